Background: an optimization exercise with open tools, aiming at small area. Do not read the settings as production practice. In this exercise RTL edits were held to simulation tests only and were not proved equivalent to the original. Runs are listed by start time; runs that overlapped did not see each other's results, and the first one shown may already differ from the original design. The series may have gaps, and a smaller design here may also do less where the tests do not look. In runs 6 to 17 the design's own scripts or RTL, not TritonCTS, make the clock network. The clock input has no modelled driver; a real chip could not lean on it and would need a root buffer or a full tree. Power is estimated from default activity; no workload was simulated.

File: flow/config.mk
export PLATFORM = sky130hd
export DESIGN_NAME = Elevator
export DESIGN_NICKNAME = Elevator
export VERILOG_FILES = /design/flow/design.v
export SDC_FILE = /design/flow/constraint.sdc
export NUM_CORES = 4
export LEC_CHECK = 0
export CAP_MARGIN = 20
export CORE_MARGIN = 2
export CORE_UTILIZATION = 40
export SLEW_MARGIN = 20
File: flow/constraint.sdc
create_clock -name core_clock -period 10.0 [get_ports {CLOCK_50}]
set_input_delay 2.0000 -clock core_clock [delete_from_list [all_inputs] [get_ports {CLOCK_50}]]
set_output_delay 2.0000 -clock core_clock [all_outputs]
set_load 0.01 [all_outputs]
File: flow/design.v
`timescale 1ns / 1ns
module Elevator(CLOCK_50, reset_n, SW, HEX0, LEDR, GPIO); 
	input [5:0] SW;
	output [2:0] LEDR;
	output [4:0] GPIO;
	output [6:0] HEX0;
	input CLOCK_50;
	input reset_n;
	reg stop;
	wire [3:0] count;
	Counter counter(.reset_n(reset_n), .Clear_b(SW[0]), .clock(CLOCK_50), .ParLoad(2'b01), .q(count));
	hex_decoder hexd0(.hex_digit(count[3:0]), .segments(HEX0));
	always @ (posedge CLOCK_50)
	begin
		if (reset_n == 1'b0)
			stop <= 1'b0;
		else if (count == 4'b0011)
			stop <= 1'b1;
	end
    StepperControl driver(CLOCK_50, reset_n, SW[3], SW[4], stop, LEDR[2:0], GPIO[3:0]);
	assign GPIO[4] = 1'b0;
endmodule
module Counter(reset_n, Clear_b, clock, ParLoad, q);
  input reset_n;
  input Clear_b;
  input clock;
  input [1:0] ParLoad;
  output reg [3:0] q;
  wire Enable;
  reg [27:0] f;
  always @(*)
  begin
	  if (ParLoad == 2'b00)
		 f = 28'd1;
	  else if (ParLoad == 2'b01)
		 f = 28'd49_999;
	  else if (ParLoad == 2'b10)
		 f = 28'd99_999;
	  else
	    f = 28'd199_499;
   end
  stop slow_rate(.reset_n(reset_n), .delay(Enable), .CLOCK_50(clock), .rate(f));
  always @(posedge clock)
  begin
    if (reset_n == 1'b0 || Clear_b == 1'b0) 
      q <= 0;
    else if (q == 4'b1111)
      q <= 0; 
    else if (Enable == 1'b1) 
      q <= q + 1'b1;
  end
endmodule
module stop(reset_n, delay, CLOCK_50, rate);
  input reset_n;
  output reg delay;
  input CLOCK_50;
  input [27:0] rate;
  reg	[27:0] count;
  always @(posedge CLOCK_50)
  begin
    if (reset_n == 1'b0)
      begin
        count<=28'd0;
        delay<=0;
      end
    else if(count==rate)
      begin
        count<=28'd0;
        delay<=1;
      end
    else
      begin
        count<=count+1;
        delay<=0;
      end
  end
endmodule
module hex_decoder(hex_digit, segments);
    input [3:0] hex_digit;
    output reg [6:0] segments;
    always @(*)
        case (hex_digit)
            4'h0: segments = 7'b100_0000;
            4'h1: segments = 7'b111_1001;
            4'h2: segments = 7'b010_0100;
            4'h3: segments = 7'b011_0000;
            4'h4: segments = 7'b001_1001;
            4'h5: segments = 7'b001_0010;
            4'h6: segments = 7'b000_0010;
            4'h7: segments = 7'b111_1000;
            4'h8: segments = 7'b000_0000;
            4'h9: segments = 7'b001_1000;
            4'hA: segments = 7'b000_1000;
            4'hB: segments = 7'b000_0011;
            4'hC: segments = 7'b100_0110;
            4'hD: segments = 7'b010_0001;
            4'hE: segments = 7'b000_0110;
            4'hF: segments = 7'b000_1110;
            default: segments = 7'h7f;
        endcase
endmodule
module StepperControl(clock, reset_n, reset, direction, stop, led, stepperPins);
input clock, reset_n, reset, direction, stop;
output [2:0] led;
reg [2:0] SevenCount;
reg [31:0] Count1;
localparam RATE = 50000;
always @ (posedge clock)
begin
    if (reset_n == 0)
        begin
            SevenCount <= 3'd0;
            Count1 <= 32'd0;
        end
    else
        begin
            if(SevenCount == 3'b111 || reset == 0)
                SevenCount <= 1'b0;
            if(Count1 + 1'b1 == RATE)
                begin
                    Count1 <= 1'b0;
                    SevenCount <= SevenCount + 1'b1;
                end
            else
                Count1 <= Count1 + 1'b1;
        end
end
assign led = ~SevenCount;
output [3:0] stepperPins;
reg [3:0] stepperPins;
reg [31:0] Count2;
reg [2:0] step; 
always @ (posedge clock)
begin
	if (reset_n == 0)
		begin
			step <= 3'd0;
			Count2 <= 32'd0;
		end
	else if (stop) 
		begin
			if(Count2 >= 5000 * (SevenCount + 1))
				begin
					step <= step + 1'b1;
					Count2 <= 1'b0;
				end
			else
				Count2 <= Count2 + 1'b1;
		 end
	else
		if(Count2 >= 45 * (SevenCount + 1))
			begin
				step <= step + 1'b1;
				Count2 <= 1'b0;
			end
		else
			Count2 <= Count2 + 1'b1;
end
always @ (*)
begin
    case(step)
        0: stepperPins = direction ? 4'b1000 : 4'b0001;
        1: stepperPins = direction ? 4'b1100 : 4'b0011;
        2: stepperPins = direction ? 4'b0100 : 4'b0010;
        3: stepperPins = direction ? 4'b0110 : 4'b0110;
        4: stepperPins = direction ? 4'b0010 : 4'b0100;
        5: stepperPins = direction ? 4'b0011 : 4'b1100;
        6: stepperPins = direction ? 4'b0001 : 4'b1000;
        7: stepperPins = direction ? 4'b1001 : 4'b1001;
    endcase
end
endmodule
File: flow/run.sh
#!/bin/bash
# synth_recipe.tcl (not shown) runs the flow's synth.tcl, then flattens the netlist and writes it again
# the make line also repeats each setting of config.mk as NAME=value (left out here)
make -C /OpenROAD-flow-scripts/flow DESIGN_CONFIG=/design/flow/config.mk WORK_HOME=/design/flow/orfs CLKGATE_MAP_FILE= SYNTH_SCRIPT=/design/flow/synth_recipe.tcl finish
==> results of run 1 <==
critical path, cell delays in order (launching register included):
cell and delay (ps):
dfxtp_1 520, inv_1 320, ha_1 480, inv_1 320, fa_1 510, xnor2_1 150
ha_1 280, a21oi_1 220, nor2b_1 70, o21a_1 170, o21ai_0 140, nand2b_1 130
nand2_1 100, xnor2_1 80, ha_1 310, nand4_1 100, or4_1 500, a31o_2 230
a21oi_1 360, or3_1 540, nor2_1 110
sequential cells by signal (all words and copies together) (netlist names):
signal                   flops
counter.q                    4
driver.step                  3
HEX0                         7
counter.slow_rate.delay      1
driver.Count2               32
stop                         1
driver.SevenCount            3
driver.Count1               32
counter.slow_rate.count     28
routing by layer:
| metal | track usage | share of wire | vias up |
|---|---|---|---|
| li1 | - | - | 2636 |
| met1 | 0.202 | 0.48 | 2442 |
| met2 | 0.284 | 0.48 | 55 |
| met3 | 0.0377 | 0.026 | 21 |
| met4 | 0.0494 | 0.014 | 0 |
| met5 | 0 | 0 | - |
cell type report:
class / count / area [um^2]
clock buffer: 9 / 225
clock inverter: 7 / 86.3
fill: 1555 / 8660
inverter: 41 / 154
multi-input combinational: 583 / 4030
sequential: 111 / 2220
tap: 216 / 270
timing repair buffer: 18 / 180
logic make-up after synthesis:
| group | after synthesis | synth area share |
|---|---|---|
| adders and majority gates | 67 | 0.132 |
| and+or+nand+nor | 307 | 0.249 |
| xor gates and xnor gates | 87 | 0.118 |
| buffers and inverters | 62 | 0.0407 |
| AOI/OAI and AO/OA | 99 | 0.103 |
| muxes | 8 | 0.0126 |
| DFF | 111 | 0.344 |
| other | 1 | 0.000581 |
final timing paths:
kind	cells past startpoint	endpoint	from	slack [ps]
setup reg to reg	20	driver.Count2[15]	driver.SevenCount[0]	4200
setup / recovery	20	driver.Count2[15]	driver.SevenCount[0]	4200
hold reg to reg	1	counter.slow_rate.count[0]	counter.slow_rate.count[0]	470
hold / removal	1	counter.slow_rate.count[0]	counter.slow_rate.count[0]	470
power by group:
group | internal [uW] | switching [uW] | leakage, uW
Clock | 201 | 178 | 0.000151
Combinational | 13.4 | 17.1 | 0.00179
Sequential | 448 | 5.03 | 0.000901
layout by cell type, fill, tap and decap left out, drive strengths merged, types with 15 or more instances in the layout:
cell           Yosys  routed
nand2             44      44
nor3              17      17
inv               40      45
nand3             33      33
nor4              18      18
a21oi             29      29
ha                65      65
nor2             107     107
clkdlybuf4s50      0      18
dfxtp            111     111
xor2              42      42
nand4             32      32
conb               1      15
xnor2             45      45
o21ai             19      19
through the flow:
step	utilization	hold slack [ps]
floorplan	-	430
global placement	0.433	442
detailed placement	0.433	452
CTS	0.453	471
global route	0.453	500
finish	0.453	465
==> flow_summary.json, run 1 <==
{
  "grt_pass1_wl_um": 22800,
  "cts_tree": "built",
  "fin_setup_tns_ps": 0,
  "cellPowerDensity_nw_per_um2": 120,
  "hold_buffers": 0,
  "cap_violations": 0,
  "synth_top_cell_by_area": "dfxtp_1",
  "clockBufferDepth": 2,
  "place_area_um2": 6850,
  "clk-insertion-delay-late_ps": 360,
  "io_buffers": 18,
  "dr.pass1.iters": 4,
  "final_hold_viol_count": 0,
  "ir_drop_mv": 0.0798,
  "setup_viol": 0,
  "netlist.area_leader.share": 0.344,
  "timing.final.crit_share": 0.580,
  "path_max_fanout": 17,
  "die_height_um": 131,
  "synth_common_cells": "dfxtp_1, nor2_1, ha_1, xnor2_1, nand2_1",
  "fin_crit_ps": 5800,
  "ant_nets": 0,
  "grt_max_degree": 28,
  "routed_wl_um": 13300,
  "synth-main-ff-cell": "dfxtp_1",
  "report.final.slew_viol_count": 0,
  "num_rows": 46,
  "clock_skew_ps": 9.15,
  "cts_buffers": 9,
  "synthCells": 742,
  "synth.area.top_cells": "dfxtp_1, ha_1, nor2_1",
  "gr-total-overflow": 0,
  "io_pins": 23,
  "antenna_found_initial": 0,
  "die_width_um": 131,
  "yosysWarningCount": 5,
  "gp_congestion": 0.852,
  "route.detailed.drc": 0,
  "tightest_slew_ps": 1010,
  "drive_above_1_share": 0.0442,
  "synth_edf_count": 0,
  "max_slew_margin": 0.328,
  "hold_class": "flop to flop",
  "grt_pass1_vias": 4999,
  "vias_per_cell": 5.23,
  "place.detailed.hpwl_um": 9990,
  "path_clk_slew_ps": 70,
  "critPathKind": "flop to flop",
  "leakage_uw": 0.00284,
  "ctsResizeCount": 0,
  "fmax_mhz": 172,
  "cts_setup_buffers": 0,
  "p_total_uw": 862,
  "diodes": 0,
  "setup_slack_ps": 4200,
  "end_kind": "flop",
  "avgSynthCellArea_um2": 8.70,
  "place_ws_ps": 4170,
  "vias": 5154,
  "cp.arrival_ps": 6020,
  "status": "finished clean",
  "area_growth_pct": 10.9,
  "yosysUniqueCellTypes": 62,
  "dr.first_iter.drc_count": 345,
  "wl_per_cell_um": 13.5,
  "ys_seq_area_frac": 0.344,
  "die_area_um2": 17200,
  "syn_area_um2": 6460,
  "synth_most_common_cell": "dfxtp_1",
  "design_area_um2": 7160,
  "cp.required_ps": 10220,
  "initial_core_util": 0.408,
  "synthArstFlopShare": 0,
  "num-nets-final": 839,
  "critPathLaunchType": "flop",
  "instances_no_fill": 985,
  "cts_root_buf": "clkbuf_16",
  "grt_use_total": 0.163,
  "cts.sinks": 111,
  "h-tree-depth": 3,
  "synth-seq-cells": 111,
  "dp.cells": 969,
  "coreArea_um2": 15800,
  "rsz0062_at_grt": "false"
}
==> run 2, diff against run 1 <==
==> flow/design.v (replaced) <==
`timescale 1ns / 1ns
module Elevator(CLOCK_50, reset_n, SW, HEX0, LEDR, GPIO);
	input [5:0] SW;
	output [2:0] LEDR;
	output [4:0] GPIO;
	output [6:0] HEX0;
	input CLOCK_50;
	input reset_n;
	localparam [15:0] TICK_START = 16'h676B;
	localparam [15:0] TICK_END   = 16'h7AFD;
	reg [15:0] tick;
	reg delay;
	reg [3:0] q;
	reg stop;
	wire wrap = &(tick | ~TICK_END);
	always @(posedge CLOCK_50)
	begin
		if (reset_n == 1'b0 || wrap)
			tick <= TICK_START;
		else
			tick <= {tick[14:0], ~(tick[15] ^ tick[6])};
		delay <= reset_n & wrap;
	end
	always @(posedge CLOCK_50)
	begin
		if (reset_n == 1'b0 || SW[0] == 1'b0 || q == 4'b1111)
			q <= 4'd0;
		else if (delay)
			q <= q + 1'b1;
	end
	always @(posedge CLOCK_50)
	begin
		if (reset_n == 1'b0)
			stop <= 1'b0;
		else if (q == 4'b0011)
			stop <= 1'b1;
	end
	hex_decoder hexd0(.hex_digit(q), .segments(HEX0));
	StepperControl driver(CLOCK_50, reset_n, SW[3], SW[4], stop, wrap, LEDR[2:0], GPIO[3:0]);
	assign GPIO[4] = 1'b0;
endmodule
module hex_decoder(hex_digit, segments);
    input [3:0] hex_digit;
    output [6:0] segments;
    localparam [15:0] SEG0 = 16'b0010_1000_0001_0010;  
    localparam [15:0] SEG1 = 16'b1101_1000_0110_0000;
    localparam [15:0] SEG2 = 16'b1101_0000_0000_0100;
    localparam [15:0] SEG3 = 16'b1000_0110_1001_0010;
    localparam [15:0] SEG4 = 16'b0000_0010_1011_1010;
    localparam [15:0] SEG5 = 16'b0010_0000_1000_1110;
    localparam [15:0] SEG6 = 16'b0001_0000_1000_0011;
    assign segments = {SEG6[hex_digit], SEG5[hex_digit], SEG4[hex_digit],
                       SEG3[hex_digit], SEG2[hex_digit], SEG1[hex_digit],
                       SEG0[hex_digit]};
endmodule
module StepperControl(clock, reset_n, reset, direction, stop, wrap, led, stepperPins);
input clock, reset_n, reset, direction, stop;
input wrap;
output [2:0] led;
output reg [3:0] stepperPins;
reg [2:0] SevenCount_n;
wire [2:0] SevenCount = ~SevenCount_n;
always @ (posedge clock)
begin
    if (reset_n == 0)
        SevenCount_n <= 3'b111;
    else if (wrap)
        SevenCount_n <= ~(SevenCount + 1'b1);
    else if (SevenCount == 3'b111 || reset == 0)
        SevenCount_n <= 3'b111;
end
assign led = SevenCount_n;
reg [5:0] sub;
reg [6:0] unit;
reg [3:0] slow;
reg [2:0] step;
wire sub_end  = ~(sub[5] | sub[3] | sub[1] | sub[0]);    
wire last_5   = (unit[6:5] == 2'b11) & (unit[3:0] == 4'b1111);  
wire slow_end = last_5 & ~sub[3];                          
wire hit = stop ? (slow > {1'b0, SevenCount}) : (unit[3:0] > {1'b0, SevenCount});
always @ (posedge clock)
begin
	if (reset_n == 0 || hit || sub_end || slow_end)
		sub <= 6'b111111;
	else
		sub <= {sub[4:0], sub[5] ^ sub[0]};
	if (reset_n == 0 || hit || slow_end)
		unit <= 7'd0;
	else if (sub_end)
		unit <= unit + 1'b1;
	if (reset_n == 0 || hit)
		slow <= 4'd0;
	else if (slow_end)
		slow <= slow + 1'b1;
	if (reset_n == 0)
		step <= 3'd0;
	else if (hit)
		step <= step + 1'b1;
end
always @ (*)
begin
    case(step)
        0: stepperPins = direction ? 4'b1000 : 4'b0001;
        1: stepperPins = direction ? 4'b1100 : 4'b0011;
        2: stepperPins = direction ? 4'b0100 : 4'b0010;
        3: stepperPins = direction ? 4'b0110 : 4'b0110;
        4: stepperPins = direction ? 4'b0010 : 4'b0100;
        5: stepperPins = direction ? 4'b0011 : 4'b1100;
        6: stepperPins = direction ? 4'b0001 : 4'b1000;
        default: stepperPins = direction ? 4'b1001 : 4'b1001;
    endcase
end
endmodule
==> flow_summary.json, run 2 <==
{
  "cts_setup_buffers": 0,
  "io_buffers": 18,
  "path_delay_family": "buffers and inverters",
  "die_area_um2": 6120,
  "ctsResizeCount": 0,
  "cts.sinks": 45,
  "max_flop_register": "tick",
  "critPathKind": "input port to primary output",
  "gp_congestion": 0.763,
  "drive_above_1_share": 0.0700,
  "status": "finished clean",
  "final_cell_mix": "dfxtp_1, nor2_1, ha_1",
  "ant_nets": 0,
  "cts_tree": "built",
  "tightest_slew_ps": 831,
  "crit_top_cell": "clkdlybuf4s50_1",
  "cpMaxStageDelayCell": "clkdlybuf4s50_1",
  "antenna_found_initial": 0,
  "h-tree-depth": 2,
  "die_width_um": 78.3,
  "place.detailed.hpwl_um": 2720,
  "rsz0062_at_grt": "false",
  "critPathLaunchType": "input port",
  "synth.area.mux_share": 0.0380,
  "synthSimpleGateAreaFrac": 0.267,
  "ir_drop_mv": 0.0765,
  "cp.buffers_inverters": 3,
  "routed_wl_um": 3840,
  "clockBufferDepth": 2,
  "num_rows": 27,
  "vias": 1612,
  "synth_common_cells": "dfxtp_1, nor2_1, ha_1, nand2_1, inv_1",
  "wl_per_cell_um": 11.7,
  "ys_seq_area_frac": 0.408,
  "synth_most_common_cell": "dfxtp_1",
  "dr.first_iter.drc_count": 25,
  "hold_buffers": 0,
  "coreArea_um2": 5410,
  "instances_no_fill": 329,
  "swShare": 0.215,
  "timing.final.crit_share": 0.550,
  "cellPowerDensity_nw_per_um2": 132,
  "path_cells": "clkdlybuf4s50_1 -> inv_1 -> nor3_1 -> or3_1 -> clkdlybuf4s50_1",
  "final_hold_viol_count": 0,
  "io_pins": 23,
  "cts_buffers": 5,
  "combPwrFrac": 0.036,
  "fin_setup_tns_ps": 0,
  "p_sw_uw": 72.6,
  "clock_skew_ps": 7.67,
  "synth_top_cell_by_area": "dfxtp_1",
  "synth-seq-cells": 45,
  "dr.pass1.iters": 4,
  "end_kind": "primary output",
  "max_stage_delay_ps": 490,
  "largest_reg_flops": 16,
  "synth_edf_count": 0,
  "fillCellCount": 546,
  "synth_top_family_by_area": "simple AND/OR/NAND/NOR gates",
  "grt_pass1_wl_um": 6580,
  "area_growth_pct": 16.4,
  "hold_class": "flop to flop",
  "yosysWarningCount": 2,
  "fmax_mhz": 182,
  "syn_area_um2": 2210,
  "route.detailed.drc": 0,
  "grt_use_total": 0.133,
  "path_clk_slew_ps": 90,
  "synthArstFlopShare": 0,
  "leakage_uw": 0.00105,
  "power_frac_seq": 0.552,
  "vias_per_cell": 4.90,
  "intPower_uw": 265,
  "synth_xor_area_frac": 0.0556,
  "synth_compound_area_frac": 0.0754,
  "diodes": 0,
  "avgSynthCellArea_um2": 9.23,
  "path_max_fanout": 5,
  "fin_crit_ps": 5500,
  "synth-main-ff-cell": "dfxtp_1",
  "p_clk_frac": 0.412,
  "gr-total-overflow": 0,
  "yosysUniqueCellTypes": 40,
  "initial_core_util": 0.408,
  "synth.area.top_cells": "dfxtp_1, ha_1, xor2_1",
  "synthCells": 239,
  "cap_violations": 0,
  "cp.arrival_ps": 3500,
  "cts_root_buf": "clkbuf_8",
  "grt_pass1_vias": 1411,
  "clk-insertion-delay-late_ps": 300,
  "final_common_cell": "dfxtp_1",
  "die_height_um": 78.3,
  "top_regs": "tick (16), driver.unit (7), driver.sub (6)",
  "netlist.area_leader.share": 0.408,
  "cp.required_ps": 8000,
  "report.final.slew_viol_count": 0,
  "max_slew_margin": 0.446,
  "grt_max_degree": 21,
  "synth_fa_ha_area_frac": 0.113,
  "num-nets-final": 284,
  "dp.cells": 321,
  "setup_viol": 0
}
-- run 2: cell types whose count changed after synthesis, sizes merged, moves of 11 or more --
cell   previous run  this run
nand4            32         6
ha               65        20
xnor2            45         3
nand3            33         7
nor4             18         2
or3              12         1
nor2            107        22
xor2             42        11
inv              40        12
a21oi            29         8
nand2            44        14
dfxtp           111        45
o21ai            19         6
-- run 2: area by class of cell --
type | instances | area [um^2] | area share
inverters | 12 | 45.0 | 0.0175
repair buffers | 20 | 195 | 0.0760
well taps | 72 | 90.1 | 0.0351
clock buffers | 5 | 68.8 | 0.0268
multi-input cells | 172 | 1220 | 0.476
flip-flops and latches | 45 | 901 | 0.351
clock inverters | 3 | 46.3 | 0.0180
-- run 2: cells by family after synthesis --
| group | count (synthesis) |
|---|---|
| AND/OR/NAND/NOR | 105 |
| multiplexers | 8 |
| AO/OA/AOI/OAI | 24 |
| buffers and inverters | 22 |
| adder cells (fa/ha/maj) | 20 |
| flip-flops | 45 |
| other | 1 |
| XOR/XNOR | 14 |
-- run 2: metrics by stage --
step / cell area [um^2] / util / worst slack, ps / hold slack, ps / total power (uW)
detailed placement: 2450 / 0.453 / 4500 / 402 / 203
finish: 2570 / 0.475 / 4500 / 411 / 338
global placement: 2450 / 0.453 / 4510 / 390 / 203
CTS: 2560 / 0.474 / 4500 / 421 / 342
global route: 2570 / 0.475 / 4430 / 442 / 351
floorplan: 2210 / - / 5480 / 386 / 198
-- run 2: layer usage --
| layer | part of all wire | GRT usage |
|---|---|---|
| met1 | 0.50 | 0.176 |
| met2 | 0.46 | 0.214 |
| met3 | 0.025 | 0.0310 |
| met4 | 0.010 | 0.0474 |
| met5 | 0 | 0 |
-- run 2: power groups by stage --
stage | clock network, uW | registers, uW | logic, uW
finish | 139 | 186 | 12.3
global route | 150 | 187 | 14.0
CTS | 143 | 186 | 12.7
detailed placement | 0 | 191 | 12.6
global placement | 0 | 191 | 12.4
floorplan | 0 | 190 | 8.30
-- run 2: worst paths after layout --
path / start / endpoint / slack, ps / depth (start not counted)
max reg2reg: driver.SevenCount_n[2] / driver.sub[0] / 7800 / 5
min reg2reg: tick[8] / tick[9] / 410 / 1
min: tick[8] / tick[9] / 410 / 1
max: SW[4] / GPIO[1] / 4500 / 5
==> run 3, diff against run 2 <==
--- a/flow/config.mk
+++ b/flow/config.mk
@@ -7,5 +7,8 @@
 export LEC_CHECK = 0
 export CAP_MARGIN = 20
 export CORE_MARGIN = 2
-export CORE_UTILIZATION = 40
+export CORE_UTILIZATION = 60
+export CTS_BUF_LIST = sky130_fd_sc_hd__clkbuf_8
+export CTS_CLUSTER_DIAMETER = 200
+export CTS_CLUSTER_SIZE = 50
 export SLEW_MARGIN = 20
==> flow_summary.json, run 3 <==
{
  "final_hold_viol_count": 0,
  "critPathLaunchType": "input port",
  "rsz0062_at_grt": "false",
  "timing.final.crit_share": 0.549,
  "clockBufferDepth": 2,
  "synth_common_cells": "dfxtp_1, nor2_1, ha_1, nand2_1, inv_1",
  "gr-total-overflow": 0,
  "regArea_um2": 901,
  "clk-insertion-delay-late_ps": 290,
  "area_growth_pct": 13.2,
  "coreArea_um2": 3610,
  "cellPowerDensity_nw_per_um2": 123,
  "dr.pass1.iters": 4,
  "io_buffers": 18,
  "hold_buffers": 0,
  "synthCells": 239,
  "routed_wl_um": 4090,
  "setup_viol": 0,
  "hold_class": "flop to flop",
  "fin_crit_ps": 5490,
  "grt_use_total": 0.227,
  "final_cell_mix": "dfxtp_1, nor2_1, ha_1",
  "io_pins": 23,
  "place.detailed.hpwl_um": 3020,
  "die_area_um2": 4180,
  "max_flop_register": "tick",
  "intPower_uw": 238,
  "diodes": 0,
  "cts_tree": "built",
  "die_width_um": 64.6,
  "multi_input_area_um2": 1210,
  "ant_nets": 0,
  "report.final.slew_viol_count": 0,
  "final_common_cell": "dfxtp_1",
  "die_height_um": 64.6,
  "leakage_uw": 0.00104,
  "cap_violations": 0,
  "netlist.area_leader.share": 0.408,
  "ir_drop_mv": 0.0948,
  "cts_buffers": 5,
  "p_clk_frac": 0.351,
  "yosysUniqueCellTypes": 40,
  "vias_per_cell": 5.54,
  "power_frac_seq": 0.610,
  "h-tree-depth": 2,
  "avgSynthCellArea_um2": 9.23,
  "grt_pass1_wl_um": 7460,
  "fmax_mhz": 182,
  "clock_skew_ps": 9.73,
  "num-nets-final": 283,
  "fillCellCount": 293,
  "synthArstFlopShare": 0,
  "cp.required_ps": 8000,
  "combPwrFrac": 0.039,
  "path_clk_slew_ps": 90,
  "cts.sinks": 45,
  "ctsResizeCount": 0,
  "gp_congestion": 0.764,
  "route.detailed.drc": 0,
  "max_slew_margin": 0.494,
  "initial_core_util": 0.612,
  "synth_edf_count": 0,
  "num_rows": 22,
  "grt_pass1_vias": 1762,
  "vias": 1684,
  "drive_above_1_share": 0.0586,
  "wl_per_cell_um": 13.5,
  "status": "finished clean",
  "swShare": 0.221,
  "grt_max_degree": 21,
  "cts_setup_buffers": 0,
  "synth.area.top_cells": "dfxtp_1, ha_1, xor2_1",
  "end_kind": "primary output",
  "tightest_slew_ps": 759,
  "dr.first_iter.drc_count": 100,
  "cp.arrival_ps": 3490,
  "fin_setup_tns_ps": 0,
  "antenna_found_initial": 0,
  "path_max_fanout": 5,
  "hold_slack_ps": 418,
  "ys_seq_area_frac": 0.408,
  "p_sw_uw": 67.5,
  "synth_top_cell_by_area": "dfxtp_1",
  "synth-seq-cells": 45,
  "yosysWarningCount": 2,
  "synth_most_common_cell": "dfxtp_1",
  "syn_area_um2": 2210,
  "synth-main-ff-cell": "dfxtp_1",
  "critPathKind": "input port to primary output",
  "cts_root_buf": "clkbuf_8",
  "largest_reg_flops": 16,
  "top_regs": "tick (16), driver.unit (7), driver.sub (6)"
}
[run 3: cell counts after synthesis]
No cell type changed its count.
[run 3: path summary, 6_finish.rpt]
path | from | end | slack (ps) | cells past startpoint
worst max-delay path | SW[4] | GPIO[1] | 4510 | 5
worst min-delay path | driver.sub[4] | driver.sub[5] | 420 | 1
worst max register to register | driver.SevenCount_n[2] | driver.sub[0] | 7740 | 5
worst min register to register | driver.sub[4] | driver.sub[5] | 420 | 1
[run 3: layout make-up]
cell class              count  area share
clock inverters             3     0.00752
repair buffers             19      0.0752
clock buffers               5      0.0276
inverters                  12      0.0180
flip-flops and latches     45       0.361
multi-input cells         172       0.487
well taps                  48      0.0241
[run 3: power by group through the flow]
stage          combinational, uW  clock, uW  sequential, uW
2_1_floorplan               8.30          0             190
3_3_place_gp                11.4          0             190
3_5_place_dp                12.1          0             191
4_1_cts                     12.1        109             187
5_1_grt                     13.6        116             187
6_report                    12.0        107             187
[run 3: through the flow]
stage / util / power (uW) / instance area, um^2 / std cells / worst slack [ps]
final: 0.692 / 306 / 2500 / 304 / 4510
after global routing: 0.692 / 317 / 2500 / 304 / 4410
after CTS: 0.692 / 308 / 2500 / 304 / 4500
after detailed placement: 0.668 / 203 / 2410 / 296 / 4510
after global placement: 0.668 / 202 / 2410 / 296 / 4540
after floorplan: - / 198 / 2210 / 239 / 5480
[run 3: cell families (layout without fill, tap and decap cells)]
family / after synthesis / in the layout / share of synthesized area
and+or+nand+nor: 105 / 105 / 0.267
DFF: 45 / 45 / 0.408
AOI/OAI and AO/OA: 24 / 24 / 0.0754
buffers and inverters: 22 / 39 / 0.0408
adders and majority gates: 20 / 20 / 0.113
xor gates and xnor gates: 14 / 14 / 0.0556
muxes: 8 / 8 / 0.0380
other: 1 / 1 / 0.00170
[run 3: metal layers]
layer / routed length, um / track usage / part of all wire / up-vias
li1: - / - / - / 849
met1: 1870 / 0.270 / 0.46 / 802
met2: 2060 / 0.408 / 0.50 / 27
met3: 111 / 0.0503 / 0.027 / 6
met4: 46 / 0.0691 / 0.011 / 0
met5: 0 / 0 / 0 / -
[run 3: worst max-delay path, cell delays in order]
cell             delay (ps)
clkdlybuf4s50_1         470
inv_1                   140
nor3_1                   60
or3_1                   340
clkdlybuf4s50_1         480
==> run 4, diff against run 3 <==
==> flow/flow/run.sh (new file) <==
#!/bin/bash
# Layout flow: the standard ORFS flow (standard.sh) with
#  - synthesis mapped for area (flow/synth_area.tcl),
#  - ports buffered with the smallest buffer,
#  - a clock tree without dummy loads.
set -euo pipefail
here=$(pwd)
bash standard.sh finish \
  SYNTH_SCRIPT="$here/flow/synth_area.tcl" \
  BUFFER_PORTS_ARGS="-buffer_cell sky130_fd_sc_hd__buf_1" \
  CTS_ARGS="-sink_clustering_enable -repair_clock_nets -dont_use_dummy_load -buf_list sky130_fd_sc_hd__clkbuf_8 -sink_clustering_size 100 -sink_clustering_max_diameter 500" \
  > "$here/flow.log" 2>&1
==> flow/flow/abc_area.script (new file) <==
strash
&get -n
&fraig -x
&st
&dch -f
&nf -R 1000
&put
strash
&get -n
&dch -f
&nf -R 1000
&put
==> flow/flow/synth_area.tcl (new file) <==
# The standard synthesis (synth_recipe.tcl, sourced below) with two changes
# that only touch the combinational logic:
#  - extract_fa is skipped, so the adder and counter logic is not frozen
#    into half/full-adder cells before technology mapping;
#  - abc maps for area (abc_area.script in this folder) instead of speed.
# Registers, their names and cell types are those of the standard synthesis.
set my_flow_dir [file dirname [file normalize [info script]]]

proc extract_fa {args} {
  puts "extract_fa skipped by flow/synth_area.tcl"
}

proc abc {args} {
  global my_flow_dir
  set i [lsearch -exact $args -script]
  if { $i >= 0 } {
    set args [lreplace $args [expr { $i + 1 }] [expr { $i + 1 }] $my_flow_dir/abc_area.script]
  }
  puts "abc $args"
  yosys abc {*}$args
}

source [file join [file dirname $my_flow_dir] synth_recipe.tcl]
==> flow/standard.sh (new file) <==
#!/bin/bash
# synth_recipe.tcl (not shown) runs the flow's synth.tcl, then flattens the netlist and writes it again
# the make line also repeats each setting of config.mk as NAME=value (left out here)
make -C /OpenROAD-flow-scripts/flow DESIGN_CONFIG=/design/flow/config.mk WORK_HOME=/design/flow/orfs CLKGATE_MAP_FILE= SYNTH_SCRIPT=/design/flow/synth_recipe.tcl "${@:-finish}"
==> flow/config.mk (replaced) <==
export PLATFORM = sky130hd
export DESIGN_NAME = Elevator
export DESIGN_NICKNAME = Elevator
export VERILOG_FILES = /design/flow/design.v
export SDC_FILE = /design/flow/constraint.sdc
export NUM_CORES = 4
export LEC_CHECK = 0
export CAP_MARGIN = 20
export CORE_MARGIN = 2
export CORE_UTILIZATION = 40
export SLEW_MARGIN = 20
removed: flow/run.sh
==> flow_summary.json, run 4 <==
{
  "status": "finished clean",
  "gr-total-overflow": 0,
  "p_sw_uw": 62.5,
  "final_hold_viol_count": 0,
  "final_common_cell": "dfxtp_1",
  "synth.area.top_cells": "dfxtp_1, o21ai_0, nor2_1",
  "syn_area_um2": 1750,
  "routed_wl_um": 3090,
  "cts_tree": "built",
  "cp.arrival_ps": 2760,
  "diodes": 0,
  "path_max_fanout": 4,
  "ant_nets": 0,
  "wl_per_cell_um": 11.3,
  "synthCells": 197,
  "cts_setup_buffers": 0,
  "cts_buffers": 5,
  "power_frac_seq": 0.631,
  "io_pins": 23,
  "h-tree-depth": 2,
  "ff2ff_path_depth": 6,
  "timing.final.crit_share": 0.476,
  "critPathLaunchType": "input port",
  "fin_setup_tns_ps": 0,
  "final_cell_mix": "dfxtp_1, nor2_1, buf_1",
  "ctsResizeCount": 0,
  "report.final.slew_viol_count": 0,
  "end_kind": "primary output",
  "crit_path_start": "SW[4]",
  "largest_reg_flops": 16,
  "combPwrFrac": 0.036,
  "antenna_found_initial": 0,
  "grt_pass1_vias": 1203,
  "cts.sinks": 45,
  "fmax_mhz": 210,
  "avgSynthCellArea_um2": 8.86,
  "critPathKind": "input port to primary output",
  "rsz0062_at_grt": "false",
  "leakage_uw": 0.000696,
  "num-nets-final": 231,
  "cts_root_buf": "clkbuf_8",
  "yosysUniqueCellTypes": 28,
  "yosysWarningCount": 2,
  "ys_seq_area_frac": 0.516,
  "r2r_end": "driver.sub[0]",
  "clk-insertion-delay-late_ps": 300,
  "intPower_uw": 234,
  "max_slew_margin": 0.579,
  "synth_common_cells": "dfxtp_1, nor2_1, nand2_1, o21ai_0, a21oi_1",
  "initial_core_util": 0.409,
  "die_width_um": 70.1,
  "cellPowerDensity_nw_per_um2": 152,
  "synth_edf_count": 0,
  "die_height_um": 70.1,
  "tightest_slew_ps": 631,
  "path_clk_slew_ps": 70,
  "area_growth_pct": 12.0,
  "die_area_um2": 4910,
  "grt_max_degree": 17,
  "top_regs": "tick (16), driver.unit (7), driver.sub (6)",
  "synth-seq-cells": 45,
  "place.detailed.hpwl_um": 2110,
  "reg2reg_from": "driver.SevenCount_n[0]",
  "netlist.area_leader.share": 0.516,
  "ir_drop_mv": 0.109,
  "cap_violations": 0,
  "utilization": 0.458,
  "synth-main-ff-cell": "dfxtp_1",
  "synthArstFlopShare": 0,
  "coreArea_um2": 4260,
  "clockBufferDepth": 2,
  "reg2reg_slack_ps": 7830,
  "grt_use_total": 0.132,
  "drive_above_1_share": 0.0317,
  "clock_skew_ps": 25.9,
  "cp.required_ps": 8000,
  "fin_crit_ps": 4760,
  "min_from": "driver.sub[4]",
  "p_clk_frac": 0.332,
  "vias": 1386,
  "max_flop_register": "tick",
  "gp_congestion": 0.742,
  "setup_viol": 0,
  "synth_most_common_cell": "dfxtp_1",
  "num_rows": 24,
  "route.detailed.drc": 0,
  "grt_pass1_wl_um": 5180,
  "io_buffers": 18,
  "synth_top_cell_by_area": "dfxtp_1",
  "dr.pass1.iters": 4,
  "hold_buffers": 0,
  "dr.first_iter.drc_count": 52,
  "hold_class": "flop to flop",
  "endpoint": "GPIO[2]",
  "vias_per_cell": 5.08,
  "swShare": 0.211
}
==> run 4: cell count changes after synthesis, moves of 8 or more <==
cell,delta
ha_1,-20
or3_1,+8
o21ai_0,+10
and2_1,-9
inv_1,-12
xor2_1,-8
==> run 4: power by group through the flow <==
stage / Combinational [uW] / Clock, uW / Sequential, uW
after CTS: 11.0 / 102 / 187
after floorplan: 7.38 / 0 / 191
after global routing: 12.1 / 109 / 188
final: 10.8 / 98.6 / 187
after global placement: 10.7 / 0 / 191
after detailed placement: 10.9 / 0 / 191
==> run 4: cells by family (layout without fill, tap and decap cells) <==
kind of cell	Yosys count	count (layout)	synth area share
buffers and inverters	5	29	0.0129
multiplexers	2	2	0.0129
flip-flops	45	45	0.516
AND/OR/NAND/NOR	92	92	0.271
AO/OA/AOI/OAI	44	44	0.145
other	1	1	0.00215
XOR/XNOR	8	8	0.0401
==> run 4: final cells by class <==
type	count	area, um^2
Clock buffer	5	68.8
Fill cell	450	2310
Inverter	4	15.0
Multi-Input combinational cell	147	822
Sequential cell	45	901
Tap cell	52	65.1
Timing Repair Buffer	20	82.6
==> run 4: per-layer routing <==
metal	routed length, um	up-vias	track usage
li1	-	742	-
met4	67	0	0.0705
met3	138	7	0.0390
met5	0	-	0
met1	1630	613	0.177
met2	1250	24	0.189
==> run 4: worst min path at each step <==
| stage | end | slack [ps] | cells after the start |
|---|---|---|---|
| after global routing | tick[9] | 430 | 1 |
| after CTS | driver.sub[5] | 420 | 1 |
| after global placement | driver.sub[5] | 390 | 1 |
| after floorplan | tick[9] | 390 | 1 |
| final | driver.sub[5] | 420 | 1 |
| after detailed placement | driver.sub[5] | 400 | 1 |
==> run 4: stage by stage <==
step / total power (uW) / setup slack (ps) / cells / hold slack [ps] / instance area (um^2)
final: 297 / 5240 / 273 / 416 / 1950
after global routing: 309 / 5170 / 273 / 432 / 1950
after CTS: 300 / 5230 / 273 / 417 / 1950
after detailed placement: 202 / 5240 / 268 / 399 / 1890
after global placement: 202 / 5240 / 268 / 393 / 1890
after floorplan: 198 / 5520 / 197 / 386 / 1750
==> run 4: worst max-delay path, stage by stage <==
cell and delay, ps:
buf_1 120, nor2_1 80, or3_1 350, nand2_1 70
buf_1 140
==> run 5, diff against run 4 <==
==> flow/flow/run.sh (replaced) <==
#!/bin/bash
# Layout flow: the standard ORFS flow (standard.sh) with
#  - synthesis mapped for area (flow/synth_area.tcl),
#  - ports buffered with the smallest buffer,
#  - a one-level clock tree (flow/cts_pre.tcl),
#  - a denser floorplan.
# make's output goes to flow.log; ORFS keeps each step's log under orfs/logs.
set -euo pipefail
here=$(pwd)
bash standard.sh finish \
  SYNTH_SCRIPT="$here/flow/synth_area.tcl" \
  BUFFER_PORTS_ARGS="-buffer_cell sky130_fd_sc_hd__buf_1" \
  PRE_CTS_TCL="$here/flow/cts_pre.tcl" \
  CORE_UTILIZATION=60 \
  > "$here/flow.log" 2>&1
==> flow/flow/cts_pre.tcl (new file) <==
# Clock tree of one level (read by run.sh as PRE_CTS_TCL): the design has a few dozen registers, so the
# clock port drives clock_nbuf clock buffers, each placed at the centre
# of its group of registers (groups by k-means on the register positions).
# clock_tree_synthesis's H-tree would add a root buffer and larger leaves.
set clock_port CLOCK_50
set clock_buf sky130_fd_sc_hd__clkbuf_8
set clock_nbuf 3

rename clock_tree_synthesis my_orig_clock_tree_synthesis
proc clock_tree_synthesis {args} {
  global clock_port clock_buf clock_nbuf
  set block [ord::get_db_block]
  set db [ord::get_db]
  set clk_net [[$block findBTerm $clock_port] getNet]
  set master [$db findMaster $clock_buf]
  set k $clock_nbuf
  set sinks {}
  foreach iterm [$clk_net getITerms] {
    set box [[$iterm getInst] getBBox]
    lappend sinks [list $iterm [expr { ([$box xMin] + [$box xMax]) / 2.0 }] [expr { ([$box yMin] + [$box yMax]) / 2.0 }]]
  }
  set n [llength $sinks]
  # initial centres: sinks spread along the sorted x order
  set sorted [lsort -real -index 1 $sinks]
  set centres {}
  for {set c 0} {$c < $k} {incr c} {
    set s [lindex $sorted [expr { int(($c + 0.5) * $n / $k) }]]
    lappend centres [list [lindex $s 1] [lindex $s 2]]
  }
  for {set it 0} {$it < 50} {incr it} {
    set assign {}
    foreach s $sinks {
      set best 0; set bd 1e30
      for {set c 0} {$c < $k} {incr c} {
        set cx [lindex $centres $c 0]; set cy [lindex $centres $c 1]
        set d [expr { ([lindex $s 1] - $cx) ** 2 + ([lindex $s 2] - $cy) ** 2 }]
        if { $d < $bd } { set bd $d; set best $c }
      }
      lappend assign $best
    }
    set new {}
    for {set c 0} {$c < $k} {incr c} {
      set sx 0; set sy 0; set m 0
      foreach s $sinks a $assign {
        if { $a == $c } { set sx [expr { $sx + [lindex $s 1] }]; set sy [expr { $sy + [lindex $s 2] }]; incr m }
      }
      if { $m > 0 } { lappend new [list [expr { $sx / $m }] [expr { $sy / $m }]] } else { lappend new [lindex $centres $c] }
    }
    set centres $new
  }
  for {set c 0} {$c < $k} {incr c} {
    set inst [odb::dbInst_create $block $master clkbuf_0_$c]
    set net [odb::dbNet_create $block clknet_0_$c]
    $net setSigType CLOCK
    set m 0
    foreach s $sinks a $assign {
      if { $a == $c } {
        set iterm [lindex $s 0]
        $iterm disconnect
        $iterm connect $net
        incr m
      }
    }
    [$inst findITerm A] connect $clk_net
    [$inst findITerm X] connect $net
    $inst setLocation [expr { int([lindex $centres $c 0]) }] [expr { int([lindex $centres $c 1]) }]
    $inst setPlacementStatus PLACED
    puts "clock buffer clkbuf_0_$c ($clock_buf) drives $m clock pins"
  }
}
==> flow_summary.json, run 5 <==
{
  "synth_edf_count": 0,
  "place.detailed.hpwl_um": 2210,
  "place_area_um2": 1850,
  "synthCells": 197,
  "die_width_um": 57.9,
  "num_rows": 19,
  "synth.area.top_cells": "dfxtp_1, o21ai_0, nor2_1",
  "synth-main-ff-cell": "dfxtp_1",
  "synth_common_cells": "dfxtp_1, nor2_1, nand2_1, o21ai_0, a21oi_1",
  "gp_congestion": 0.804,
  "haltStage": "clock tree synthesis",
  "status": "aborted with a tool error",
  "syn_area_um2": 1750,
  "io_buffers": 18,
  "stop_error": "Error: cts.tcl, 36 can't read \"clock_port\": no such variable",
  "die_height_um": 57.9,
  "avgSynthCellArea_um2": 8.86,
  "synthArstFlopShare": 0,
  "yosysWarningCount": 2,
  "ys_seq_area_frac": 0.516,
  "synth-seq-cells": 45,
  "synth_most_common_cell": "dfxtp_1",
  "dp.cells": 246,
  "synth_top_cell_by_area": "dfxtp_1",
  "yosysUniqueCellTypes": 28,
  "initial_core_util": 0.633,
  "netlist.area_leader.share": 0.516,
  "io_pins": 23
}
==> run 5: cell counts after synthesis <==
Identical to the previous run, type by type.
==> run 5: cell families after synthesis <==
family / count (synthesis) / share of synthesized area
AOI/OAI and AO/OA: 44 / 0.145
xor gates and xnor gates: 8 / 0.0401
buffers and inverters: 5 / 0.0129
DFF: 45 / 0.516
muxes: 2 / 0.0129
other: 1 / 0.00215
and+or+nand+nor: 92 / 0.271
==> run 5: how the worst min path moves through the flow <==
stage               cells past startpoint            end     startpoint
global placement                        1        tick[9]        tick[8]
floorplan                               1        tick[9]        tick[8]
detailed placement                      1  driver.sub[3]  driver.sub[2]
==> run 5: power groups by stage <==
| stage | sequential, uW | clock [uW] | combinational [uW] |
|---|---|---|---|
| floorplan | 191 | 0 | 7.38 |
| global placement | 191 | 0 | 9.96 |
| detailed placement | 192 | 0 | 10.5 |
==> run 5: metrics by stage <==
stage / worst slack [ps] / utilization / hold WS, ps / power, uW
floorplan: 5520 / - / 386 / 198
global placement: 5260 / 0.672 / 393 / 201
detailed placement: 5230 / 0.672 / 411 / 202
==> run 6, diff against run 5 <==
--- a/flow/flow/cts_pre.tcl
+++ b/flow/flow/cts_pre.tcl
@@ -2,12 +2,12 @@
 # clock port drives clock_nbuf clock buffers, each placed at the centre
 # of its group of registers (groups by k-means on the register positions).
 # clock_tree_synthesis's H-tree would add a root buffer and larger leaves.
-set clock_port CLOCK_50
-set clock_buf sky130_fd_sc_hd__clkbuf_8
-set clock_nbuf 3
+set ::clock_port CLOCK_50
+set ::clock_buf sky130_fd_sc_hd__clkbuf_8
+set ::clock_nbuf 3
 
-rename clock_tree_synthesis my_orig_clock_tree_synthesis
-proc clock_tree_synthesis {args} {
+rename ::clock_tree_synthesis ::my_orig_clock_tree_synthesis
+proc ::clock_tree_synthesis {args} {
   global clock_port clock_buf clock_nbuf
   set block [ord::get_db_block]
   set db [ord::get_db]
==> flow_summary.json, run 6 <==
{
  "synthCells": 197,
  "timing.final.crit_share": 0.478,
  "power_frac_seq": 0.700,
  "dr.first_iter.drc_count": 94,
  "routed_wl_um": 3050,
  "path_clk_slew_ps": 120,
  "yosysUniqueCellTypes": 28,
  "synth-main-ff-cell": "dfxtp_1",
  "reg2reg_from": "driver.SevenCount_n[0]",
  "ys_seq_area_frac": 0.516,
  "report.final.slew_viol_count": 0,
  "min_path_cells": 1,
  "num_rows": 19,
  "ctsResizeCount": 0,
  "avgSynthCellArea_um2": 8.86,
  "fin_setup_tns_ps": 0,
  "p_clk_frac": 0.261,
  "fmax_mhz": 209,
  "ir_drop_mv": 0.122,
  "hold_class": "flop to flop",
  "yosysWarningCount": 2,
  "gp_congestion": 0.804,
  "synth_most_common_cell": "dfxtp_1",
  "top_regs": "tick (16), driver.unit (7), driver.sub (6)",
  "io_pins": 23,
  "final_common_cell": "dfxtp_1",
  "hold_buffers": 0,
  "end_kind": "primary output",
  "dr.pass1.iters": 4,
  "synth_common_cells": "dfxtp_1, nor2_1, nand2_1, o21ai_0, a21oi_1",
  "critPathLaunchType": "input port",
  "antenna_found_initial": 0,
  "largest_reg_flops": 16,
  "clk-insertion-delay-late_ps": 170,
  "swShare": 0.192,
  "crit_path_start": "SW[4]",
  "coreArea_um2": 2760,
  "cp.required_ps": 8000,
  "vias": 1408,
  "p_total_uw": 268,
  "wl_per_cell_um": 12.2,
  "synth_edf_count": 0,
  "clock_skew_ps": 51.4,
  "rsz0062_at_grt": "false",
  "place_ws_ps": 5230,
  "design_area_um2": 1890,
  "synth_top_cell_by_area": "dfxtp_1",
  "area_growth_pct": 8.46,
  "synth-seq-cells": 45,
  "hold_slack_ps": 403,
  "grt_use_total": 0.198,
  "setup_viol": 0,
  "critPathKind": "input port to primary output",
  "place_area_um2": 1850,
  "cts_setup_buffers": 0,
  "grt_pass1_vias": 1313,
  "gr-total-overflow": 0,
  "ant_nets": 0,
  "p_sw_uw": 51.4,
  "final_hold_viol_count": 0,
  "final_cell_mix": "dfxtp_1, nor2_1, buf_1",
  "path_max_fanout": 4,
  "grt_pass1_wl_um": 5500,
  "route.detailed.drc": 0,
  "drive_above_1_share": 0.0183,
  "synth.area.top_cells": "dfxtp_1, o21ai_0, nor2_1",
  "cap_violations": 0,
  "setup_slack_ps": 5220,
  "syn_area_um2": 1750,
  "die_area_um2": 3360,
  "leakage_uw": 0.000676,
  "io_buffers": 18,
  "combPwrFrac": 0.039,
  "diodes": 0,
  "status": "finished clean",
  "min_from": "tick[8]",
  "tightest_slew_ps": 704,
  "num-nets-final": 228,
  "cp.arrival_ps": 2780,
  "cellPowerDensity_nw_per_um2": 142,
  "place.detailed.hpwl_um": 2210,
  "grt_max_degree": 23,
  "max_flop_register": "tick",
  "die_height_um": 57.9,
  "vias_per_cell": 5.65,
  "intPower_uw": 217,
  "ff2ff_path_depth": 6,
  "initial_core_util": 0.633,
  "die_width_um": 57.9,
  "synthArstFlopShare": 0,
  "fin_crit_ps": 4780,
  "netlist.area_leader.share": 0.516,
  "max_slew_margin": 0.531
}
-- run 6: worst paths after layout --
kind,endpoint,slack [ps]
setup / recovery,GPIO[2],5220
hold / removal,tick[9],400
setup reg to reg,driver.sub[0],7710
hold reg to reg,tick[9],400
-- run 6: logic make-up (layout without fill, tap and decap cells) --
family          Yosys count  count (layout)  share of synthesized area
other cells               1               1                    0.00215
simple gates             92              92                      0.271
mux                       2               2                     0.0129
buf+inv                   5              26                     0.0129
xor+xnor                  8               8                     0.0401
compound gates           44              44                      0.145
flops                    45              45                      0.516
-- run 6: per-layer routing --
layer	global-route usage	part of all wire	vias up	wire (um)
li1	-	-	741	-
met1	0.272	0.50	634	1510
met2	0.344	0.45	30	1370
met3	0.0223	0.042	3	127
met4	0.0299	0.012	0	36
met5	0	0	-	0
-- run 6: cell type report --
class                      instances  area, um^2
tap                               31        38.8
buffer                             3        41.3
inverter                           4        15.0
timing repair buffer              19        75.1
fill                             248         865
sequential                        45         901
multi-input combinational        147         822
-- run 6: power groups by stage --
stage / Sequential, uW / Clock [uW] / Combinational, uW
final: 188 / 70.0 / 10.4
after global routing: 188 / 77.5 / 12.0
after CTS: 192 / 54.5 / 10.5
after detailed placement: 192 / 0 / 10.5
after global placement: 191 / 0 / 9.96
after floorplan: 191 / 0 / 7.38
-- run 6: through the flow --
| step | std cells | util |
|---|---|---|
| after global placement | 246 | 0.672 |
| after detailed placement | 246 | 0.672 |
| after CTS | 249 | 0.686 |
| after floorplan | 197 | - |
| after global routing | 249 | 0.686 |
| final | 249 | 0.686 |
-- run 6: worst max-delay path, stage by stage --
cell,delay (ps)
buf_1,140
nor2_1,90
or3_1,340
nand2_1,70
buf_1,140
==> run 7, diff against run 6 <==
==> flow/design.v (replaced) <==
`timescale 1ns / 1ns
module Elevator(CLOCK_50, reset_n, SW, HEX0, LEDR, GPIO);
	input [5:0] SW;
	output [2:0] LEDR;
	output [4:0] GPIO;
	output [6:0] HEX0;
	input CLOCK_50;
	input reset_n;
	localparam [15:0] TICK_START = 16'h676B;
	localparam [15:0] TICK_END   = 16'h7AFD;
	localparam [15:0] TICK_POL   = 16'hAAAA;
	reg [15:0] tick_r;
	wire [15:0] tick = tick_r ^ TICK_POL;
	wire wrap = &(tick | ~TICK_END);
	wire [15:0] tick_next = (reset_n == 1'b0 || wrap) ? TICK_START :
	                        {tick[14:0], ~(tick[15] ^ tick[6])};
	reg delay;
	always @(posedge CLOCK_50)
	begin
		tick_r <= tick_next ^ TICK_POL;
		delay <= reset_n & wrap;
	end
	localparam [15:0] Q_NEXT0 = 16'b1011001010110010;
	localparam [15:0] Q_NEXT1 = 16'b0000101001111011;
	localparam [15:0] Q_NEXT2 = 16'b1010000100011111;
	localparam [15:0] Q_NEXT3 = 16'b1100000111100011;
	localparam [15:0] SEG0 = 16'b1100110000000000;
	localparam [15:0] SEG1 = 16'b0001010100010101;
	localparam [15:0] SEG2 = 16'b0011000100000001;
	localparam [15:0] SEG3 = 16'b1001100011001000;
	localparam [15:0] SEG4 = 16'b1000100010101100;
	localparam [15:0] SEG5 = 16'b1110000010100000;
	localparam [15:0] SEG6 = 16'b1000000010000011;
	localparam [3:0] Q_0 = 4'd1, Q_3 = 4'd5, Q_15 = 4'd12;
	reg [3:0] q;
	reg stop;
	wire [3:0] q_next = {Q_NEXT3[q], Q_NEXT2[q], Q_NEXT1[q], Q_NEXT0[q]};
	always @(posedge CLOCK_50)
	begin
		if (reset_n == 1'b0 || SW[0] == 1'b0 || q == Q_15)
			q <= Q_0;
		else if (delay)
			q <= q_next;
	end
	always @(posedge CLOCK_50)
	begin
		if (reset_n == 1'b0)
			stop <= 1'b0;
		else if (q == Q_3)
			stop <= 1'b1;
	end
	assign HEX0 = {SEG6[q], SEG5[q], SEG4[q], SEG3[q], SEG2[q], SEG1[q], SEG0[q]};
	StepperControl driver(CLOCK_50, reset_n, SW[3], SW[4], stop, wrap, LEDR[2:0], GPIO[3:0]);
	assign GPIO[4] = 1'b0;
endmodule
module StepperControl(clock, reset_n, reset, direction, stop, wrap, led, stepperPins);
input clock, reset_n, reset, direction, stop;
input wrap;
output [2:0] led;
output [3:0] stepperPins;
reg [2:0] SevenCount_n;
wire [2:0] SevenCount = ~SevenCount_n;
always @ (posedge clock)
begin
    if (reset_n == 0)
        SevenCount_n <= 3'b111;
    else if (wrap)
        SevenCount_n <= ~(SevenCount + 1'b1);
    else if (SevenCount == 3'b111 || reset == 0)
        SevenCount_n <= 3'b111;
end
assign led = SevenCount_n;
reg [5:0] sub;
reg [6:0] unit;
reg [3:0] slow;
wire sub_end  = ~(sub[5] | sub[3] | sub[1] | sub[0]);    
wire last_5   = (unit[6:5] == 2'b11) & (unit[3:0] == 4'b1111);  
wire slow_end = last_5 & ~sub[3];                          
wire hit = stop ? (slow > {1'b0, SevenCount}) : (unit[3:0] > {1'b0, SevenCount});
always @ (posedge clock)
begin
	if (reset_n == 0 || hit || sub_end || slow_end)
		sub <= 6'b111111;
	else
		sub <= {sub[4:0], sub[5] ^ sub[0]};
	if (reset_n == 0 || hit || slow_end)
		unit <= 7'd0;
	else if (sub_end)
		unit <= unit + 1'b1;
	if (reset_n == 0 || hit)
		slow <= 4'd0;
	else if (slow_end)
		slow <= slow + 1'b1;
end
localparam [7:0] STEP_NEXT0 = 8'b00110011;
localparam [7:0] STEP_NEXT1 = 8'b11100001;
localparam [7:0] STEP_NEXT2 = 8'b10101010;
localparam [7:0] PIN_F0 = 8'b11000100;
localparam [7:0] PIN_F1 = 8'b10100010;
localparam [7:0] PIN_F2 = 8'b00011010;
localparam [7:0] PIN_F3 = 8'b00001101;
localparam [7:0] PIN_B0 = 8'b00001101;
localparam [7:0] PIN_B1 = 8'b00011010;
localparam [7:0] PIN_B2 = 8'b10100010;
localparam [7:0] PIN_B3 = 8'b11000100;
reg [2:0] step;
always @ (posedge clock)
begin
	if (reset_n == 0)
		step <= 3'd0;
	else if (hit)
		step <= {STEP_NEXT2[step], STEP_NEXT1[step], STEP_NEXT0[step]};
end
assign stepperPins = direction ? {PIN_F3[step], PIN_F2[step], PIN_F1[step], PIN_F0[step]}
                               : {PIN_B3[step], PIN_B2[step], PIN_B1[step], PIN_B0[step]};
endmodule
==> flow/flow/run.sh (replaced) <==
#!/bin/bash
# Layout flow: the standard ORFS flow (standard.sh) with
#  - synthesis mapped for area (flow/synth_area.tcl), kept only if its
#    registers are exactly the standard synthesis's (same names and cells);
#  - ports buffered with the smallest buffer;
#  - a one-level clock tree (flow/cts_pre.tcl);
set -euo pipefail
here=$(pwd)
res="$here/orfs/results/$FLOW_PLATFORM/Elevator/base"

regs() {
  # register instance, cell and output net of a synthesised netlist
  awk '/sky130_fd_sc_hd__df/ {cell=$1; name=$2} cell && /\.Q\(/ {print name, cell, $0; cell=""}' "$1" | sed 's/  */ /g' | sort
}

# 1. the standard synthesis, for reference
bash standard.sh synth > "$here/synth_standard.log" 2>&1
cp "$res/1_2_yosys.v" "$here/synth_standard.v"
regs "$here/synth_standard.v" > "$here/regs_standard.txt"

# 2. the area-mapped synthesis
rm -f "$res"/1_*
bash standard.sh synth SYNTH_SCRIPT="$here/flow/synth_area.tcl" > "$here/synth_area.log" 2>&1
regs "$res/1_2_yosys.v" > "$here/regs_area.txt"
if ! cmp -s "$here/regs_standard.txt" "$here/regs_area.txt"; then
  echo "registers differ from the standard synthesis: using the standard synthesis" | tee -a "$here/synth_area.log"
  rm -f "$res"/1_*
  bash standard.sh synth > "$here/synth_standard2.log" 2>&1
fi

# 3. the layout
bash standard.sh finish \
  BUFFER_PORTS_ARGS="-buffer_cell sky130_fd_sc_hd__buf_1" \
  PRE_CTS_TCL="$here/flow/cts_pre.tcl" \
  CORE_UTILIZATION= \
  > "$here/layout.log" 2>&1
--- a/flow/flow/cts_pre.tcl
+++ b/flow/flow/cts_pre.tcl
@@ -1,6 +1,6 @@
 # Clock tree of one level (read by run.sh as PRE_CTS_TCL): the design has a few dozen registers, so the
 # clock port drives clock_nbuf clock buffers, each placed at the centre
-# of its group of registers (groups by k-means on the register positions).
+# of its group of registers (groups of equal size by k-means on the register positions).
 # clock_tree_synthesis's H-tree would add a root buffer and larger leaves.
 set ::clock_port CLOCK_50
 set ::clock_buf sky130_fd_sc_hd__clkbuf_8
@@ -27,16 +27,26 @@
     set s [lindex $sorted [expr { int(($c + 0.5) * $n / $k) }]]
     lappend centres [list [lindex $s 1] [lindex $s 2]]
   }
+  # k-means with groups of at most ceil(n/k) registers: each round hands
+  # the (register, centre) pairs out nearest first
+  set cap [expr { ($n + $k - 1) / $k }]
   for {set it 0} {$it < 50} {incr it} {
-    set assign {}
-    foreach s $sinks {
-      set best 0; set bd 1e30
+    set pairs {}
+    for {set i 0} {$i < $n} {incr i} {
+      set s [lindex $sinks $i]
       for {set c 0} {$c < $k} {incr c} {
-        set cx [lindex $centres $c 0]; set cy [lindex $centres $c 1]
-        set d [expr { ([lindex $s 1] - $cx) ** 2 + ([lindex $s 2] - $cy) ** 2 }]
-        if { $d < $bd } { set bd $d; set best $c }
+        set d [expr { ([lindex $s 1] - [lindex $centres $c 0]) ** 2 + ([lindex $s 2] - [lindex $centres $c 1]) ** 2 }]
+        lappend pairs [list $d $i $c]
       }
-      lappend assign $best
+    }
+    set assign [lrepeat $n -1]
+    set count [lrepeat $k 0]
+    foreach p [lsort -real -index 0 $pairs] {
+      lassign $p d i c
+      if { [lindex $assign $i] < 0 && [lindex $count $c] < $cap } {
+        lset assign $i $c
+        lset count $c [expr { [lindex $count $c] + 1 }]
+      }
     }
     set new {}
     for {set c 0} {$c < $k} {incr c} {
--- a/flow/config.mk
+++ b/flow/config.mk
@@ -6,6 +6,6 @@
 export NUM_CORES = 4
 export LEC_CHECK = 0
 export CAP_MARGIN = 20
-export CORE_MARGIN = 2
-export CORE_UTILIZATION = 40
+export CORE_AREA = 2 2 61 61
+export DIE_AREA = 0 0 63 63
 export SLEW_MARGIN = 20
==> flow_summary.json, run 7 <==
{
  "synth.area.top_cells": "dfxtp_1, nor2_1, a21oi_1",
  "design_area_um2": 1870,
  "place_area_um2": 1830,
  "min_from": "tick_r[10]",
  "area_growth_pct": 10.3,
  "netlist.area_leader.share": 0.532,
  "clk-insertion-delay-late_ps": 150,
  "synth_top_cell_by_area": "dfxtp_1",
  "yosysWarningCount": 2,
  "cellPowerDensity_nw_per_um2": 143,
  "die_area_um2": 3970,
  "grt_use_total": 0.152,
  "drive_above_1_share": 0.0237,
  "vias": 1344,
  "avgSynthCellArea_um2": 8.96,
  "synth_edf_count": 0,
  "grt_max_degree": 19,
  "path_max_fanout": 6,
  "io_buffers": 18,
  "fin_setup_tns_ps": 0,
  "critPathKind": "input port to primary output",
  "path_clk_slew_ps": 90,
  "die_height_um": 63,
  "reg2reg_from": "driver.SevenCount_n[1]",
  "hold_class": "flop to flop",
  "status": "finished clean",
  "rsz0062_at_grt": "false",
  "routed_wl_um": 2970,
  "cp.arrival_ps": 2590,
  "synth-main-ff-cell": "dfxtp_1",
  "cp.buffers_inverters": 2,
  "clock_skew_ps": 2.37,
  "route.detailed.drc": 0,
  "cts_setup_buffers": 0,
  "dp.cells": 254,
  "path_cells": "buf_1 -> mux2i_1 -> buf_1",
  "io_pins": 23,
  "final_cell_mix": "dfxtp_1, nor2_1, buf_1",
  "gr-total-overflow": 0,
  "dr.first_iter.drc_count": 49,
  "initial_core_util": 0.507,
  "dr.pass1.iters": 4,
  "utilization": 0.559,
  "grt_pass1_vias": 1167,
  "instances_no_fill": 257,
  "ctsResizeCount": 0,
  "diodes": 0,
  "hold_buffers": 0,
  "antenna_found_initial": 0,
  "synth_common_cells": "dfxtp_1, nor2_1, a21oi_1, nand2_1, o21ai_0",
  "critPathLaunchType": "input port",
  "timing.final.crit_share": 0.459,
  "crit_path_start": "SW[4]",
  "synthCells": 189,
  "synth_most_common_cell": "dfxtp_1",
  "largest_reg_flops": 16,
  "die_width_um": 63,
  "synthArstFlopShare": 0,
  "cp.required_ps": 8000,
  "vias_per_cell": 5.23,
  "gp_congestion": 0.738,
  "path_delay_family": "buffers and inverters",
  "ys_seq_area_frac": 0.532,
  "leakage_uw": 0.000678,
  "cap_violations": 0,
  "wl_per_cell_um": 11.6,
  "p_total_uw": 267,
  "syn_area_um2": 1690,
  "max_stage_delay_ps": 220,
  "final_hold_viol_count": 0,
  "fmax_mhz": 218,
  "max_flop_register": "tick_r",
  "cpMaxStageDelayCell": "buf_1",
  "top_regs": "tick_r (16), driver.unit (7), driver.sub (6)",
  "grt_pass1_wl_um": 5150,
  "max_slew_margin": 0.451,
  "ir_drop_mv": 0.0657,
  "crit_top_cell": "buf_1",
  "num_rows": 21,
  "final_common_cell": "dfxtp_1",
  "setup_viol": 0,
  "synth-seq-cells": 45,
  "report.final.slew_viol_count": 0,
  "ant_nets": 0,
  "num-nets-final": 221,
  "fin_crit_ps": 4590,
  "tightest_slew_ps": 814,
  "end_kind": "primary output",
  "yosysUniqueCellTypes": 35,
  "place.detailed.hpwl_um": 2160,
  "coreArea_um2": 3340
}
run 7: report_power, final:
part           internal [uW]  switching (uW)
Combinational           4.22            6.06
Clock                   27.7            41.9
Sequential               184            3.01
run 7: path summary, 6_finish.rpt:
| check | endpoint | slack, ps | cells after the start |
|---|---|---|---|
| setup / recovery | GPIO[2] | 5410 | 3 |
| hold / removal | tick_r[11] | 380 | 1 |
| setup reg to reg | driver.sub[0] | 7530 | 7 |
| hold reg to reg | tick_r[11] | 380 | 1 |
run 7: area by class of cell:
class | count | area [um^2]
Fill cell | 331 | 1470
Sequential cell | 45 | 901
Multi-Input combinational cell | 140 | 773
Timing Repair Buffer | 20 | 82.6
Tap cell | 46 | 57.6
Buffer | 3 | 41.3
Inverter | 3 | 11.3
run 7: kinds of logic (layout without fill, tap and decap cells):
family / count (synthesis) / count (layout) / synth area share
xor+xnor: 8 / 8 / 0.0414
flops: 45 / 45 / 0.532
other cells: 1 / 1 / 0.00222
buf+inv: 4 / 26 / 0.0111
compound gates: 43 / 43 / 0.147
mux: 3 / 3 / 0.0177
simple gates: 85 / 85 / 0.248
run 7: per-stage QoR:
step,setup slack [ps],hold slack [ps]
final,5410,379
after global placement,5430,347
after CTS,5390,357
after floorplan,5720,343
after detailed placement,5390,357
after global routing,5340,396
run 7: metal layers:
metal	vias up	GRT usage	part of all wire
li1	709	-	-
met1	612	0.206	0.47
met2	18	0.270	0.48
met3	5	0.0108	0.032
met4	0	0.0222	0.016
met5	-	0	0
==> run 8, diff against run 7 <==
--- a/flow/config.mk
+++ b/flow/config.mk
@@ -8,4 +8,5 @@
 export CAP_MARGIN = 20
 export CORE_AREA = 2 2 61 61
 export DIE_AREA = 0 0 63 63
+export GPL_TIMING_DRIVEN = 0
 export SLEW_MARGIN = 20
==> flow_summary.json, run 8 <==
{
  "leakage_uw": 0.000673,
  "ant_nets": 0,
  "synth_top_cell_by_area": "dfxtp_1",
  "netlist.area_leader.share": 0.532,
  "clk-insertion-delay-late_ps": 150,
  "ctsResizeCount": 0,
  "final_hold_viol_count": 0,
  "largest_reg_flops": 16,
  "vias": 1357,
  "syn_area_um2": 1690,
  "synth-main-ff-cell": "dfxtp_1",
  "timing.final.crit_share": 0.460,
  "vias_per_cell": 5.30,
  "dr.pass1.iters": 5,
  "hold_buffers": 0,
  "avgSynthCellArea_um2": 8.96,
  "dr.first_iter.drc_count": 90,
  "area_growth_pct": 10.2,
  "gp_congestion": 0.747,
  "ir_drop_mv": 0.0660,
  "fin_crit_ps": 4600,
  "min_path_cells": 1,
  "grt_pass1_vias": 1229,
  "yosysUniqueCellTypes": 35,
  "antenna_found_initial": 0,
  "cts_setup_buffers": 0,
  "route.detailed.drc": 0,
  "fmax_mhz": 217,
  "fin_setup_tns_ps": 0,
  "final_common_cell": "dfxtp_1",
  "synthCells": 189,
  "end_kind": "primary output",
  "grt_use_total": 0.155,
  "diodes": 0,
  "crit_path_start": "SW[4]",
  "fillCellCount": 327,
  "grt_max_degree": 19,
  "ff2ff_path_depth": 7,
  "die_height_um": 63,
  "report.final.slew_viol_count": 0,
  "routed_wl_um": 2950,
  "status": "finished clean",
  "final_cell_mix": "dfxtp_1, nor2_1, buf_1",
  "path_clk_slew_ps": 80,
  "max_flop_register": "tick_r",
  "rsz0062_at_grt": "false",
  "setup_viol": 0,
  "io_pins": 23,
  "path_max_fanout": 6,
  "gr-total-overflow": 0,
  "cp.required_ps": 8000,
  "drive_above_1_share": 0.0238,
  "min_from": "tick_r[10]",
  "cap_violations": 0,
  "synthArstFlopShare": 0,
  "critPathLaunchType": "input port",
  "hold_class": "flop to flop",
  "io_buffers": 18,
  "clock_skew_ps": 4.77,
  "die_area_um2": 3970,
  "synth_edf_count": 0,
  "ys_seq_area_frac": 0.532,
  "top_regs": "tick_r (16), driver.unit (7), driver.sub (6)",
  "yosysWarningCount": 2,
  "num_rows": 21,
  "synth_common_cells": "dfxtp_1, nor2_1, a21oi_1, nand2_1, o21ai_0",
  "die_width_um": 63,
  "cellPowerDensity_nw_per_um2": 143,
  "num-nets-final": 220,
  "synth_most_common_cell": "dfxtp_1",
  "synth.area.top_cells": "dfxtp_1, nor2_1, a21oi_1",
  "grt_pass1_wl_um": 5290,
  "cp.arrival_ps": 2600,
  "place.detailed.hpwl_um": 2160,
  "max_slew_margin": 0.489,
  "synth-seq-cells": 45,
  "coreArea_um2": 3340,
  "initial_core_util": 0.507,
  "reg2reg_from": "driver.SevenCount_n[1]",
  "utilization": 0.559,
  "tightest_slew_ps": 757,
  "wl_per_cell_um": 11.5,
  "critPathKind": "input port to primary output"
}
run 8: cell counts after synthesis:
No cell type changed its count.
run 8: logic make-up after synthesis:
| family | Yosys count | synth area share |
|---|---|---|
| mux | 3 | 0.0177 |
| flops | 45 | 0.532 |
| other cells | 1 | 0.00222 |
| simple gates | 85 | 0.248 |
| xor+xnor | 8 | 0.0414 |
| compound gates | 43 | 0.147 |
| buf+inv | 4 | 0.0111 |
run 8: final timing paths:
check / slack [ps] / endpoint
worst max-delay path: 5400 / GPIO[1]
worst min-delay path: 370 / tick_r[11]
worst max register to register: 7490 / driver.sub[0]
worst min register to register: 370 / tick_r[11]
run 8: layout make-up:
class | instances | area [um^2] | area share
sequential | 45 | 901 | 0.483
timing repair buffer | 18 | 67.6 | 0.0362
multi-input combinational | 140 | 779 | 0.418
buffer | 4 | 48.8 | 0.0262
tap | 46 | 57.6 | 0.0309
inverter | 3 | 11.3 | 0.00604
run 8: per-layer routing:
| layer | vias to the layer above | wire length (um) | GRT usage |
|---|---|---|---|
| li1 | 706 | - | - |
| met3 | 5 | 104 | 0.0108 |
| met5 | - | 0 | 0 |
| met1 | 623 | 1400 | 0.201 |
| met2 | 23 | 1410 | 0.290 |
| met4 | 0 | 38 | 0.0139 |
run 8: worst max-delay path: stages:
cell and delay, ps:
buf_1 230, mux2i_1 210, buf_1 160
run 8: stage by stage:
step	power (uW)	hold slack, ps	area, um^2	setup slack, ps	std cells
floorplan	198	343	1690	5720	189
global placement	201	348	1820	5430	253
detailed placement	202	357	1820	5400	253
CTS	257	357	1860	5400	256
global route	280	390	1870	5320	256
finish	267	373	1870	5400	256
run 8: power breakdown:
| part | internal (uW) | total, uW | switching [uW] |
|---|---|---|---|
| combinational | 4.21 | 10.1 | 5.91 |
| clock | 27.7 | 69.5 | 41.9 |
| sequential | 184 | 187 | 3.07 |
| total | 216 | 267 | 50.8 |
==> run 9, diff against run 8 <==
--- a/flow/flow/cts_pre.tcl
+++ b/flow/flow/cts_pre.tcl
@@ -3,7 +3,7 @@
 # of its group of registers (groups of equal size by k-means on the register positions).
 # clock_tree_synthesis's H-tree would add a root buffer and larger leaves.
 set ::clock_port CLOCK_50
-set ::clock_buf sky130_fd_sc_hd__clkbuf_8
+set ::clock_buf sky130_fd_sc_hd__buf_6
 set ::clock_nbuf 3
 
 rename ::clock_tree_synthesis ::my_orig_clock_tree_synthesis
--- a/flow/config.mk
+++ b/flow/config.mk
@@ -8,5 +8,4 @@
 export CAP_MARGIN = 20
 export CORE_AREA = 2 2 61 61
 export DIE_AREA = 0 0 63 63
-export GPL_TIMING_DRIVEN = 0
 export SLEW_MARGIN = 20
==> flow_summary.json, run 9 <==
{
  "fin_setup_tns_ps": 0,
  "synth-main-ff-cell": "dfxtp_1",
  "grt_use_total": 0.152,
  "path_clk_slew_ps": 100,
  "coreArea_um2": 3340,
  "end_kind": "primary output",
  "grt_pass1_vias": 1167,
  "io_pins": 23,
  "intPower_uw": 213,
  "rsz0062_at_grt": "false",
  "synth_most_common_cell": "dfxtp_1",
  "grt_max_degree": 19,
  "regArea_um2": 901,
  "critPathKind": "input port to primary output",
  "swShare": 0.194,
  "num-nets-final": 221,
  "avgSynthCellArea_um2": 8.96,
  "cellPowerDensity_nw_per_um2": 142,
  "cp.arrival_ps": 2590,
  "synthArstFlopShare": 0,
  "synthCells": 189,
  "synth-seq-cells": 45,
  "fillCellCount": 332,
  "synth.area.top_cells": "dfxtp_1, nor2_1, a21oi_1",
  "dr.first_iter.drc_count": 50,
  "leakage_uw": 0.000675,
  "die_height_um": 63,
  "status": "finished clean",
  "drive_above_1_share": 0.0237,
  "netlist.area_leader.share": 0.532,
  "fin_crit_ps": 4590,
  "final_hold_viol_count": 0,
  "p_clk_frac": 0.251,
  "cp.required_ps": 8000,
  "synth_edf_count": 0,
  "clock_skew_ps": 3.11,
  "io_buffers": 18,
  "timing.final.crit_share": 0.459,
  "dp.cells": 254,
  "combPwrFrac": 0.039,
  "synth_top_cell_by_area": "dfxtp_1",
  "report.final.slew_viol_count": 0,
  "power_frac_seq": 0.710,
  "wl_per_cell_um": 11.6,
  "cap_violations": 0,
  "ant_nets": 0,
  "vias": 1345,
  "max_slew_margin": 0.450,
  "ys_seq_area_frac": 0.532,
  "gp_congestion": 0.738,
  "final_common_cell": "dfxtp_1",
  "yosysUniqueCellTypes": 35,
  "dr.pass1.iters": 4,
  "grt_pass1_wl_um": 5150,
  "max_flop_register": "tick_r",
  "hold_buffers": 0,
  "synth_common_cells": "dfxtp_1, nor2_1, a21oi_1, nand2_1, o21ai_0",
  "syn_area_um2": 1690,
  "clk-insertion-delay-late_ps": 120,
  "ir_drop_mv": 0.0634,
  "instances_no_fill": 257,
  "tightest_slew_ps": 814,
  "fmax_mhz": 218,
  "hold_class": "flop to flop",
  "die_width_um": 63,
  "antenna_found_initial": 0,
  "diodes": 0,
  "route.detailed.drc": 0,
  "path_max_fanout": 6,
  "top_regs": "tick_r (16), driver.unit (7), driver.sub (6)",
  "p_sw_uw": 51.1,
  "num_rows": 21,
  "gr-total-overflow": 0,
  "yosysWarningCount": 2,
  "final_cell_mix": "dfxtp_1, nor2_1, buf_1",
  "cts_setup_buffers": 0,
  "multi_input_area_um2": 773,
  "die_area_um2": 3970,
  "vias_per_cell": 5.23,
  "place.detailed.hpwl_um": 2160,
  "area_growth_pct": 9.83,
  "critPathLaunchType": "input port",
  "largest_reg_flops": 16,
  "routed_wl_um": 2980,
  "initial_core_util": 0.507,
  "p_total_uw": 264,
  "setup_viol": 0,
  "ctsResizeCount": 0
}
-- run 9: cell counts after synthesis --
No cell type changed its count.
-- run 9: stage by stage --
| step | setup slack [ps] | instance area [um^2] | hold slack (ps) | utilization |
|---|---|---|---|---|
| finish | 5410 | 1860 | 381 | 0.557 |
| global route | 5340 | 1860 | 399 | 0.557 |
| CTS | 5390 | 1860 | 357 | 0.557 |
| detailed placement | 5390 | 1830 | 357 | 0.547 |
| global placement | 5430 | 1830 | 347 | 0.547 |
| floorplan | 5720 | 1690 | 343 | - |
-- run 9: power groups by stage --
| stage | logic, uW | registers, uW | clock network, uW |
|---|---|---|---|
| 2_1_floorplan | 6.79 | 191 | 0 |
| 3_3_place_gp | 10.0 | 191 | 0 |
| 3_5_place_dp | 10.3 | 192 | 0 |
| 4_1_cts | 10.5 | 192 | 51.2 |
| 5_1_grt | 11.7 | 188 | 75.2 |
| 6_report | 10.3 | 187 | 66.2 |
-- run 9: cell families (layout without fill, tap and decap cells) --
group,after synthesis,in the layout,share of synthesized area
xor+xnor,8,8,0.0414
flops,45,45,0.532
compound gates,43,43,0.147
other cells,1,1,0.00222
simple gates,85,85,0.248
mux,3,3,0.0177
buf+inv,4,26,0.0111
-- run 9: routing by layer --
| metal | global-route usage | vias up | share of wire |
|---|---|---|---|
| met5 | 0 | - | 0 |
| met2 | 0.270 | 18 | 0.48 |
| met3 | 0.0108 | 5 | 0.032 |
| met1 | 0.206 | 611 | 0.47 |
| met4 | 0.0222 | 0 | 0.016 |
| li1 | - | 711 | - |
-- run 9: area by class of cell --
type / count / share of cell area
tap: 46 / 0.0310
inverter: 3 / 0.00606
timing repair buffer: 20 / 0.0444
sequential: 45 / 0.485
multi-input combinational: 140 / 0.416
buffer: 3 / 0.0182
-- run 9: worst paths after layout --
| check | slack [ps] | startpoint | cells after the start | to |
|---|---|---|---|---|
| worst min-delay path | 380 | tick_r[10] | 1 | tick_r[11] |
| worst min register to register | 380 | tick_r[10] | 1 | tick_r[11] |
| worst max-delay path | 5410 | SW[4] | 3 | GPIO[2] |
| worst max register to register | 7530 | driver.SevenCount_n[1] | 7 | driver.sub[0] |
-- run 9: critical path, stage by stage --
cell	delay, ps
buf_1	220
mux2i_1	210
buf_1	160
==> run 10, diff against run 9 <==
--- a/flow/flow/run.sh
+++ b/flow/flow/run.sh
@@ -1,7 +1,8 @@
 #!/bin/bash
 # Layout flow: the standard ORFS flow (standard.sh) with
 #  - synthesis mapped for area (flow/synth_area.tcl), kept only if its
-#    registers are exactly the standard synthesis's (same names and cells);
+#    registers are exactly the standard synthesis's (same names and cells),
+#    with the smallest buffer for pass-through outputs;
 #  - ports buffered with the smallest buffer;
 #  - a one-level clock tree (flow/cts_pre.tcl);
 set -euo pipefail
@@ -20,7 +21,8 @@
 
 # 2. the area-mapped synthesis
 rm -f "$res"/1_*
-bash standard.sh synth SYNTH_SCRIPT="$here/flow/synth_area.tcl" > "$here/synth_area.log" 2>&1
+bash standard.sh synth SYNTH_SCRIPT="$here/flow/synth_area.tcl" \
+  MIN_BUF_CELL_AND_PORTS="sky130_fd_sc_hd__buf_1 A X" > "$here/synth_area.log" 2>&1
 regs "$res/1_2_yosys.v" > "$here/regs_area.txt"
 if ! cmp -s "$here/regs_standard.txt" "$here/regs_area.txt"; then
   echo "registers differ from the standard synthesis: using the standard synthesis" | tee -a "$here/synth_area.log"
==> flow/flow/abc_area1.script (new file) <==
strash
&get -n
&fraig -x
&st
&dch -f
&nf -R 1000
&put
strash
&get -n
&dch -f
&nf -R 1000
&put
==> flow/flow/abc_area10.script (new file) <==
strash
dc2
&get -n
&fraig -x
&st
&dch
&nf -R 5000
&put
strash
&get -n
&dch -f
&nf -R 5000
&put
==> flow/flow/abc_area11.script (new file) <==
strash
balance
rewrite
refactor
balance
rewrite -z
refactor -z
balance
&get -n
&st
&dch
&nf -R 2000
&put
strash
&get -n
&dch -f
&nf -R 2000
&put
==> flow/flow/abc_area12.script (new file) <==
strash
dc2
&get -n
&st
&dch
&nf -R 2000
&put
==> flow/flow/abc_area2.script (new file) <==
strash
&get -n
&fraig -x
&st
&dch -f
&nf -R 1000
&put
strash
&get -n
&dch -f
&nf -R 1000
&put
strash
&get -n
&dch -f
&nf -R 1000
&put
==> flow/flow/abc_area3.script (new file) <==
&get -n
&st
&dch -f
&nf -R 1000
&put
==> flow/flow/abc_area4.script (new file) <==
strash
&get -n
&fraig -x
&st
&dc2
&dch -f
&nf -R 1000
&put
==> flow/flow/abc_area6.script (new file) <==
strash
dc2
&get -n
&fraig -x
&st
&dch
&nf -R 2000
&put
strash
&get -n
&dch -f
&nf -R 2000
&put
==> flow/flow/abc_area8.script (new file) <==
strash
&get -n
&fraig -x
&st
&dc2
&dch -f
&nf -R 1000
&put
strash
dch -f
map -a
==> flow/flow/abc_area9.script (new file) <==
strash
dc2
dc2
&get -n
&fraig -x
&st
&dch
&nf -R 2000
&put
strash
&get -n
&dch -f
&nf -R 2000
&put
==> flow/flow/synth_area.tcl (replaced) <==
# The standard synthesis (synth_recipe.tcl, sourced below) with two changes
# that only touch the combinational logic:
#  - extract_fa is skipped, so the adder and counter logic is not frozen
#    into half/full-adder cells before technology mapping;
#  - abc maps for area: it runs once with each abc_area*.script in this
#    folder and keeps the mapping with the smallest cell area.
# Registers, their names and cell types are those of the standard synthesis.
set my_flow_dir [file dirname [file normalize [info script]]]

proc extract_fa {args} {
  puts "extract_fa skipped by flow/synth_area.tcl"
}

proc abc {args} {
  global my_flow_dir
  set i [lsearch -exact $args -script]
  set lib [lindex $args [expr { [lsearch -exact $args -liberty] + 1 }]]
  yosys design -save my_pre_abc
  set best_area ""
  foreach script [lsort [glob $my_flow_dir/abc_area*.script]] {
    yosys design -load my_pre_abc
    set try_args [lreplace $args [expr { $i + 1 }] [expr { $i + 1 }] $script]
    puts "abc $try_args"
    yosys abc {*}$try_args
    set stat_file $my_flow_dir/../abc_try.stat
    yosys tee -q -o $stat_file stat -liberty $lib
    set f [open $stat_file r]
    set text [read $f]
    close $f
    regexp {Chip area for module[^:]*:\s*([0-9.]+)} $text -> area
    puts "abc with [file tail $script]: cell area $area"
    if { $best_area eq "" || $area < $best_area } {
      set best_area $area
      yosys design -save my_best_abc
    }
  }
  yosys design -load my_best_abc
  puts "abc: kept the mapping with cell area $best_area"
}

source [file join [file dirname $my_flow_dir] synth_recipe.tcl]
--- a/flow/config.mk
+++ b/flow/config.mk
@@ -8,4 +8,5 @@
 export CAP_MARGIN = 20
 export CORE_AREA = 2 2 61 61
 export DIE_AREA = 0 0 63 63
+export GPL_TIMING_DRIVEN = 0
 export SLEW_MARGIN = 20
removed: flow/flow/abc_area.script
==> flow_summary.json, run 10 <==
{
  "status": "finished clean",
  "reg2reg_from": "driver.SevenCount_n[1]",
  "grt_pass1_vias": 1238,
  "netlist.area_leader.share": 0.541,
  "top_regs": "tick_r (16), driver.unit (7), driver.sub (6)",
  "synth_top_cell_by_area": "dfxtp_1",
  "end_kind": "primary output",
  "avgSynthCellArea_um2": 8.76,
  "path_clk_slew_ps": 90,
  "p_total_uw": 265,
  "die_area_um2": 3970,
  "synth-seq-cells": 45,
  "initial_core_util": 0.499,
  "tightest_slew_ps": 811,
  "coreArea_um2": 3340,
  "max_slew_margin": 0.453,
  "timing.final.crit_share": 0.462,
  "hold_class": "flop to flop",
  "routed_wl_um": 3140,
  "fin_setup_tns_ps": 0,
  "area_growth_pct": 9.55,
  "grt_max_degree": 16,
  "synth.area.top_cells": "dfxtp_1, nor2_1, a21oi_1",
  "die_height_um": 63,
  "path_max_fanout": 6,
  "diodes": 0,
  "synth_edf_count": 0,
  "gr-total-overflow": 0,
  "cts_setup_buffers": 0,
  "synth_common_cells": "dfxtp_1, nor2_1, nand2_1, a21oi_1, o21ai_0",
  "dr.pass1.iters": 4,
  "fin_crit_ps": 4620,
  "dr.first_iter.drc_count": 61,
  "yosysUniqueCellTypes": 30,
  "num_rows": 21,
  "synth-main-ff-cell": "dfxtp_1",
  "cellPowerDensity_nw_per_um2": 145,
  "cp.arrival_ps": 2620,
  "io_buffers": 18,
  "rsz0062_at_grt": "false",
  "setup_viol": 0,
  "critPathKind": "input port to primary output",
  "critPathLaunchType": "input port",
  "reg2reg_slack_ps": 7500,
  "syn_area_um2": 1660,
  "grt_use_total": 0.163,
  "num-nets-final": 221,
  "yosysWarningCount": 2,
  "drive_above_1_share": 0.0142,
  "ant_nets": 0,
  "cap_violations": 0,
  "endpoint": "GPIO[1]",
  "gp_congestion": 0.776,
  "ys_seq_area_frac": 0.541,
  "final_cell_mix": "dfxtp_1, nor2_1, nand2_1",
  "final_common_cell": "dfxtp_1",
  "clock_skew_ps": 5.26,
  "synthArstFlopShare": 0,
  "max_flop_register": "tick_r",
  "place_ws_ps": 5390,
  "ir_drop_mv": 0.0662,
  "crit_path_start": "SW[4]",
  "final_hold_viol_count": 0,
  "hold_buffers": 0,
  "fmax_mhz": 217,
  "vias": 1365,
  "wl_per_cell_um": 12.2,
  "io_pins": 23,
  "synth_most_common_cell": "dfxtp_1",
  "r2r_end": "driver.sub[0]",
  "ff2ff_path_depth": 6,
  "synthCells": 190,
  "leakage_uw": 0.000662,
  "largest_reg_flops": 16,
  "route.detailed.drc": 0,
  "grt_pass1_wl_um": 5550,
  "place.detailed.hpwl_um": 2250,
  "report.final.slew_viol_count": 0,
  "cp.required_ps": 8000,
  "setup_slack_ps": 5380,
  "antenna_found_initial": 0,
  "clk-insertion-delay-late_ps": 130,
  "vias_per_cell": 5.31,
  "die_width_um": 63,
  "ctsResizeCount": 0
}
[run 10: changes by cell type after synthesis, moves of 2 or more]
| cell | change |
|---|---|
| and2_0 | +3 |
| nand2_1 | +3 |
| nand2b_1 | -2 |
| nor2_1 | +4 |
| nor2b_1 | -7 |
| nor4_1 | +2 |
| o21ai_0 | +2 |
| xnor2_1 | -2 |
[run 10: critical path, cell delays in order]
cell and delay [ps]:
buf_1 220, mux2i_1 220, buf_1 170
[run 10: per-layer routing]
metal,vias up,global-route usage,share of wire
met5,-,0,0
li1,711,-,-
met3,3,0.0126,0.044
met1,629,0.222,0.47
met2,22,0.291,0.47
met4,0,0.0194,0.0092
[run 10: worst min-delay path by stage]
stage                from          to  slack, ps  cells past startpoint
3_3_place_gp   tick_r[10]  tick_r[11]        350                      1
3_5_place_dp   tick_r[10]  tick_r[11]        350                      1
6_report       tick_r[10]  tick_r[11]        370                      1
4_1_cts        tick_r[10]  tick_r[11]        350                      1
2_1_floorplan  tick_r[10]  tick_r[11]        340                      1
5_1_grt        tick_r[10]  tick_r[11]        380                      1
[run 10: cell type report]
| type | count | area [um^2] |
|---|---|---|
| fillers | 348 | 1510 |
| flip-flops and latches | 45 | 901 |
| multi-input cells | 140 | 744 |
| repair buffers | 18 | 67.6 |
| well taps | 46 | 57.6 |
| plain buffers | 4 | 37.5 |
| inverters | 4 | 15.0 |
[run 10: power by group]
group | leakage, uW | switching, uW | internal [uW] | total [uW]
registers | 0.000368 | 3.07 | 184 | 188
logic | 0.000276 | 6.51 | 3.69 | 10.2
clock network | 0.0000182 | 43.1 | 24.2 | 67.3
total | 0.000662 | 52.7 | 212 | 265
[run 10: kinds of logic (layout without fill, tap and decap cells)]
kind of cell / after synthesis / after routing / share of synthesized area
compound gates: 43 / 43 / 0.149
xor+xnor: 5 / 5 / 0.0263
buf+inv: 5 / 26 / 0.0113
flops: 45 / 45 / 0.541
mux: 4 / 4 / 0.0241
other cells: 1 / 1 / 0.00225
simple gates: 87 / 87 / 0.246
[run 10: through the flow]
stage / hold WS [ps] / utilization / std cells / cell area (um^2)
floorplan: 343 / - / 190 / 1660
global placement: 353 / 0.536 / 254 / 1790
detailed placement: 352 / 0.536 / 254 / 1790
CTS: 352 / 0.546 / 257 / 1820
global route: 384 / 0.546 / 257 / 1820
finish: 372 / 0.546 / 257 / 1820
==> run 11, diff against run 10 <==
--- a/flow/design.v
+++ b/flow/design.v
@@ -20,18 +20,18 @@
 		tick_r <= tick_next ^ TICK_POL;
 		delay <= reset_n & wrap;
 	end
-	localparam [15:0] Q_NEXT0 = 16'b1011001010110010;
-	localparam [15:0] Q_NEXT1 = 16'b0000101001111011;
-	localparam [15:0] Q_NEXT2 = 16'b1010000100011111;
-	localparam [15:0] Q_NEXT3 = 16'b1100000111100011;
-	localparam [15:0] SEG0 = 16'b1100110000000000;
-	localparam [15:0] SEG1 = 16'b0001010100010101;
-	localparam [15:0] SEG2 = 16'b0011000100000001;
-	localparam [15:0] SEG3 = 16'b1001100011001000;
-	localparam [15:0] SEG4 = 16'b1000100010101100;
-	localparam [15:0] SEG5 = 16'b1110000010100000;
-	localparam [15:0] SEG6 = 16'b1000000010000011;
-	localparam [3:0] Q_0 = 4'd1, Q_3 = 4'd5, Q_15 = 4'd12;
+	localparam [15:0] Q_NEXT0 = 16'b0111000010001111;
+	localparam [15:0] Q_NEXT1 = 16'b1010101010101010;
+	localparam [15:0] Q_NEXT2 = 16'b1100110011001100;
+	localparam [15:0] Q_NEXT3 = 16'b1111000011110000;
+	localparam [15:0] SEG0 = 16'b0101000010100000;
+	localparam [15:0] SEG1 = 16'b1010110010010000;
+	localparam [15:0] SEG2 = 16'b1010101000000000;
+	localparam [15:0] SEG3 = 16'b0001100100101010;
+	localparam [15:0] SEG4 = 16'b0001010100100110;
+	localparam [15:0] SEG5 = 16'b0101001100000100;
+	localparam [15:0] SEG6 = 16'b1001000101000000;
+	localparam [3:0] Q_0 = 4'd6, Q_3 = 4'd2, Q_15 = 4'd11;
 	reg [3:0] q;
 	reg stop;
 	wire [3:0] q_next = {Q_NEXT3[q], Q_NEXT2[q], Q_NEXT1[q], Q_NEXT0[q]};
==> flow_summary.json, run 11 <==
{
  "status": "finished clean",
  "ctsResizeCount": 0,
  "instances_no_fill": 255,
  "cp.arrival_ps": 2600,
  "fin_crit_ps": 4600,
  "critPathKind": "input port to primary output",
  "max_slew_margin": 0.578,
  "synth-main-ff-cell": "dfxtp_1",
  "cp.buffers_inverters": 2,
  "largest_reg_flops": 16,
  "path_delay_family": "buffers and inverters",
  "synth_edf_count": 0,
  "dr.first_iter.drc_count": 92,
  "synthArstFlopShare": 0,
  "io_buffers": 18,
  "syn_area_um2": 1650,
  "final_hold_viol_count": 0,
  "synthCells": 187,
  "path_cells": "buf_1 -> mux2i_1 -> buf_1",
  "synth_common_cells": "dfxtp_1, nand2_1, nor2_1, a21oi_1, o21ai_0",
  "cp.required_ps": 8000,
  "grt_pass1_wl_um": 5260,
  "die_height_um": 63,
  "max_flop_register": "tick_r",
  "cellPowerDensity_nw_per_um2": 145,
  "timing.final.crit_share": 0.460,
  "wl_per_cell_um": 11.6,
  "cts_setup_buffers": 0,
  "io_pins": 23,
  "hold_buffers": 0,
  "reg2reg_slack_ps": 7500,
  "report.final.slew_viol_count": 0,
  "crit_top_cell": "buf_1",
  "synth.area.top_cells": "dfxtp_1, nand2_1, nor2_1",
  "diodes": 0,
  "gr-total-overflow": 0,
  "design_area_um2": 1810,
  "fillCellCount": 338,
  "initial_core_util": 0.493,
  "dp.cells": 251,
  "rsz0062_at_grt": "false",
  "coreArea_um2": 3340,
  "antenna_found_initial": 0,
  "synth_most_common_cell": "dfxtp_1",
  "num_rows": 21,
  "netlist.area_leader.share": 0.548,
  "vias_per_cell": 5.35,
  "path_max_fanout": 6,
  "clk-insertion-delay-late_ps": 120,
  "max_stage_delay_ps": 220,
  "grt_use_total": 0.153,
  "final_cell_mix": "dfxtp_1, nand2_1, nor2_1",
  "ys_seq_area_frac": 0.548,
  "top_regs": "tick_r (16), driver.unit (7), driver.sub (6)",
  "ir_drop_mv": 0.100,
  "synth_top_cell_by_area": "dfxtp_1",
  "cpMaxStageDelayCell": "buf_1",
  "yosysWarningCount": 2,
  "die_area_um2": 3970,
  "utilization": 0.542,
  "gp_congestion": 0.713,
  "drive_above_1_share": 0.0191,
  "end_kind": "primary output",
  "route.detailed.drc": 0,
  "final_common_cell": "dfxtp_1",
  "fmax_mhz": 217,
  "place_area_um2": 1770,
  "tightest_slew_ps": 626,
  "avgSynthCellArea_um2": 8.80,
  "leakage_uw": 0.000664,
  "num-nets-final": 219,
  "dr.pass1.iters": 4,
  "hold_class": "flop to flop",
  "clock_skew_ps": 6.84,
  "critPathLaunchType": "input port",
  "area_growth_pct": 9.96,
  "place.detailed.hpwl_um": 2210,
  "ant_nets": 0,
  "grt_max_degree": 16,
  "vias": 1364,
  "setup_viol": 0,
  "grt_pass1_vias": 1232,
  "path_clk_slew_ps": 90,
  "synth-seq-cells": 45,
  "yosysUniqueCellTypes": 28,
  "die_width_um": 63,
  "routed_wl_um": 2970,
  "cap_violations": 0,
  "fin_setup_tns_ps": 0
}
-- run 11: changes by cell type after synthesis, sizes merged, moves of 3 or more --
| cell | change |
|---|---|
| and2 | -3 |
| xnor2 | +3 |
| nor2 | -5 |
| nand2 | +6 |
-- run 11: report_power, final --
part           leakage, uW  switching [uW]  internal [uW]
Clock            0.0000182            41.4           24.1
Sequential        0.000368            3.05            184
Combinational     0.000278            6.23           3.63
-- run 11: kinds of logic after synthesis --
logic type / count (synthesis) / share of synthesized area
multiplexers: 3 / 0.0183
other: 1 / 0.00228
XOR/XNOR: 8 / 0.0426
flip-flops: 45 / 0.548
AND/OR/NAND/NOR: 80 / 0.221
AO/OA/AOI/OAI: 43 / 0.153
buffers and inverters: 7 / 0.0160
-- run 11: stage by stage --
| stage | setup slack [ps] | hold WS [ps] | power [uW] |
|---|---|---|---|
| detailed placement | 5390 | 355 | 202 |
| floorplan | 5720 | 343 | 197 |
| CTS | 5390 | 360 | 253 |
| global route | 5360 | 408 | 275 |
| finish | 5400 | 381 | 263 |
| global placement | 5430 | 351 | 201 |
-- run 11: layout make-up --
| type | count | area (um^2) | area share |
|---|---|---|---|
| multi-input combinational | 135 | 718 | 0.397 |
| timing repair buffer | 19 | 72.6 | 0.0401 |
| buffer | 4 | 37.5 | 0.0207 |
| sequential | 45 | 901 | 0.498 |
| inverter | 6 | 22.5 | 0.0124 |
| tap | 46 | 57.6 | 0.0318 |
-- run 11: metal layers --
metal	GRT usage	up-vias	wire [um]
met3	0.0108	5	80
li1	-	697	-
met4	0.0194	0	51
met5	0	-	0
met1	0.184	647	1350
met2	0.299	15	1490
-- run 11: worst paths after layout --
path / startpoint / to / depth (start not counted)
worst min register to register: tick_r[10] / tick_r[11] / 1
worst max register to register: driver.SevenCount_n[1] / driver.sub[0] / 6
worst min-delay path: tick_r[10] / tick_r[11] / 1
worst max-delay path: SW[4] / GPIO[2] / 3
-- run 11: worst register-to-register path, delay by kind of cell, from the launching register on --
family | cells | cell delay [ps]
compound gates | 3 | 790
flops | 1 | 400
simple gates | 3 | 1180
==> run 12, diff against run 11 <==
--- a/flow/flow/cts_pre.tcl
+++ b/flow/flow/cts_pre.tcl
@@ -3,8 +3,8 @@
 # of its group of registers (groups of equal size by k-means on the register positions).
 # clock_tree_synthesis's H-tree would add a root buffer and larger leaves.
 set ::clock_port CLOCK_50
-set ::clock_buf sky130_fd_sc_hd__buf_6
-set ::clock_nbuf 3
+set ::clock_buf sky130_fd_sc_hd__buf_8
+set ::clock_nbuf 2
 
 rename ::clock_tree_synthesis ::my_orig_clock_tree_synthesis
 proc ::clock_tree_synthesis {args} {
==> flow_summary.json, run 12 <==
{
  "timing.final.crit_share": 0.460,
  "critPathKind": "input port to primary output",
  "final_hold_viol_count": 0,
  "rsz0062_at_grt": "false",
  "cpMaxStageDelayCell": "buf_1",
  "tightest_slew_ps": 627,
  "p_sw_uw": 50.4,
  "largest_reg_flops": 16,
  "place_ws_ps": 5390,
  "end_kind": "primary output",
  "path_max_fanout": 6,
  "utilization": 0.541,
  "vias": 1370,
  "gr-total-overflow": 0,
  "coreArea_um2": 3340,
  "setup_slack_ps": 5400,
  "final_cell_mix": "dfxtp_1, nand2_1, nor2_1",
  "ctsResizeCount": 0,
  "synth_most_common_cell": "dfxtp_1",
  "avgSynthCellArea_um2": 8.80,
  "leakage_uw": 0.000661,
  "num_rows": 21,
  "synth_edf_count": 0,
  "path_cells": "buf_1 -> mux2i_1 -> buf_1",
  "cp.required_ps": 8000,
  "yosysUniqueCellTypes": 28,
  "ys_seq_area_frac": 0.548,
  "path_clk_slew_ps": 110,
  "critPathLaunchType": "input port",
  "final_common_cell": "dfxtp_1",
  "gp_congestion": 0.713,
  "ant_nets": 0,
  "synth-main-ff-cell": "dfxtp_1",
  "hold_class": "flop to flop",
  "synth_top_cell_by_area": "dfxtp_1",
  "dp.cells": 251,
  "grt_pass1_vias": 1221,
  "p_clk_frac": 0.245,
  "setup_viol": 0,
  "yosysWarningCount": 2,
  "multi_input_area_um2": 718,
  "regArea_um2": 901,
  "route.detailed.drc": 0,
  "max_flop_register": "tick_r",
  "intPower_uw": 211,
  "fmax_mhz": 217,
  "synthArstFlopShare": 0,
  "crit_top_cell": "buf_1",
  "dr.pass1.iters": 4,
  "instances_no_fill": 254,
  "cts_setup_buffers": 0,
  "combPwrFrac": 0.038,
  "cp.buffers_inverters": 2,
  "grt_pass1_wl_um": 5210,
  "die_width_um": 63,
  "drive_above_1_share": 0.0144,
  "area_growth_pct": 9.73,
  "vias_per_cell": 5.39,
  "syn_area_um2": 1650,
  "synth-seq-cells": 45,
  "die_height_um": 63,
  "diodes": 0,
  "clock_skew_ps": 4.43,
  "clk-insertion-delay-late_ps": 140,
  "netlist.area_leader.share": 0.548,
  "cp.arrival_ps": 2600,
  "max_slew_margin": 0.577,
  "num-nets-final": 218,
  "swShare": 0.193,
  "status": "finished clean",
  "top_regs": "tick_r (16), driver.unit (7), driver.sub (6)",
  "synth_common_cells": "dfxtp_1, nand2_1, nor2_1, a21oi_1, o21ai_0",
  "cellPowerDensity_nw_per_um2": 145,
  "initial_core_util": 0.493,
  "synthCells": 187,
  "grt_max_degree": 24,
  "ir_drop_mv": 0.0992,
  "antenna_found_initial": 0,
  "hold_slack_ps": 384,
  "hold_buffers": 0,
  "place.detailed.hpwl_um": 2210,
  "synth.area.top_cells": "dfxtp_1, nand2_1, nor2_1",
  "wl_per_cell_um": 11.6,
  "io_buffers": 18,
  "io_pins": 23,
  "power_frac_seq": 0.717,
  "fin_setup_tns_ps": 0,
  "path_delay_family": "buffers and inverters",
  "die_area_um2": 3970,
  "fin_crit_ps": 4600,
  "routed_wl_um": 2940,
  "dr.first_iter.drc_count": 74,
  "cap_violations": 0,
  "grt_use_total": 0.151,
  "max_stage_delay_ps": 220,
  "fillCellCount": 340,
  "report.final.slew_viol_count": 0
}
-- run 12: cell type report --
cell class | instances | share of cell area
plain buffers | 3 | 0.0187
flip-flops and latches | 45 | 0.499
repair buffers | 19 | 0.0402
well taps | 46 | 0.0319
multi-input cells | 135 | 0.398
inverters | 6 | 0.0125
-- run 12: final timing paths --
path / startpoint / cells after the start / end / slack (ps)
max: SW[4] / 3 / GPIO[2] / 5400
min reg2reg: tick_r[10] / 1 / tick_r[11] / 380
max reg2reg: driver.SevenCount_n[1] / 6 / driver.sub[0] / 7500
min: tick_r[10] / 1 / tick_r[11] / 380
-- run 12: power by group through the flow --
| stage | Combinational, uW | Clock, uW | Sequential (uW) |
|---|---|---|---|
| global route | 11.5 | 73.8 | 188 |
| global placement | 9.61 | 0 | 191 |
| floorplan | 6.48 | 0 | 191 |
| finish | 9.88 | 64.1 | 187 |
| CTS | 10.1 | 50.0 | 192 |
| detailed placement | 9.99 | 0 | 192 |
-- run 12: routing by layer --
layer | track usage | vias to the layer above | share of wire
met5 | 0 | - | 0
met4 | 0.00833 | 0 | 0.0068
met2 | 0.299 | 18 | 0.51
met1 | 0.184 | 653 | 0.45
li1 | - | 695 | -
met3 | 0.0108 | 4 | 0.027
-- run 12: per-stage QoR --
stage / power (uW) / instance area, um^2
global route: 274 / 1810
global placement: 201 / 1770
detailed placement: 202 / 1770
CTS: 252 / 1800
floorplan: 197 / 1650
finish: 261 / 1810
-- run 12: cells by family (layout without fill, tap and decap cells) --
logic type	Yosys count	after routing	share of synthesized area
AND/OR/NAND/NOR	80	80	0.221
flip-flops	45	45	0.548
AO/OA/AOI/OAI	43	43	0.153
XOR/XNOR	8	8	0.0426
buffers and inverters	7	28	0.0160
multiplexers	3	3	0.0183
other	1	1	0.00228
-- run 12: worst reg2reg max path, cell delays in order (launching register included) --
cell,delay [ps]
dfxtp_1,410
a22oi_1,190
o21ai_0,100
o21ai_0,510
nand2_1,250
or2_0,480
or3_1,450
==> run 13, diff against run 12 <==
--- a/flow/flow/cts_pre.tcl
+++ b/flow/flow/cts_pre.tcl
@@ -3,8 +3,8 @@
 # of its group of registers (groups of equal size by k-means on the register positions).
 # clock_tree_synthesis's H-tree would add a root buffer and larger leaves.
 set ::clock_port CLOCK_50
-set ::clock_buf sky130_fd_sc_hd__buf_8
-set ::clock_nbuf 2
+set ::clock_buf sky130_fd_sc_hd__buf_4
+set ::clock_nbuf 4
 
 rename ::clock_tree_synthesis ::my_orig_clock_tree_synthesis
 proc ::clock_tree_synthesis {args} {
==> flow_summary.json, run 13 <==
{
  "tightest_slew_ps": 627,
  "hold_class": "flop to flop",
  "vias_per_cell": 5.38,
  "leakage_uw": 0.000665,
  "largest_reg_flops": 16,
  "reg2reg_from": "driver.SevenCount_n[0]",
  "crit_path_start": "SW[4]",
  "min_from": "tick_r[10]",
  "hold_buffers": 0,
  "cpMaxStageDelayCell": "buf_1",
  "diodes": 0,
  "final_common_cell": "dfxtp_1",
  "max_slew_margin": 0.578,
  "yosysWarningCount": 2,
  "grt_use_total": 0.156,
  "gp_congestion": 0.713,
  "synth_common_cells": "dfxtp_1, nand2_1, nor2_1, a21oi_1, o21ai_0",
  "io_pins": 23,
  "area_growth_pct": 9.73,
  "cellPowerDensity_nw_per_um2": 143,
  "rsz0062_at_grt": "false",
  "grt_pass1_wl_um": 5360,
  "dr.first_iter.drc_count": 86,
  "syn_area_um2": 1650,
  "cp.arrival_ps": 2600,
  "gr-total-overflow": 0,
  "route.detailed.drc": 0,
  "final_cell_mix": "dfxtp_1, nand2_1, nor2_1",
  "critPathKind": "input port to primary output",
  "fmax_mhz": 218,
  "synth.area.mux_share": 0.0183,
  "synth-seq-cells": 45,
  "ys_seq_area_frac": 0.548,
  "report.final.slew_viol_count": 0,
  "vias": 1378,
  "synth.area.top_cells": "dfxtp_1, nand2_1, nor2_1",
  "fin_crit_ps": 4600,
  "ctsResizeCount": 0,
  "synth_top_cell_by_area": "dfxtp_1",
  "grt_pass1_vias": 1248,
  "antenna_found_initial": 0,
  "setup_viol": 0,
  "max_flop_register": "tick_r",
  "place.detailed.hpwl_um": 2210,
  "initial_core_util": 0.493,
  "ir_drop_mv": 0.0945,
  "final_hold_viol_count": 0,
  "utilization": 0.541,
  "path_max_fanout": 6,
  "cp.required_ps": 8000,
  "max_stage_delay_ps": 220,
  "dr.pass1.iters": 4,
  "top_regs": "tick_r (16), driver.unit (7), driver.sub (6)",
  "synthCells": 187,
  "synth_most_common_cell": "dfxtp_1",
  "clk-insertion-delay-late_ps": 140,
  "num_rows": 21,
  "routed_wl_um": 2980,
  "wl_per_cell_um": 11.7,
  "critPathLaunchType": "input port",
  "synthSimpleGateAreaFrac": 0.221,
  "crit_top_cell": "buf_1",
  "cts_setup_buffers": 0,
  "end_kind": "primary output",
  "num-nets-final": 220,
  "avgSynthCellArea_um2": 8.80,
  "grt_max_degree": 14,
  "yosysUniqueCellTypes": 28,
  "fillCellCount": 344,
  "status": "finished clean",
  "ant_nets": 0,
  "synth_xor_area_frac": 0.0426,
  "timing.final.crit_share": 0.460,
  "synth_edf_count": 0,
  "clock_skew_ps": 4.44,
  "fin_setup_tns_ps": 0,
  "drive_above_1_share": 0.0238,
  "synth_top_family_by_area": "simple AND/OR/NAND/NOR gates",
  "path_cells": "buf_1 -> mux2i_1 -> buf_1",
  "die_height_um": 63,
  "coreArea_um2": 3340,
  "io_buffers": 18,
  "synth_compound_area_frac": 0.153,
  "synth-main-ff-cell": "dfxtp_1",
  "synth_fa_ha_area_frac": 0,
  "cap_violations": 0,
  "die_area_um2": 3970,
  "path_clk_slew_ps": 100,
  "synthArstFlopShare": 0,
  "netlist.area_leader.share": 0.548,
  "die_width_um": 63
}
==> run 13: cell count changes in the layout (fill, tap and decap cells not counted), sizes merged <==
cell  change
buf       +2
==> run 13: metrics by stage <==
step           cells  cell area (um^2)  hold WS [ps]  worst slack [ps]  total power (uW)
6_report         256              1810           382              5400               259
5_1_grt          256              1810           411              5360               272
4_1_cts          255              1800           360              5390               250
3_5_place_dp     251              1770           355              5390               202
3_3_place_gp     251              1770           351              5430               201
2_1_floorplan    187              1650           343              5720               197
==> run 13: logic make-up after synthesis <==
| group | count (synthesis) |
|---|---|
| other cells | 1 |
| buf+inv | 7 |
| compound gates | 43 |
| simple gates | 80 |
| mux | 3 |
| flops | 45 |
| xor+xnor | 8 |
==> run 13: metal layers <==
layer / wire [um] / share of wire / GRT usage
met1: 1330 / 0.44 / 0.182
met2: 1540 / 0.52 / 0.311
met5: 0 / 0 / 0
met3: 79 / 0.026 / 0.0126
met4: 34 / 0.011 / 0.0167
==> run 13: layout make-up <==
type,count,area (um^2),area share
well taps,46,57.6,0.0319
multi-input cells,135,718,0.398
flip-flops and latches,45,901,0.499
plain buffers,5,33.8,0.0187
repair buffers,19,72.6,0.0402
inverters,6,22.5,0.0125
==> run 13: path summary, 6_finish.rpt <==
path | depth (start not counted) | slack (ps) | to
worst max-delay path | 3 | 5400 | GPIO[2]
worst min-delay path | 1 | 380 | tick_r[11]
worst max register to register | 6 | 7500 | driver.sub[0]
worst min register to register | 1 | 380 | tick_r[11]
==> run 13: where the power goes <==
part	switching (uW)	total [uW]	internal (uW)
logic	6.27	9.90	3.63
clock network	40.4	61.5	21.0
registers	3.06	187	184
total	49.8	259	209
==> run 13: critical path: cells and delay by family <==
family	cells	cell delay, ps
buffers and inverters	2	390
multiplexers	1	210
==> run 14, diff against run 13 <==
--- a/flow/config.mk
+++ b/flow/config.mk
@@ -5,8 +5,8 @@
 export SDC_FILE = /design/flow/constraint.sdc
 export NUM_CORES = 4
 export LEC_CHECK = 0
-export CAP_MARGIN = 20
+export CAP_MARGIN = 5
 export CORE_AREA = 2 2 61 61
 export DIE_AREA = 0 0 63 63
 export GPL_TIMING_DRIVEN = 0
-export SLEW_MARGIN = 20
+export SLEW_MARGIN = 5
==> flow_summary.json, run 14 <==
{
  "vias_per_cell": 5.39,
  "synth.area.mux_share": 0.0183,
  "max_slew_margin": 0.330,
  "coreArea_um2": 3340,
  "instances_no_fill": 255,
  "cellPowerDensity_nw_per_um2": 144,
  "largest_reg_flops": 16,
  "setup_slack_ps": 5400,
  "synth_most_common_cell": "dfxtp_1",
  "grt_use_met3": 0.0126,
  "ant_nets": 0,
  "min_from": "tick_r[10]",
  "path_max_fanout": 6,
  "leakage_uw": 0.000661,
  "die_area_um2": 3970,
  "clock_skew_ps": 3.67,
  "clk-insertion-delay-late_ps": 140,
  "synth_xor_area_frac": 0.0426,
  "antenna_found_initial": 0,
  "num-nets-final": 219,
  "p_clk_frac": 0.238,
  "synth_edf_count": 0,
  "p_total_uw": 259,
  "combPwrFrac": 0.038,
  "dp.cells": 251,
  "synthSimpleGateAreaFrac": 0.221,
  "grt_use_met2": 0.311,
  "synth-main-ff-cell": "dfxtp_1",
  "place_ws_ps": 5390,
  "synth.area.top_cells": "dfxtp_1, nand2_1, nor2_1",
  "yosysUniqueCellTypes": 28,
  "swShare": 0.193,
  "fin_crit_ps": 4600,
  "report.final.slew_viol_count": 0,
  "synthArstFlopShare": 0,
  "netlist.area_leader.share": 0.548,
  "cp.required_ps": 8000,
  "num_rows": 21,
  "critPathLaunchType": "input port",
  "synth_top_family_by_area": "simple AND/OR/NAND/NOR gates",
  "fmax_mhz": 218,
  "synth_fa_ha_area_frac": 0,
  "synth_compound_area_frac": 0.153,
  "synthCells": 187,
  "wl_per_cell_um": 11.7,
  "routed_wl_um": 2980,
  "rsz0062_at_grt": "false",
  "vias": 1375,
  "io_pins": 23,
  "design_area_um2": 1800,
  "gp_congestion": 0.713,
  "yosysWarningCount": 2,
  "synth_top_cell_by_area": "dfxtp_1",
  "busiest_layer": "met2",
  "p_sw_uw": 49.9,
  "die_width_um": 63,
  "synth_common_cells": "dfxtp_1, nand2_1, nor2_1, a21oi_1, o21ai_0",
  "grt_use_total": 0.156,
  "drive_above_1_share": 0.0191,
  "crit_path_start": "SW[4]",
  "top_regs": "tick_r (16), driver.unit (7), driver.sub (6)",
  "grt_pass1_vias": 1248,
  "power_frac_seq": 0.724,
  "status": "finished clean",
  "end_kind": "primary output",
  "ir_drop_mv": 0.0945,
  "avgSynthCellArea_um2": 8.80,
  "fin_setup_tns_ps": 0,
  "die_height_um": 63,
  "cp.arrival_ps": 2600,
  "setup_viol": 0,
  "path_clk_slew_ps": 100,
  "synth-seq-cells": 45,
  "hold_buffers": 0,
  "reg2reg_from": "driver.SevenCount_n[0]",
  "ctsResizeCount": 0,
  "timing.final.crit_share": 0.460,
  "area_growth_pct": 9.43,
  "place_area_um2": 1770,
  "diodes": 0,
  "cap_violations": 0,
  "initial_core_util": 0.493,
  "dr.first_iter.drc_count": 87,
  "route.detailed.drc": 0,
  "intPower_uw": 209,
  "syn_area_um2": 1650,
  "hold_class": "flop to flop",
  "max_flop_register": "tick_r",
  "use_met1": 0.182,
  "critPathKind": "input port to primary output",
  "tightest_slew_ps": 997,
  "cts_setup_buffers": 0,
  "ys_seq_area_frac": 0.548,
  "grt_max_degree": 14,
  "final_cell_mix": "dfxtp_1, nand2_1, nor2_1",
  "final_hold_viol_count": 0,
  "gr-total-overflow": 0,
  "final_common_cell": "dfxtp_1",
  "place.detailed.hpwl_um": 2210,
  "grt_pass1_wl_um": 5360,
  "dr.pass1.iters": 4,
  "io_buffers": 18,
  "reg2reg_slack_ps": 7500
}
## run 14: cell counts after synthesis
No cell type changed its count.
## run 14: layout make-up
| cell class | count | area [um^2] |
|---|---|---|
| Buffer | 5 | 33.8 |
| Fill cell | 345 | 1540 |
| Inverter | 6 | 22.5 |
| Multi-Input combinational cell | 135 | 718 |
| Sequential cell | 45 | 901 |
| Tap cell | 46 | 57.6 |
| Timing Repair Buffer | 18 | 67.6 |
## run 14: layer usage
layer  vias to the layer above  share of wire
met4                         0          0.011
met3                         5          0.029
met1                       655           0.44
li1                        697              -
met2                        18           0.52
met5                         -              0
## run 14: path summary, 6_finish.rpt
kind,to,cells after the start
worst min register to register,tick_r[11],1
worst max register to register,driver.sub[0],6
worst max-delay path,GPIO[2],3
worst min-delay path,tick_r[11],1
## run 14: cell families (layout without fill, tap and decap cells)
kind of cell | Yosys count | after routing
buffers and inverters | 7 | 29
XOR/XNOR | 8 | 8
flip-flops | 45 | 45
other | 1 | 1
AND/OR/NAND/NOR | 80 | 80
multiplexers | 3 | 3
AO/OA/AOI/OAI | 43 | 43
## run 14: worst max-delay path, stage by stage
cell,delay (ps)
buf_1,220
mux2i_1,210
buf_1,170
## run 14: power groups by stage
stage / Sequential, uW / Clock, uW / Combinational (uW)
floorplan: 191 / 0 / 6.48
global placement: 191 / 0 / 9.61
detailed placement: 192 / 0 / 9.99
CTS: 192 / 48.2 / 10.1
global route: 188 / 71.9 / 11.5
finish: 187 / 61.6 / 9.89
## run 14: through the flow
step / util / hold slack [ps]
6_report: 0.540 / 382
5_1_grt: 0.540 / 411
4_1_cts: 0.540 / 360
3_5_place_dp: 0.531 / 355
3_3_place_gp: 0.531 / 351
2_1_floorplan: - / 343
==> run 15, diff against run 14 <==
--- a/flow/config.mk
+++ b/flow/config.mk
@@ -5,8 +5,8 @@
 export SDC_FILE = /design/flow/constraint.sdc
 export NUM_CORES = 4
 export LEC_CHECK = 0
-export CAP_MARGIN = 5
+export CAP_MARGIN = 0
 export CORE_AREA = 2 2 61 61
 export DIE_AREA = 0 0 63 63
 export GPL_TIMING_DRIVEN = 0
-export SLEW_MARGIN = 5
+export SLEW_MARGIN = 0
==> flow_summary.json, run 15 <==
{
  "status": "finished clean",
  "leakage_uw": 0.000661,
  "tightest_slew_ps": 997,
  "clock_skew_ps": 3.67,
  "initial_core_util": 0.493,
  "final_hold_viol_count": 0,
  "design_area_um2": 1800,
  "io_buffers": 18,
  "die_area_um2": 3970,
  "multi_input_area_um2": 718,
  "dr.first_iter.drc_count": 87,
  "hold_buffers": 0,
  "fillCellCount": 345,
  "ctsResizeCount": 0,
  "grt_pass1_vias": 1248,
  "cts_setup_buffers": 0,
  "top_layer": "met4",
  "fmax_mhz": 218,
  "synth-seq-cells": 45,
  "grt_max_degree": 14,
  "wl_per_cell_um": 11.7,
  "synth_common_cells": "dfxtp_1, nand2_1, nor2_1, a21oi_1, o21ai_0",
  "num-nets-final": 219,
  "rsz0062_at_grt": "false",
  "setup_slack_ps": 5400,
  "synth_top_cell_by_area": "dfxtp_1",
  "dp.cells": 251,
  "grt_pass1_wl_um": 5360,
  "ant_nets": 0,
  "synth-main-ff-cell": "dfxtp_1",
  "critPathLaunchType": "input port",
  "max_flop_register": "tick_r",
  "wl_met2_um": 1540,
  "area_growth_pct": 9.43,
  "vias": 1375,
  "hold_class": "flop to flop",
  "vias_per_cell": 5.39,
  "setup_viol": 0,
  "report.final.slew_viol_count": 0,
  "dr.pass1.iters": 4,
  "critPathKind": "input port to primary output",
  "num_rows": 21,
  "die_height_um": 63,
  "end_kind": "primary output",
  "yosysUniqueCellTypes": 28,
  "netlist.area_leader.share": 0.548,
  "path_max_fanout": 6,
  "gp_congestion": 0.713,
  "cp.required_ps": 8000,
  "largest_reg_flops": 16,
  "routed_wl_um": 2980,
  "place_ws_ps": 5390,
  "regArea_um2": 901,
  "cap_violations": 0,
  "instances_no_fill": 255,
  "fin_crit_ps": 4600,
  "ys_seq_area_frac": 0.548,
  "cellPowerDensity_nw_per_um2": 144,
  "syn_area_um2": 1650,
  "synthCells": 187,
  "top_regs": "tick_r (16), driver.unit (7), driver.sub (6)",
  "fin_setup_tns_ps": 0,
  "met3_length_um": 85,
  "max_slew_margin": 0.330,
  "synth_most_common_cell": "dfxtp_1",
  "synth_edf_count": 0,
  "timing.final.crit_share": 0.460,
  "place.detailed.hpwl_um": 2210,
  "route.detailed.drc": 0,
  "die_width_um": 63,
  "io_pins": 23,
  "drive_above_1_share": 0.0191,
  "antenna_found_initial": 0,
  "final_common_cell": "dfxtp_1",
  "m1WireLength_um": 1320,
  "path_clk_slew_ps": 100,
  "place_area_um2": 1770,
  "diodes": 0,
  "final_cell_mix": "dfxtp_1, nand2_1, nor2_1",
  "grt_use_total": 0.156,
  "yosysWarningCount": 2,
  "clk-insertion-delay-late_ps": 140,
  "cp.arrival_ps": 2600,
  "coreArea_um2": 3340,
  "synthArstFlopShare": 0,
  "gr-total-overflow": 0,
  "synth.area.top_cells": "dfxtp_1, nand2_1, nor2_1",
  "avgSynthCellArea_um2": 8.80,
  "ir_drop_mv": 0.0945
}
[run 15: layer usage]
layer  global-route usage  vias to the layer above
li1                     -                      697
met1                0.182                      655
met2                0.311                       18
met3               0.0126                        5
met4               0.0167                        0
met5                    0                        -
[run 15: final timing paths]
| check | from | endpoint | slack [ps] | depth (start not counted) |
|---|---|---|---|---|
| setup / recovery | SW[4] | GPIO[2] | 5400 | 3 |
| hold / removal | tick_r[10] | tick_r[11] | 380 | 1 |
| setup reg to reg | driver.SevenCount_n[0] | driver.sub[0] | 7500 | 6 |
| hold reg to reg | tick_r[10] | tick_r[11] | 380 | 1 |
[run 15: layout make-up]
| class | instances | area share |
|---|---|---|
| multi-input combinational | 135 | 0.399 |
| sequential | 45 | 0.500 |
| timing repair buffer | 18 | 0.0375 |
| tap | 46 | 0.0320 |
| inverter | 6 | 0.0125 |
| buffer | 5 | 0.0188 |
[run 15: power breakdown]
group	internal [uW]	leakage, uW	switching [uW]
Sequential	184	0.000368	3.06
Clock	21.0	0.0000192	40.6
Combinational	3.63	0.000273	6.26
Total	209	0.000661	49.9
[run 15: stage by stage]
step / hold slack, ps / utilization / power, uW
floorplan: 343 / - / 197
global placement: 351 / 0.531 / 201
detailed placement: 355 / 0.531 / 202
CTS: 360 / 0.540 / 250
global route: 411 / 0.540 / 272
finish: 382 / 0.540 / 259
[run 15: worst max-delay path, stage by stage]
cell and delay (ps):
buf_1 220, mux2i_1 210, buf_1 170
[run 15: cells by family after synthesis]
kind of cell,share of synthesized area
compound gates,0.153
xor+xnor,0.0426
buf+inv,0.0160
flops,0.548
mux,0.0183
other cells,0.00228
simple gates,0.221
==> run 16, diff against run 15 <==
--- a/flow/config.mk
+++ b/flow/config.mk
@@ -5,8 +5,9 @@
 export SDC_FILE = /design/flow/constraint.sdc
 export NUM_CORES = 4
 export LEC_CHECK = 0
-export CAP_MARGIN = 0
+export CAP_MARGIN = 5
 export CORE_AREA = 2 2 61 61
 export DIE_AREA = 0 0 63 63
 export GPL_TIMING_DRIVEN = 0
-export SLEW_MARGIN = 0
+export PLACE_DENSITY = 0.85
+export SLEW_MARGIN = 5
==> flow_summary.json, run 16 <==
{
  "synth-seq-cells": 45,
  "reg2reg_slack_ps": 7470,
  "regArea_um2": 901,
  "ant_nets": 0,
  "cellPowerDensity_nw_per_um2": 144,
  "hold_slack_ps": 374,
  "io_pins": 23,
  "initial_core_util": 0.493,
  "leakage_uw": 0.000661,
  "die_width_um": 63,
  "multi_input_area_um2": 718,
  "gr-total-overflow": 0,
  "fmax_mhz": 218,
  "gp_congestion": 0.757,
  "tightest_slew_ps": 1010,
  "fillCellCount": 319,
  "synth_common_cells": "dfxtp_1, nand2_1, nor2_1, a21oi_1, o21ai_0",
  "io_buffers": 18,
  "cp.arrival_ps": 2590,
  "end_kind": "primary output",
  "r2r_end": "driver.sub[0]",
  "dr.pass1.iters": 6,
  "syn_area_um2": 1650,
  "grt_max_degree": 14,
  "min_path_cells": 1,
  "synth_top_cell_by_area": "dfxtp_1",
  "critPathLaunchType": "input port",
  "clk-insertion-delay-late_ps": 140,
  "yosysUniqueCellTypes": 28,
  "largest_reg_flops": 16,
  "avgSynthCellArea_um2": 8.80,
  "critPathKind": "input port to primary output",
  "synthCells": 187,
  "fin_crit_ps": 4590,
  "reg2reg_from": "driver.SevenCount_n[1]",
  "path_clk_slew_ps": 100,
  "die_height_um": 63,
  "grt_use_total": 0.136,
  "final_common_cell": "dfxtp_1",
  "cts_setup_buffers": 0,
  "routed_wl_um": 2810,
  "synth-main-ff-cell": "dfxtp_1",
  "setup_viol": 0,
  "min_from": "tick_r[10]",
  "ys_seq_area_frac": 0.548,
  "die_area_um2": 3970,
  "diodes": 0,
  "cap_violations": 0,
  "report.final.slew_viol_count": 0,
  "coreArea_um2": 3340,
  "rsz0062_at_grt": "false",
  "cp.required_ps": 8000,
  "ctsResizeCount": 0,
  "dr.first_iter.drc_count": 17,
  "grt_pass1_wl_um": 4690,
  "clock_skew_ps": 11.4,
  "grt_pass1_vias": 1054,
  "synthArstFlopShare": 0,
  "max_flop_register": "tick_r",
  "netlist.area_leader.share": 0.548,
  "utilization": 0.540,
  "final_hold_viol_count": 0,
  "synth_most_common_cell": "dfxtp_1",
  "path_max_fanout": 6,
  "synth.area.top_cells": "dfxtp_1, nand2_1, nor2_1",
  "status": "finished clean",
  "yosysWarningCount": 2,
  "fin_setup_tns_ps": 0,
  "ff2ff_path_depth": 6,
  "drive_above_1_share": 0.0191,
  "vias": 1302,
  "crit_path_start": "SW[4]",
  "antenna_found_initial": 0,
  "route.detailed.drc": 0,
  "hold_buffers": 0,
  "top_regs": "tick_r (16), driver.unit (7), driver.sub (6)",
  "hold_class": "flop to flop",
  "area_growth_pct": 9.43,
  "synth_edf_count": 0,
  "num-nets-final": 219,
  "hold_end": "tick_r[11]",
  "max_slew_margin": 0.322,
  "ir_drop_mv": 0.0653,
  "timing.final.crit_share": 0.459,
  "place.detailed.hpwl_um": 1990,
  "vias_per_cell": 5.11,
  "num_rows": 21,
  "wl_per_cell_um": 11.0,
  "final_cell_mix": "dfxtp_1, nand2_1, nor2_1"
}
==> run 16: cell counts in the layout (fill, tap and decap cells not counted) <==
Identical to the previous run, type by type.
==> run 16: worst max-delay path by stage <==
| stage | cells past startpoint | to |
|---|---|---|
| 3_3_place_gp | 3 | GPIO[1] |
| 3_5_place_dp | 3 | GPIO[1] |
| 2_1_floorplan | 1 | GPIO[3] |
| 5_1_grt | 3 | GPIO[2] |
| 6_report | 3 | GPIO[1] |
| 4_1_cts | 3 | GPIO[1] |
==> run 16: kinds of logic (layout without fill, tap and decap cells) <==
group,after synthesis,count (layout),synth area share
muxes,3,3,0.0183
AOI/OAI and AO/OA,43,43,0.153
DFF,45,45,0.548
buffers and inverters,7,29,0.0160
other,1,1,0.00228
xor gates and xnor gates,8,8,0.0426
and+or+nand+nor,80,80,0.221
==> run 16: metal layers <==
metal,share of wire,vias to the layer above,GRT usage
li1,-,698,-
met1,0.54,575,0.210
met2,0.40,24,0.202
met3,0.039,5,0.0180
met4,0.016,0,0.0250
met5,0,-,0
==> run 16: critical path, stage by stage <==
cell	delay, ps
buf_1	210
mux2i_1	220
buf_1	160
==> run 16: metrics by stage <==
step | instance area, um^2 | setup WS [ps] | std cells | total power [uW]
after floorplan | 1650 | 5720 | 187 | 197
after global placement | 1770 | 5430 | 251 | 201
after detailed placement | 1770 | 5400 | 251 | 201
after CTS | 1800 | 5400 | 255 | 250
after global routing | 1800 | 5330 | 255 | 271
final | 1800 | 5410 | 255 | 260
==> run 16: area by class of cell <==
cell class | instances | share of cell area
Buffer | 5 | 0.0188
Inverter | 6 | 0.0125
Multi-Input combinational cell | 135 | 0.399
Sequential cell | 45 | 0.500
Tap cell | 46 | 0.0320
Timing Repair Buffer | 18 | 0.0375
==> run 16: power breakdown <==
| part | leakage [uW] | internal (uW) | total, uW | switching, uW |
|---|---|---|---|---|
| Sequential | 0.000368 | 184 | 187 | 3.04 |
| Combinational | 0.000273 | 3.62 | 9.73 | 6.10 |
| Clock | 0.0000192 | 21.1 | 63.0 | 42.0 |
==> run 17, diff against run 16 <==
--- a/flow/flow/cts_pre.tcl
+++ b/flow/flow/cts_pre.tcl
@@ -1,5 +1,5 @@
-# Clock tree of one level (read by run.sh as PRE_CTS_TCL): the design has a few dozen registers, so the
-# clock port drives clock_nbuf clock buffers, each placed at the centre
+# Clock tree of one level (read by run.sh as PRE_CTS_TCL): the design has a
+# few dozen registers, so the clock port drives clock_nbuf buffers, each placed at the centre
 # of its group of registers (groups of equal size by k-means on the register positions).
 # clock_tree_synthesis's H-tree would add a root buffer and larger leaves.
 set ::clock_port CLOCK_50
--- a/flow/config.mk
+++ b/flow/config.mk
@@ -9,5 +9,4 @@
 export CORE_AREA = 2 2 61 61
 export DIE_AREA = 0 0 63 63
 export GPL_TIMING_DRIVEN = 0
-export PLACE_DENSITY = 0.85
 export SLEW_MARGIN = 5
==> flow_summary.json, run 17 <==
{
  "ir_drop_mv": 0.0945,
  "crit_top_cell": "buf_1",
  "place.detailed.hpwl_um": 2210,
  "status": "finished clean",
  "hold_buffers": 0,
  "dp.cells": 251,
  "path_clk_slew_ps": 100,
  "vias_per_cell": 5.39,
  "yosysWarningCount": 2,
  "fmax_mhz": 218,
  "fillCellCount": 345,
  "avgSynthCellArea_um2": 8.80,
  "grt_use_total": 0.156,
  "routed_wl_um": 2980,
  "cellPowerDensity_nw_per_um2": 144,
  "gr-total-overflow": 0,
  "fin_setup_tns_ps": 0,
  "diodes": 0,
  "synth_top_family_by_area": "simple AND/OR/NAND/NOR gates",
  "cpMaxStageDelayCell": "buf_1",
  "final_cell_mix": "dfxtp_1, nand2_1, nor2_1",
  "timing.final.crit_share": 0.460,
  "final_common_cell": "dfxtp_1",
  "instances_no_fill": 255,
  "drive_above_1_share": 0.0191,
  "rsz0062_at_grt": "false",
  "cp.arrival_ps": 2600,
  "leakage_uw": 0.000661,
  "die_height_um": 63,
  "critPathKind": "input port to primary output",
  "initial_core_util": 0.493,
  "max_flop_register": "tick_r",
  "dr.pass1.iters": 4,
  "cap_violations": 0,
  "synth_common_cells": "dfxtp_1, nand2_1, nor2_1, a21oi_1, o21ai_0",
  "synth_edf_count": 0,
  "regArea_um2": 901,
  "grt_pass1_wl_um": 5360,
  "report.final.slew_viol_count": 0,
  "num_rows": 21,
  "synth.area.mux_share": 0.0183,
  "synthArstFlopShare": 0,
  "yosysUniqueCellTypes": 28,
  "ys_seq_area_frac": 0.548,
  "cp.required_ps": 8000,
  "max_slew_margin": 0.330,
  "multi_input_area_um2": 718,
  "synth_top_cell_by_area": "dfxtp_1",
  "synthSimpleGateAreaFrac": 0.221,
  "hold_class": "flop to flop",
  "synth-main-ff-cell": "dfxtp_1",
  "final_hold_viol_count": 0,
  "fin_crit_ps": 4600,
  "ctsResizeCount": 0,
  "setup_viol": 0,
  "ant_nets": 0,
  "area_growth_pct": 9.43,
  "path_max_fanout": 6,
  "clock_skew_ps": 3.67,
  "end_kind": "primary output",
  "path_cells": "buf_1 -> mux2i_1 -> buf_1",
  "synth_compound_area_frac": 0.153,
  "coreArea_um2": 3340,
  "max_stage_delay_ps": 220,
  "critPathLaunchType": "input port",
  "synth_most_common_cell": "dfxtp_1",
  "top_regs": "tick_r (16), driver.unit (7), driver.sub (6)",
  "grt_pass1_vias": 1248,
  "wl_per_cell_um": 11.7,
  "vias": 1375,
  "largest_reg_flops": 16,
  "gp_congestion": 0.713,
  "grt_max_degree": 14,
  "netlist.area_leader.share": 0.548,
  "synthCells": 187,
  "cts_setup_buffers": 0,
  "synth-seq-cells": 45,
  "utilization": 0.540,
  "antenna_found_initial": 0,
  "synth_fa_ha_area_frac": 0,
  "num-nets-final": 219,
  "synth.area.top_cells": "dfxtp_1, nand2_1, nor2_1",
  "synth_xor_area_frac": 0.0426,
  "route.detailed.drc": 0,
  "io_pins": 23,
  "syn_area_um2": 1650,
  "die_area_um2": 3970,
  "tightest_slew_ps": 997,
  "io_buffers": 18,
  "clk-insertion-delay-late_ps": 140,
  "die_width_um": 63,
  "dr.first_iter.drc_count": 87
}
run 17: cell counts after synthesis:
No cell type changed its count.
run 17: cell families after synthesis:
logic type	after synthesis
DFF	45
xor gates and xnor gates	8
muxes	3
buffers and inverters	7
AOI/OAI and AO/OA	43
and+or+nand+nor	80
other	1
run 17: per-layer routing:
metal  routed length, um  up-vias  GRT usage
met4                  34        0     0.0167
met2                1540       18      0.311
li1                    -      697          -
met1                1320      655      0.182
met3                  85        5     0.0126
met5                   0        -          0
run 17: path summary, 6_finish.rpt:
path / to / depth (start not counted) / slack, ps / from
min reg2reg: tick_r[11] / 1 / 380 / tick_r[10]
max: GPIO[2] / 3 / 5400 / SW[4]
max reg2reg: driver.sub[0] / 6 / 7500 / driver.SevenCount_n[0]
min: tick_r[11] / 1 / 380 / tick_r[10]
run 17: layout make-up:
| cell class | instances | area share |
|---|---|---|
| sequential | 45 | 0.500 |
| multi-input combinational | 135 | 0.399 |
| buffer | 5 | 0.0188 |
| timing repair buffer | 18 | 0.0375 |
| inverter | 6 | 0.0125 |
| tap | 46 | 0.0320 |
run 17: through the flow:
stage	setup WS, ps	hold WS, ps	cell area, um^2	total power (uW)
6_report	5400	382	1800	259
4_1_cts	5390	360	1800	250
2_1_floorplan	5720	343	1650	197
5_1_grt	5360	411	1800	272
3_3_place_gp	5430	351	1770	201
3_5_place_dp	5390	355	1770	202
run 17: power by group:
group          leakage [uW]  internal [uW]  switching (uW)  total, uW
logic              0.000273           3.63            6.26       9.89
registers          0.000368            184            3.06        187
clock network     0.0000192           21.0            40.6       61.6
run 17: critical path: cells and delay by family:
family	cells	cell delay [ps]
muxes	1	210
buffers and inverters	2	390

separate check: timing with driven ports:
Ports are ideal in the flow. The routed layouts listed here were re-timed in OpenROAD. Step 1 assumes that a clkbuf_16 drives the clock port and a buf_2 every other input. Step 2 times the ports against the registers' clock, not the clock port: input delays grow and output delays shrink by t, the midpoint of the rising clock arrivals with the driver on. a / b / c = no drivers / after step 1 / after step 2; a / b = the first two.
run | shift t [ns] | setup slack, ns | worst register clock-pin slew, ns | worst slew at a driven data input, ns
run 1 | 0.395 | 4.202 / 4.202 / 4.202 | 0.08 / 0.08 | 0.03
run 2 | 0.319 | 4.503 / 4.481 / 4.481 | 0.09 / 0.09 | 0.03
run 3 | 0.312 | 4.506 / 4.480 / 4.480 | 0.09 / 0.09 | 0.03
run 4 | 0.315 | 5.241 / 5.218 / 5.218 | 0.09 / 0.09 | 0.03
run 6 | 0.195 | 5.223 / 5.201 / 5.201 | 0.12 / 0.12 | 0.03
run 7 | 0.192 | 5.406 / 5.385 / 5.385 | 0.09 / 0.09 | 0.03
run 8 | 0.191 | 5.401 / 5.380 / 5.380 | 0.09 / 0.09 | 0.03
run 9 | 0.171 | 5.406 / 5.385 / 5.385 | 0.10 / 0.10 | 0.03
run 10 | 0.175 | 5.385 / 5.360 / 5.360 | 0.10 / 0.10 | 0.03
run 11 | 0.171 | 5.402 / 5.379 / 5.379 | 0.10 / 0.10 | 0.03
run 12 | 0.177 | 5.402 / 5.379 / 5.379 | 0.11 / 0.11 | 0.03
run 13 | 0.178 | 5.404 / 5.381 / 5.381 | 0.10 / 0.10 | 0.03
run 14 | 0.179 | 5.404 / 5.381 / 5.381 | 0.10 / 0.10 | 0.03
run 15 | 0.179 | 5.404 / 5.381 / 5.381 | 0.10 / 0.10 | 0.03
run 16 | 0.180 | 5.407 / 5.383 / 5.383 | 0.10 / 0.10 | 0.04
run 17 | 0.179 | 5.404 / 5.381 / 5.381 | 0.10 / 0.10 | 0.03
After both steps every run listed still meets setup and hold. For run 3, which loses most, drivers alone change the setup slack by -0.026 ns; drivers and shift together by -0.026 ns.
